Background: an optimization exercise with open tools, aiming at small area and a short achievable clock period. Do not read the settings as production practice.
At most, simulation tests tie the RTL to the original design; equivalence was not proved.
Order is by start time. A run may have started before the one above it ended, and the first run may already hold edits.
Some runs may be left out. An edit can pass the tests and still lose a function that they never use.
The RTL of runs 3, 4 and 7 was laid out without a check of its function.
Power figures rest on the tool's default switching activity, not on a simulated workload.

==> flow/design.v <==
`timescale 1ns/1ns
module ALU_design(OPA_1,OPB_1,CIN,CLK,RST,CMD,CE,MODE,INP_VALID,COUT,OFLOW,RES,G,E,L,ERR);
    parameter WIDTH_O = 32;
    parameter WIDTH_C = 4;
    parameter WIDTH_RES = 2 * WIDTH_O;
    input [WIDTH_O-1:0] OPA_1, OPB_1;
    input CLK, RST, CE, MODE, CIN;
    input [WIDTH_C-1:0] CMD;
    input [1:0]INP_VALID;
    output reg signed [WIDTH_RES-1:0] RES;
    output reg COUT;
    output reg OFLOW;
    output reg G;
    output reg E;
    output reg L;
    output reg ERR;
    reg [WIDTH_O-1:0] OPA, OPB;
    integer shift; 
    reg signed [WIDTH_RES-1:0] RES_temp;
    reg COUT_temp, OFLOW_temp, G_temp, E_temp, L_temp, ERR_temp;
    reg [WIDTH_O-1:0]OPA_2,OPB_2;
    always@(posedge CLK or posedge RST)begin   
        if (RST) begin
            OPA <= 0;
            OPB <= 0;
        end else begin
            OPA <= OPA_1;
            OPB <= OPB_1;
        end
    end
    always @(posedge CLK) begin
        case (CMD)
            4'b1001: begin
                OPA_2 = OPA + 1;
                OPB_2 = OPB + 1;
            end
            4'b1010: begin
                OPA_2 = OPA << 1;
                OPB_2 = OPB;
            end
            default: begin
                OPA_2 = OPA;
                OPB_2 = OPB;
            end
        endcase
    end
    always @(posedge CLK or posedge RST) begin
        if (RST) begin
            RES   <= 0;
            COUT  <= 0;
            OFLOW <= 0;
            G     <= 0;
            E     <= 0;
            L     <= 0;
            ERR   <= 0;
        end else if (CE) begin
            RES   <= RES_temp;
            COUT  <= COUT_temp;
            OFLOW <= OFLOW_temp;
            G     <= G_temp;
            E     <= E_temp;
            L     <= L_temp;
            ERR   <= ERR_temp;
        end
    end
always @(*) begin
    if (RST) begin
        RES_temp   = {WIDTH_RES+1{1'b0}};
        COUT_temp  = 1'b0;
        OFLOW_temp = 1'b0;
        G_temp     = 1'b0;
        E_temp     = 1'b0;
        L_temp     = 1'b0;
        ERR_temp   = 1'b0;
    end 
    else if (CE) begin
        RES_temp   = {WIDTH_RES+1{1'b0}};
        COUT_temp  = 1'b0;
        OFLOW_temp = 1'b0;
        G_temp     = 1'b0;
        E_temp     = 1'b0;
        L_temp     = 1'b0;
        ERR_temp   = 1'b0;
        if (MODE == 1'b1) begin
		RES_temp = {WIDTH_RES+1{1'b0}};
                COUT_temp = 1'b0;
                OFLOW_temp = 1'b0;
                G_temp = 1'b0;
                E_temp = 1'b0;
                L_temp = 1'b0;
                ERR_temp = 1'b0;
            if (INP_VALID == 2'b11) begin
                    case (CMD)
                    4'b0000: 
                    begin
                        RES_temp[WIDTH_O-1:0] = OPA + OPB;
                        COUT_temp = RES_temp[WIDTH_O] ? 1 : 0;
                    end
                    4'b0001: 
                    begin
                        OFLOW_temp = (OPA < OPB) ? 1 : 0;
                        RES_temp = OPA - OPB;
                    end
                    4'b0010: 
                    begin
                        RES_temp = OPA + OPB + CIN;
                        COUT_temp = RES_temp[WIDTH_O] ? 1 : 0;
                    end
                    4'b0011: 
                    begin
                        OFLOW_temp = (OPA < OPB) ? 1 : 0;
                        RES_temp = OPA - OPB - CIN;
                    end
                       4'b0100:
                       begin
                           RES_temp = OPA + 1;               
                           OFLOW_temp = RES_temp[WIDTH_O] ? 1 : 0;
                       end
                   4'b0101:
                       begin
                        RES_temp = OPA - 1;               
                           OFLOW_temp = (OPA < 1'b1) ? 1 : 0;
                       end
                       4'b0110:
                       begin
                           RES_temp = OPB + 1;              
                           OFLOW_temp = RES_temp[WIDTH_O] ? 1 : 0;
                       end
                   4'b0111:
                   begin
                           RES_temp = OPB - 1;              
                           OFLOW_temp = (OPB < 1'b1) ? 1 : 0;
                   end
                   4'b1000: 
                   begin
                        RES_temp = {WIDTH_O+1{1'b0}};
                        if (OPA == OPB)
                        begin
                            E_temp = 1'b1;
                            G_temp = 1'b0;
                            L_temp = 1'b0;
                        end
                        else if (OPA > OPB)
                        begin
                            E_temp = 1'b0;
                            G_temp = 1'b1;
                            L_temp = 1'b0;
                        end
                        else
                        begin
                            E_temp = 1'b0;
                            G_temp = 1'b0;
                            L_temp = 1'b1;
                        end
                   end
                   4'b1001: 
                   begin
                        RES_temp = OPA_2 * OPB_2;
                        COUT_temp = RES_temp[WIDTH_O] ? 1 : 0;
                   end
                   4'b1010: 
                   begin
                        RES_temp = OPA_2 * OPB_2;
                        COUT_temp = RES_temp[WIDTH_O] ? 1 : 0;
                   end
                   4'b1011: 
                   begin
                        RES_temp = $signed(OPA) + $signed(OPB);
                        COUT_temp =  RES_temp[WIDTH_O] ? 1 : 0;
                        OFLOW_temp = (~(OPA[WIDTH_O-1] ^ OPB[WIDTH_O-1])) & (OPA[WIDTH_O-1] ^ RES_temp[WIDTH_O-1]);
                        E_temp = (RES_temp == 0) ? 1 : 0;
                        G_temp = (RES_temp > 0) ? 1 : 0;
                        L_temp = (RES_temp < 0) ? 1 : 0;
                   end
                   4'b1100: 
                   begin
                        RES_temp = $signed(OPA) - $signed(OPB);
                        COUT_temp =  (OPA < OPB) ? 1 : 0;
                        OFLOW_temp =(OPA[WIDTH_O-1] != OPB[WIDTH_O-1]) && (RES_temp[WIDTH_O-1] != OPA[WIDTH_O-1]);
                        E_temp = (RES_temp == 0) ? 1 : 0;
                        G_temp = (RES_temp > 0) ? 1 : 0;
                        L_temp = (RES_temp < 0) ? 1 : 0;
                   end
                   default:
                   begin
                        RES_temp = 'b0;
                        COUT_temp = 1'b0;
                        OFLOW_temp = 1'b0;
                        G_temp = 1'b0;
                        E_temp = 1'b0;
                        L_temp = 1'b0;
                        ERR_temp = 1'b1;
                   end
                   endcase
               end  
            else if (INP_VALID == 2'b01) begin
                       case(CMD)
                       4'b0100:
                       begin
                           RES_temp = OPA + 1;               
                           OFLOW_temp = RES_temp[WIDTH_O] ? 1 : 0;
                       end
                       4'b0101:
                       begin
                        RES_temp = OPA - 1;                
                            OFLOW_temp = (OPA < 1'b1) ? 1 : 0;
                       end
                       endcase
            end
            else if (INP_VALID == 2'b10) begin
                      case(CMD)
                       4'b0110:
                       begin
                           RES_temp = OPB + 1;              
                           OFLOW_temp = RES_temp[WIDTH_O] ? 1 : 0;
                       end
                       4'b0111:
                       begin
                           RES_temp = OPB - 1;             
                           OFLOW_temp = (OPB < 1'b1) ? 1 : 0;
                       end
                       endcase
            end
            else begin
                ERR_temp = 1'b1;
            end
        end 
        else if (MODE == 1'b0) begin
                    RES_temp = 'b0;
                    COUT_temp = 1'b0;
                    OFLOW_temp = 1'b0;
                    G_temp = 1'b0;
                    E_temp = 1'b0;
                    L_temp = 1'b0;
                    ERR_temp = 1'b0;
                    case (CMD)
                        4'b0000: RES_temp = {1'b0, OPA & OPB}; 
                        4'b0001: RES_temp = {1'b0, ~(OPA & OPB)}; 
                        4'b0010: RES_temp = {1'b0, OPA | OPB}; 
                        4'b0011: RES_temp = {1'b0, ~(OPA | OPB)}; 
                        4'b0100: RES_temp = {1'b0, OPA ^ OPB}; 
                        4'b0101: RES_temp = {1'b0, ~(OPA ^ OPB)}; 
                        4'b0110: RES_temp = {1'b0, ~OPA}; 
                        4'b0111: RES_temp = {1'b0, ~OPB}; 
                        4'b1000: RES_temp = {1'b0, OPA >> 1}; 
                        4'b1001: RES_temp = {1'b0, OPA << 1}; 
                        4'b1010: RES_temp = {1'b0, OPB >> 1}; 
                        4'b1011: RES_temp = {1'b0, OPB << 1}; 
                        4'b1100: 
                        begin
                            shift = OPB % WIDTH_O;
                            RES_temp = {1'b0, (OPA << shift) | (OPA >> (WIDTH_O - shift))};
                            if (|OPB[WIDTH_O-1:4])
                                ERR_temp = 1'b1;
                            else
                                ERR_temp = 1'b0;
                        end
                        4'b1101: 
                        begin
                            shift = OPB % WIDTH_O;
                            RES_temp = {1'b0, (OPA >> shift) | (OPA << (WIDTH_O - shift))};
                            if (|OPB[WIDTH_O-1:4])
                                ERR_temp = 1'b1;
                            else
                                ERR_temp = 1'b0;
                        end
                        default:
                        begin
                            RES_temp = 'b0;
                            COUT_temp = 1'b0;
                            OFLOW_temp = 1'b0;
                            G_temp = 1'b0;
                            E_temp = 1'b0;
                            L_temp = 1'b0;
                            ERR_temp = 1'b1;
                        end
                    endcase
        end
    end 
    else begin
        RES_temp   = 'b0;
        COUT_temp  = 1'b0;
        OFLOW_temp = 1'b0;
        G_temp     = 1'b0;
        E_temp     = 1'b0;
        L_temp     = 1'b0;
        ERR_temp   = 1'b0;
    end
end
endmodule
==> flow/run.sh <==
#!/bin/bash
# synth_recipe.tcl (not shown) runs the flow's synth.tcl, then flattens the netlist and writes it again
# the make line also repeats each setting of config.mk as NAME=value (left out here)
make -C /OpenROAD-flow-scripts/flow DESIGN_CONFIG=/design/flow/config.mk WORK_HOME=/design/flow/orfs CLKGATE_MAP_FILE= SYNTH_SCRIPT=/design/flow/synth_recipe.tcl finish
==> flow/config.mk <==
export PLATFORM = sky130hd
export DESIGN_NAME = ALU_design
export DESIGN_NICKNAME = ALU_design
export VERILOG_FILES = /design/flow/design.v
export SDC_FILE = /design/flow/constraint.sdc
export NUM_CORES = 4
export LEC_CHECK = 0
export CAP_MARGIN = 20
export CORE_MARGIN = 2
export CORE_UTILIZATION = 40
export SLEW_MARGIN = 20
==> flow/constraint.sdc <==
create_clock -name core_clock -period 10.5 [get_ports {CLK}]
set_input_delay 2.1000 -clock core_clock [delete_from_list [all_inputs] [get_ports {CLK}]]
set_output_delay 2.1000 -clock core_clock [all_outputs]
set_load 0.01 [all_outputs]
==> results of run 1 <==
## how the worst min path moves through the flow
stage	endpoint	start	depth (start not counted)	slack (ns)
floorplan	L	L	1	0.52
global placement	L	L	1	0.48
detailed placement	RES[9]	RES[9]	1	0.47
CTS	L	L	1	0.50
global route	ERR	ERR	1	0.51
finish	L	L	1	0.50
## layout by cell type, fill, tap and decap left out, drive strengths merged, types with 27 or more instances in the layout
master / instances
a21o: 53
and3: 33
a21oi: 404
mux2: 43
and2: 607
a221o: 48
nand3: 110
nand2: 859
o221ai: 45
nor3: 117
nor2: 420
mux2i: 133
o22ai: 100
xnor2: 171
a22oi: 66
a221oi: 83
fa: 900
nand4: 51
a211oi: 76
xor2: 52
nor4: 56
clkdlybuf4s50: 142
inv: 981
o31ai: 33
o21ai: 323
mux4: 30
a31oi: 54
or3: 31
buf: 212
o211ai: 60
nand2b: 27
ha: 370
dfxtp: 64
dfrtp: 134
## cell families after synthesis
logic type / Yosys count / synth area share (%)
simple gates: 2395 / 19.7
compound gates: 1595 / 17.8
buf+inv: 1538 / 9.73
fa+ha+maj: 1270 / 37.6
xor+xnor: 223 / 3.36
mux: 206 / 4.14
flops: 198 / 7.70
## stage by stage
step	cells	util [%]	cell area, µm²	hold slack (ns)
finish	9282	43.0	64300	0.497
global placement	9239	42.6	63700	0.479
floorplan	7425	-	60200	0.521
global route	9275	43.0	64300	0.513
detailed placement	9240	42.6	63700	0.472
CTS	9272	43.0	64300	0.500
## final cells by class
class / instances / area share [%]
antenna: 10 / 0.0389
clock buffer: 18 / 0.667
clock inverter: 14 / 0.231
inverter: 983 / 5.74
multi-input combinational: 5689 / 77.4
sequential: 198 / 7.24
tap: 2016 / 3.92
timing repair buffer: 354 / 4.77
## registers in the layout (all words and copies together), names as in the netlist
signal  count
COUT        1
E           1
ERR         1
G           1
L           1
OFLOW       1
OPA        32
OPA_2      32
OPB        32
OPB_2      32
RES        64
## worst reg2reg max path, stage by stage, from the launching register on
cell      delay (ns)
dfxtp_1         1.08
buf_4           0.39
and2_1          0.18
fa_1            0.41
inv_1           0.09
fa_1            0.39
inv_1           0.09
fa_1            0.44
fa_1            0.59
fa_1            0.47
fa_1            0.47
fa_1            0.60
fa_1            0.47
ha_1            0.45
nand2_1         0.14
or3_1           0.50
nor3_1          0.21
o311a_1         0.31
nor2_1          0.14
o31ai_1         0.70
a21oi_1         0.18
o311ai_0        0.51
a21oi_1         0.15
xnor2_1         0.15
a221o_1         0.34
## per-layer routing
layer / up-vias / wire length, µm / share of wire [%]
li1: 24360 / - / -
met1: 29300 / 115000 / 39
met2: 3793 / 122000 / 42
met3: 813 / 31900 / 11
met4: 16 / 21800 / 7.5
met5: - / 103 / 0.036
## synth_stat cells, drive strengths merged, types with 66 or more instances
cell      n  share of area (%)
nor2    420                2.6
o22ai   100                1.0
a211oi   76                1.0
dfrtp   134                5.6
buf      86               0.67
and2    607                6.3
inv     976                6.1
nand2   859                5.4
a22oi    66               0.82
a221oi   83                1.2
a21oi   404                3.4
fa      900                 30
mux2i   133                2.2
nand3   110               0.93
xnor2   171                2.6
ha      370                7.7
o21ai   323                2.7
clkbuf  469                2.9
nor3    117                1.0
==> run summary, run 1 <==
Fmax=0.104 GHz; Post-synth ARST share=67.7%; WP data required=10.93 ns; number of synthesized flops with an enable pin=0; slew of the pin with the lowest slew margin=1.24 ns; vias in the first global route=56,472; DR DRC count=0; CTS tree=yes; core area=150,000 µm²; sequential fraction of the synthesis area=7.70%; dpl hpwl=226,000 µm; Critical Path Stages=24; Worst-Skew Late Latency=0.56 ns; status=finished clean; routed len/inst=31.2 µm; Multi-input gate area=49,800 µm²; register bit total from synthesis=198; gr busiest metal=met2; Top Ports=145; min Tclk post-route=9.59 ns; R2R depth=24; GPL Wtd Cong=1.11; slack of the critical path=0.910 ns; final setup vio count=0; vias=58,282; maximum root-to-sink buffer count=2; Worst Setup SP=OPA_2[9]; hold buffers post-CTS=0; drt initial violations=7,794; Routed Antenna Nets=0; starting density of the core=40.2%; GRT Overall Usage=37.4%; crit path DAT=10.02 ns; Post-Syn Area=60,200 µm²; Register Area=4660 µm²; family with the most delay on the worst path=adder cells; pre-CTS setup slack=1.13 ns; most common flop cell mapped by yosys=dfrtp_1; worst rel slew slack=16.6%; r2r startpoint=OPA_2[9]; HP Class=flip-flop to flip-flop; crit-path max FO=20; Rows=142; CP dominant cell by count=fa_1; share of cells above drive strength 1=6.15%; area grow syn2layout=6.96%; initial antenna violation count=27; met3 usage=10.1%; CTS Buf Count=17; Reg-to-Reg End=RES[63]; PostCTS Resize Cnt=0; skew final=0.0321 ns; clock root buffer=clkbuf_16; largest net degree at the start of global routing=67; fill cell count=15,246; syn avg cell area=8.10 µm²; slowest CP cell=dfxtp_1; Crit. End Element=flip-flop; detailed-router iteration count before antenna repair=9; vias per cell=6.28; critical path type=flip-flop to flip-flop; CP peak stage delay=1.08 ns; met1 Use GR=49.3%; CTS sink count=198; Setup Buffers After CTS=0; sum of negative setup slack=0 ns; Die Wd=392 µm; Synth cell types=115; Fin. Hold Viols=0; Die ar.=154,000 µm²; wire length of the first global-routing pass=414,000 µm; Reg2Reg Setup Slack=0.91 ns; GRT met2 Usage=54.3%; Critical Path Sink=RES[63]; RSZ-0062 raised after global routing=false; Max-Cap Viols=0; GRT overflow=0; final wirelength=290,000 µm; Tcrit/Tclk final=91.3%; Slew Viols, Final=0; port buffer count=144; Final nets=8,588; total number of H-tree levels=4; die height=392 µm; clk slew on worst S/H paths=0.08 ns; CP Cell Sequence=buf_4 > and2_1 > fa_1 > inv_1 > fa_1 > inv_1 > fa_1 > fa_1 > fa_1 > fa_1 > fa_1 > fa_1 > ha_1 > nand2_1 > or3_1 > nor3_1 > o311a_1 > nor2_1 > o31ai_1 > a21oi_1 > o311ai_0 > a21oi_1 > xnor2_1 > a221o_1; Critical path buffers and inverters=3; Mapped Cells=7,425; Yosys warnings=1; type of origin of the critical path=flip-flop
Power of run 1 is not shown: default switching activity piles up to over one toggle a cycle in this logic, so the estimate is an artifact.
--- run 2: outline of the changes from run 1 ---
flow/design.v: 290 -> 1094 lines; modules unchanged: 0
  ALU_design: edited, 289 -> 1064 lines, shown in part
  alu_prefix: new, 21 lines
  alu_fa: new, 4 lines
  alu_ha: new, 4 lines
==> module ALU_design, changes in run 2, first 25 of 1295 lines <==
@@ -14,10 +14,6 @@
     output reg L;
     output reg ERR;
-    reg [WIDTH_O-1:0] OPA, OPB;
-    integer shift; 
-    reg signed [WIDTH_RES-1:0] RES_temp;
-    reg COUT_temp, OFLOW_temp, G_temp, E_temp, L_temp, ERR_temp;
-    reg [WIDTH_O-1:0]OPA_2,OPB_2;
-    always@(posedge CLK or posedge RST)begin   
+    reg [31:0] OPA, OPB;
+    always @(posedge CLK or posedge RST) begin
         if (RST) begin
             OPA <= 0;
@@ -28,20 +24,1023 @@
         end
     end
+    wire sel9  = (CMD == 4'd9);
+    wire sel10 = (CMD == 4'd10);
+    wire ma31  = OPA[31] & ~sel10;
+    reg  s10q, killq;
+    always @(posedge CLK) begin
+        s10q  <= sel10;
+        killq <= sel9 & ((&OPA) | (&OPB));
+    end
+    wire [63:0] px, py;
==> module alu_prefix as of run 2 <==
module alu_prefix(input [31:0] g, input [31:0] p, output [31:0] G, output [31:0] P);
    wire [31:0] gl [0:5];
    wire [31:0] pl [0:5];
    assign gl[0] = g;
    assign pl[0] = p;
    genvar l, i;
    generate for (l = 0; l < 5; l = l + 1) begin : lv
        for (i = 0; i < 32; i = i + 1) begin : b
            if ((i >> l) & 1) begin : n
                localparam integer J = ((i >> l) << l) - 1;
                assign gl[l+1][i] = gl[l][i] | pl[l][i] & gl[l][J];
                assign pl[l+1][i] = pl[l][i] & pl[l][J];
            end else begin : w
                assign gl[l+1][i] = gl[l][i];
                assign pl[l+1][i] = pl[l][i];
            end
        end
    end endgenerate
    assign G = gl[5];
    assign P = pl[5];
endmodule
==> module alu_fa as of run 2 <==
module alu_fa(input a, input b, input c, output s, output co);
    assign s = a ^ b ^ c;
    assign co = (a & b) | (a & c) | (b & c);
endmodule
==> module alu_ha as of run 2 <==
module alu_ha(input a, input b, output s, output co);
    assign s = a ^ b;
    assign co = a & b;
endmodule
--- a/flow/config.mk
+++ b/flow/config.mk
@@ -6,6 +6,8 @@
 export NUM_CORES = 4
 export LEC_CHECK = 0
-export CAP_MARGIN = 20
+export CAP_MARGIN = 25
 export CORE_MARGIN = 2
 export CORE_UTILIZATION = 40
+export SETUP_SLACK_MARGIN = 5
 export SLEW_MARGIN = 20
+export SYNTH_HIERARCHICAL = 1
==> run 2 against run 1 <==
Compared with the run above:
- worst hold slack got worse by 0.022 ns
- critical path type is now input pin to flip-flop
- sequential share of layout area increased by 3.8 points
- wire length fell by 16%
- count of clock-buffer cells in the layout rose by 26
- non-clock buffer count is 87 higher
- register-to-register slack gained 4.1 ns
- area after synthesis shrank 20%
- global-route usage rose by 0.46 points
- synthesized cell count fell by 28%
- highest routed layer unchanged
- setup slack better by 4.0 ns
==> run summary, run 2 <==
status=finished clean; RSZ-0062 raised after global routing=true; Post-synth ARST share=50.8% (-17 points); type of origin of the critical path=input pin; critical path type=input pin to flip-flop; total number of H-tree levels=2 (-2); GPL Wtd Cong=1.05 (-5.7%); register bit total from synthesis=264 (+33%); Top Ports=145 (unchanged); skew final=0.0385 ns (+0.00636 ns); Post-synth top cells=xnor2_1 (670), fa_1 (529), a22oi_1 (506); dpl hpwl=160,000 µm (-29%); vias in the first global route=46,131 (-18%); core area=118,000 µm² (-21%); Fin. Hold Viols=0 (unchanged); GRT Overall Usage=37.9% (+0.46 points); die height=350 µm (-11%); Final nets=6,165 (-28%); min Tclk post-route=5.56 ns (-4.03 ns); initial antenna violation count=14 (-48%); port buffer count=144 (unchanged); area grow syn2layout=14.2%; CTS Buf Count=35 (+18); leading cell type in the layout, fill and taps excluded=xnor2_1; slew of the pin with the lowest slew margin=1.23 ns (-0.0112 ns); Layout Cells excl Fill=6,933 (-25%); CP peak stage delay=0.65 ns (-0.43 ns); Synth cell types=105 (-8.7%); drt initial violations=7,874 (+1.0%); clock root buffer=clkbuf_16; clk slew on worst S/H paths=0.07 ns (about the same); Reg2Reg Setup Slack=5.00 ns (+4.09 ns); detailed-router iteration count before antenna repair=7 (-2); Max-Cap Viols=0 (unchanged); Largest Register=RES; top-area cell type share of the netlist area=22.1% (-7.8 points); Yosys warnings=8 (+7); Die Wd=350 µm (-11%); wire length of the first global-routing pass=336,000 µm (-19%); final setup vio count=0 (unchanged); most frequent cells in the layout=xnor2_1 (668), fa_1 (525), a22oi_1 (504); routed len/inst=35.2 µm (+13%); Tcrit/Tclk final=53.0% (-38 points); hold buffers post-CTS=0 (unchanged); Die ar.=122,000 µm² (-20%); Post-Syn Area=47,900 µm² (-20%); crit-path max FO=58 (+190%); Largest regs=RES x64, OPA x32, OPB x32; sum of negative setup slack=0 ns (unchanged); Worst-Skew Late Latency=0.61 ns (+0.05 ns); max reg flops=64 (unchanged); vias per cell=6.90 (+9.9%); HP Class=flip-flop to flip-flop; most area-hungry cell type in the Yosys netlist=fa_1; syn avg cell area=8.94 µm² (+10%); sequential fraction of the synthesis area=12.4% (+4.7 points); CP Cell Sequence=clkdlybuf4s50_1 > buf_4 > nand2b_1 > nor3b_2 > buf_4 > buf_12 > and2_1 > a21oi_1 > o221ai_1 > a211oi_1 > o2111ai_1 > a21oi_1 > a21oi_1; GRT overflow=0 (unchanged); largest cells by area after synthesis=fa_1 (22%), xnor2_1 (12%), a22oi_1 (7.9%); worst rel slew slack=17.6% (+1.0 points); crit path DAT=6.05 ns (-3.97 ns); Cell Pwr Density=275 nW/µm²; DR DRC count=0 (unchanged); starting density of the core=40.4% (+0.20 points); CTS tree=yes; slowest CP cell=a21oi_1; largest net degree at the start of global routing=62 (-7.5%); Lkg Pwr=20.6 nW; Mapped Cells=5,353 (-28%); IR drop worst, VDD=236 µV; vias=47,842 (-18%); most common flop cell mapped by yosys=dfrtp_1; final wirelength=244,000 µm (-16%); Fmax=0.180 GHz (+72%); share of cells above drive strength 1=11.7% (+5.5 points); CP dominant cell by count=a21oi_1; placed cells=6,740 (-27%); number of synthesized flops with an enable pin=0 (unchanged); most common cell in the netlist=xnor2_1; Rows=126 (-11%); Routed Antenna Nets=0 (unchanged); Slew Viols, Final=0 (unchanged); Crit. End Element=flip-flop; WP data required=10.99 ns (+0.06 ns); maximum root-to-sink buffer count=3 (+1); CTS sink count=264 (+33%)
## run 2: cell types whose count changed after synthesis, moves of 53 or more
cell      delta
a21oi_1     -98
a22oi_1    +440
and2_1     -498
clkbuf_1    -97
dfxtp_1     +66
fa_1       -371
ha_1       -112
inv_1      -790
nand2_1    -594
o21ai_0    -167
o22ai_1     -53
xnor2_1    +505
## run 2: Yosys stat by module (local to each module, per instance)
module / times used / cells
ALU_design: 1 / 4514
alu_fa: 528 / 1
alu_ha: 47 / 1
alu_prefix: 2 / 132
## run 2: final timing paths
kind	cells after the start	startpoint	endpoint
min in group asynchronous	2	RST	RES[15]
hold reg to reg	1	RES[47]	RES[47]
max in group asynchronous	3	RST	OPA[3]
hold / removal	1	RES[47]	RES[47]
setup reg to reg	13	OPA[0]	mq_31_1
setup / recovery	13	CMD[2]	RES[12]
## run 2: cell type report
cell class / count / area, µm²
fill: 11333 / 63800
multi-input combinational: 4369 / 39600
sequential: 264 / 6040
timing repair buffer: 441 / 4960
tap: 1600 / 2000
clock buffer: 44 / 962
inverter: 192 / 827
clock inverter: 18 / 251
antenna: 5 / 12.5
## run 2: power by group
part	leakage (nW)	total [mW]	internal, mW	switching (mW)
registers	2.63	1.74	1.58	0.160
clock network	0.579	1.31	0.760	0.551
logic	17.3	12.0	5.15	6.80
total	20.6	15.0	7.49	7.52
## run 2: cells by family (layout without fill, tap and decap cells)
kind of cell	after synthesis	in the layout	synth area share [%]
compound gates	1498	1498	21.9
xor+xnor	700	700	12.8
fa+ha+maj	787	787	28.9
buf+inv	721	695	5.94
flops	264	264	12.4
mux	200	200	5.88
other cells	2	7	0.0157
simple gates	1181	1182	12.1
## run 2: metal layers
layer  global-route usage (%)  up-vias  routed length (µm)
met3                     13.7     1017               38400
li1                         -    19094                   -
met4                     24.8       10               20200
met5                        0        -                  57
met1                     48.9    23431               88900
met2                     52.9     4290               96700
## run 2: repair_timing
action	4_1_cts	5_1_grt
gates resized for setup	129	161
pin swaps	4	26
buffers inserted	27	73
hold endpoints to repair	0	0
gates cloned	4	21
setup endpoints to repair	109	64
## run 2: stage by stage
step           power [mW]  worst slack, ns  cell area (µm²)  hold WS, ns  utilization [%]
2_1_floorplan        9.66             4.94            47900        0.516                -
3_3_place_gp         12.9             3.95            50700        0.465             42.8
3_5_place_dp         13.2             4.07            50700        0.466             42.8
4_1_cts              14.7             4.93            52800        0.479             44.6
5_1_grt              16.4             4.98            54600        0.499             46.1
6_report             15.0             4.94            54600        0.475             46.2
## run 2: critical path: cells and delay by family
| family | cells | cell delay [ns] |
|---|---|---|
| AO/OA/AOI/OAI | 6 | 2.17 |
| AND/OR/NAND/NOR | 3 | 0.52 |
| buffers and inverters | 4 | 1.22 |
--- run 3: outline of the changes from run 2 ---
flow/design.v: 1094 -> 2224 lines; modules unchanged: 3
  ALU_design: edited, 1064 -> 2191 lines, shown in part
  alu_bsel: new, 3 lines
==> module ALU_design as of run 3, first 34 of 2191 lines <==
module ALU_design(OPA_1,OPB_1,CIN,CLK,RST,CMD,CE,MODE,INP_VALID,COUT,OFLOW,RES,G,E,L,ERR);
    parameter WIDTH_O = 32;
    parameter WIDTH_C = 4;
    parameter WIDTH_RES = 2 * WIDTH_O;
    input [WIDTH_O-1:0] OPA_1, OPB_1;
    input CLK, RST, CE, MODE, CIN;
    input [WIDTH_C-1:0] CMD;
    input [1:0]INP_VALID;
    output reg signed [WIDTH_RES-1:0] RES;
    output reg COUT;
    output reg OFLOW;
    output reg G;
    output reg E;
    output reg L;
    output reg ERR;
    reg [31:0] OPA, OPB;
    always @(posedge CLK or posedge RST) begin
        if (RST) begin
            OPA <= 0;
            OPB <= 0;
        end else begin
            OPA <= OPA_1;
            OPB <= OPB_1;
        end
    end
    wire sel9  = (CMD == 4'd9);
    wire sel10 = (CMD == 4'd10);
    wire ma31  = OPA[31] & ~sel10;
    reg  s10q, killq;
    always @(posedge CLK) begin
        s10q  <= sel10;
        killq <= sel9 & ((&OPA) | (&OPB));
    end
    wire [63:0] px, py;
==> module alu_bsel as of run 3 <==
module alu_bsel(input one, input two, input y, input yl, output ns);
    assign ns = (one & y) | (two & yl);
endmodule
==> run 3 against run 2 <==
Compared with the run above:
- sequential power grew 15%
- maximum frequency decreased by 4.5%
- combinational power shrank 3%
- non-clock buffer count is 81 lower
- clock skew shrank 0.00062 ns
- register-to-register slack better by 0.04 ns
- clock power increased by 9.9%
- critical endpoint is now OFLOW
- final area shrank 11%
- global-route usage fell by 3.9 points
- wire length shrank 24%
==> run summary, run 3 <==
Synth cell types=83 (-21%); Post-synth ARST share=41.1% (-9.7 points); total number of H-tree levels=2 (unchanged); crit path DAT=6.26 ns (+0.21 ns); area grow syn2layout=15.1%; Register Area=7260 µm² (+20%); skew final=0.0379 ns (-0.000615 ns); Tcrit/Tclk final=55.4% (+2.5 points); GRT Overall Usage=33.9% (-3.9 points); most frequent cells in the layout=fa_1 (530), a22o_1 (501), xor2_1 (484); Lkg Pwr=20.0 nW (-2.7%); most common cell in the netlist=fa_1; vias per cell=6.59 (-4.5%); Reg2Reg Setup Slack=5.04 ns (+0.04 ns); wire length of the first global-routing pass=270,000 µm (-20%); largest net degree at the start of global routing=90 (+45%); Largest regs=RES x64, OPA x32, OPB x32; CP peak stage delay=0.46 ns (-0.19 ns); Rows=119 (-5.6%); starting density of the core=40.2% (-0.23 points); Largest Register=RES; Fin. Hold Viols=0 (unchanged); Final nets=5,184 (-16%); Fmax=0.172 GHz (-4.5%); Mapped Cells=4,296 (-20%); Top Ports=145 (unchanged); hold buffers post-CTS=0 (unchanged); Seq pwr share=13.3% (+1.7 points); Routed Antenna Nets=0 (unchanged); Clock power frac=9.6% (+0.9 points); Hold Slack=0.478 ns (+0.00261 ns); register bit total from synthesis=326 (+23%); CTS tree=yes; GRT overflow=0 (unchanged); dpl hpwl=127,000 µm (-21%); GPL Wtd Cong=1.04 (-1.1%); power share of the combinational group=77.2% (-2.5 points); Max-Cap Viols=0 (unchanged); Worst-Skew Late Latency=0.63 ns (+0.02 ns); core area=105,000 µm² (-11%); routed len/inst=31.9 µm (-9.5%); die height=329 µm (-6.0%); CTS sink count=326 (+23%); slew of the pin with the lowest slew margin=1.12 ns (-0.111 ns); R2R depth=13 (unchanged); final wirelength=187,000 µm (-24%); P_sw=8.05 mW (+7.1%); syn avg cell area=9.82 µm² (+9.8%); leading cell type in the layout, fill and taps excluded=fa_1; share of cells above drive strength 1=12.6% (+0.90 points); fill cell count=9,856 (-13%); Post-synth top cells=fa_1 (532), a22o_1 (501), xor2_1 (500); WP data required=10.94 ns (-0.05 ns); slowest CP cell=or4_1; maximum root-to-sink buffer count=3 (unchanged); critical path type=input pin to flip-flop; worst rel slew slack=25.5% (+7.9 points); Yosys warnings=7 (-1); IR drop worst, VDD=264 µV (+12%); final setup vio count=0 (unchanged); largest cells by area after synthesis=fa_1 (25%), a22o_1 (10%), xor2_1 (10%); most area-hungry cell type in the Yosys netlist=fa_1; CP Cell Sequence=buf_12 > buf_12 > nor2_4 > nand2_2 > o31ai_4 > buf_6 > buf_6 > o21ai_2 > nand2_1 > fa_2 > fa_2 > a211oi_4 > o21ai_2 > a21o_1 > a21oi_2 > xor2_1 > nor4_1 > nand4_1 > or4_1 > or4_1 > o21bai_1 > a31oi_1; switch share=53.3% (+3.3 points); sum of negative setup slack=0 ns (unchanged); Critical path buffers and inverters=4 (unchanged); most common flop cell mapped by yosys=dfxtp_1; Cell Pwr Density=311 nW/µm² (+13%); type of origin of the critical path=input pin; initial antenna violation count=8 (-6); max reg flops=64 (unchanged); Post-Syn Area=42,200 µm² (-12%); top-area cell type share of the netlist area=25.2% (+3.1 points); clk slew on worst S/H paths=0.06 ns (about the same); Tot Pwr=15.1 mW (+0.59%); number of synthesized flops with an enable pin=0 (unchanged); status=finished clean; vias in the first global route=38,495 (-17%); hold path cells=1 (unchanged); RSZ-0062 raised after global routing=true; Slew Viols, Final=0 (unchanged); drt initial violations=4,876 (-38%); CTS Buf Count=41 (+17%); Die ar.=108,000 µm² (-12%); Crit. End Element=flip-flop; Multi-input gate area=34,600 µm² (-13%); Die Wd=329 µm (-6.0%); crit-path max FO=5 (-91%); Internal=7.04 mW (-6.0%); port buffer count=144 (unchanged); min Tclk post-route=5.82 ns (+0.260 ns); vias=38,530 (-19%); clock root buffer=clkbuf_16; family with the most delay on the worst path=simple AND/OR/NAND/NOR gates; HP Class=flip-flop to flip-flop; DR DRC count=0 (unchanged); sequential fraction of the synthesis area=17.1% (+4.6 points); Critical Path Stages=22 (+9); detailed-router iteration count before antenna repair=8 (+1)
run 3: cell types whose count changed in the layout (fill, tap and decap cells not counted), sizes merged, moves of 96 or more:
cell	previous run	this run
a22o	33	501
a22oi	506	36
xor2	30	500
nor2	378	145
xnor2	670	87
ha	258	162
run 3: metal layers:
| metal | track usage [%] | up-vias | part of all wire [%] |
|---|---|---|---|
| li1 | - | 15833 | - |
| met1 | 43.7 | 19304 | 38 |
| met2 | 50.5 | 2704 | 43 |
| met3 | 10.7 | 683 | 12 |
| met4 | 18.9 | 6 | 6.5 |
| met5 | 0 | - | 0.019 |
run 3: cell type report:
cell class	instances	area share [%]
multi-input combinational	3605	71.2
sequential	326	15.0
timing repair buffer	360	6.78
tap	1391	3.58
clock buffer	50	2.29
inverter	81	0.685
clock inverter	26	0.448
antenna	7	0.0361
run 3: through the flow:
| step | std cells | setup slack, ns | util (%) | instance area (µm²) |
|---|---|---|---|---|
| floorplan | 4296 | 4.24 | - | 42600 |
| global route | 5840 | 4.50 | 46.2 | 48500 |
| CTS | 5812 | 4.71 | 45.6 | 47900 |
| detailed placement | 5702 | 2.60 | 43.7 | 45900 |
| global placement | 5702 | 2.63 | 43.7 | 45900 |
| finish | 5846 | 4.68 | 46.3 | 48600 |
run 3: cells by family after synthesis:
family | synth area share, %
other | 0.0178
multiplexers | 4.57
buffers and inverters | 3.32
XOR/XNOR | 12.2
adder cells (fa/ha/maj) | 30.6
flip-flops | 17.1
AND/OR/NAND/NOR | 8.64
AO/OA/AOI/OAI | 23.6
run 3: modules after synthesis, one instance, submodules excluded:
module,flip-flops and latches,times used
alu_ha,0,46
alu_fa,0,529
ALU_design,326,1
alu_bsel,0,496
run 3: path summary, 6_finish.rpt:
kind | start | endpoint
setup reg to reg | OPA[9] | mq_31_2
min in group asynchronous | RST | OPA[9]
max in group asynchronous | RST | OPB[24]
hold / removal | RES[51] | RES[51]
hold reg to reg | RES[51] | RES[51]
setup / recovery | CMD[0] | OFLOW
run 3: power by group through the flow:
stage | Clock, mW | Sequential (mW) | Combinational, mW
finish | 1.44 | 2.00 | 11.6
floorplan | 0 | 1.99 | 7.31
global placement | 0 | 2.02 | 11.1
CTS | 1.47 | 2.00 | 11.3
global route | 1.51 | 2.04 | 12.7
detailed placement | 0 | 2.02 | 11.1
run 3: timing repair:
item / in CTS / in global routing
cloned: 5 / 1
pin swaps: 16 / 39
resized for setup: 83 / 105
buffers inserted: 29 / 26
setup endpoints to repair: 136 / 53
## Run 4: large edit since run 3, in outline
flow/design.v: 2224 -> 2098 lines; modules unchanged: 4
  ALU_design: edited, 2191 -> 2065 lines, shown in part
==> module ALU_design as of run 4, first 34 of 2065 lines <==
module ALU_design(OPA_1,OPB_1,CIN,CLK,RST,CMD,CE,MODE,INP_VALID,COUT,OFLOW,RES,G,E,L,ERR);
    parameter WIDTH_O = 32;
    parameter WIDTH_C = 4;
    parameter WIDTH_RES = 2 * WIDTH_O;
    input [WIDTH_O-1:0] OPA_1, OPB_1;
    input CLK, RST, CE, MODE, CIN;
    input [WIDTH_C-1:0] CMD;
    input [1:0]INP_VALID;
    output reg signed [WIDTH_RES-1:0] RES;
    output reg COUT;
    output reg OFLOW;
    output reg G;
    output reg E;
    output reg L;
    output reg ERR;
    reg [31:0] OPA, OPB;
    always @(posedge CLK or posedge RST) begin
        if (RST) begin
            OPA <= 0;
            OPB <= 0;
        end else begin
            OPA <= OPA_1;
            OPB <= OPB_1;
        end
    end
    wire sel9  = (CMD == 4'd9);
    wire sel10 = (CMD == 4'd10);
    wire ma31  = OPA[31] & ~sel10;
    reg  s10q, killq;
    always @(posedge CLK) begin
        s10q  <= sel10;
        killq <= sel9 & ((&OPA) | (&OPB));
    end
    wire [63:0] px, py;
==> run 4 against run 3 <==
Compared with the run above:
- final area up 5.6%
- wire length up 11%
- core utilization up 2.6 points
- maximum frequency up 2.9%
- sequential cell count down 62
- sequential power down 14%
- total power up 2.3%
- synthesized cell count up 2.4%
- highest routed layer unchanged
==> run summary, run 4 <==
crit path DAT=6.14 ns (-0.12 ns); vias in the first global route=40,496 (+5.2%); DR DRC count=0 (unchanged); min Tclk post-route=5.66 ns (-0.164 ns); largest cells by area after synthesis=fa_1 (25%), a22o_1 (10%), xor2_1 (10%); clock root buffer=clkbuf_16; most area-hungry cell type in the Yosys netlist=fa_1; area grow syn2layout=21.4%; critical path type=input pin to flip-flop; sum of negative setup slack=0 ns (unchanged); Mapped Cells=4,400 (+2.4%); vias=41,092 (+6.6%); GRT Overall Usage=37.3% (+3.4 points); Hold Slack=0.495 ns (+0.0168 ns); Design Area, Final=51,300 µm² (+5.6%); final setup vio count=0 (unchanged); wire length of the first global-routing pass=294,000 µm (+9.0%); most common flop cell mapped by yosys=dfrtp_1; number of synthesized flops with an enable pin=0 (unchanged); family with the most delay on the worst path=compound AO/OA/AOI/OAI gates; Largest regs=RES x64, OPA x32, OPB x32; routed len/inst=34.2 µm (+7.0%); Top Ports=145 (unchanged); final wirelength=208,000 µm (+11%); Die ar.=108,000 µm² (+0.14%); skew final=0.0189 ns (-0.0190 ns); worst rel slew slack=22.1% (-3.4 points); Slew Viols, Final=0 (unchanged); Max-Cap Viols=0 (unchanged); Post-synth top cells=fa_1 (531), a22o_1 (500), xor2_1 (494); IR drop worst, VDD=272 µV (+2.8%); core area=105,000 µm² (unchanged); CP dominant cell by count=buf_12; sequential fraction of the synthesis area=14.1% (-3.0 points); Worst-Skew Late Latency=0.61 ns (-0.02 ns); CP Cell Sequence=buf_6 > buf_12 > buf_12 > clkinv_4 > buf_12 > nor2_4 > nand2_2 > buf_12 > buf_4 > buf_4 > buf_12 > nand2_1 > ha_2 > a21o_1 > a31o_2 > a21oi_1 > o21a_1 > a21boi_0 > a211o_1 > or4_1 > nor4_4 > a21oi_1; dpl hpwl=133,000 µm (+4.7%); CTS Buf Count=37 (-9.8%); Final nets=5,421 (+4.6%); Placed Instance Area=46,000 µm² (+0.30%); register bit total from synthesis=264 (-19%); initial antenna violation count=14 (+6); clk slew on worst S/H paths=0.05 ns (about the same); Die Wd=329 µm (about the same); CP peak stage delay=0.45 ns (about the same); RSZ-0062 raised after global routing=true; Lkg Pwr=20.8 nW (+3.9%); port buffer count=144 (unchanged); CTS tree=yes; GPL Wtd Cong=1.03 (-0.71%); syn avg cell area=9.60 µm² (-2.2%); Tcrit/Tclk final=53.9% (-1.6 points); Synth cell types=97 (+17%); max reg flops=64 (unchanged); type of origin of the critical path=input pin; slowest CP cell=or4_1; largest net degree at the start of global routing=73 (-19%); most common cell in the netlist=fa_1; Critical path buffers and inverters=9 (+5); slew of the pin with the lowest slew margin=1.16 ns (+0.0423 ns); HP Class=flip-flop to flip-flop; crit-path max FO=10 (+5); Largest Register=RES; total number of H-tree levels=2 (unchanged); drt initial violations=5,632 (+16%); Cell Pwr Density=301 nW/µm² (-3.1%); Yosys warnings=7 (unchanged); leading cell type in the layout, fill and taps excluded=fa_1; CTS sink count=264 (-19%); Fmax=0.177 GHz (+2.9%); WP data required=10.98 ns (+0.04 ns); top-area cell type share of the netlist area=25.2% (-0.083 points); Routed Antenna Nets=0 (unchanged); maximum root-to-sink buffer count=3 (unchanged); share of cells above drive strength 1=17.0% (+4.4 points); GRT overflow=0 (unchanged); vias per cell=6.76 (+2.6%); status=finished clean; Post-Syn Area=42,200 µm² (+0.14%); most frequent cells in the layout=fa_1 (510), a22o_1 (498), xor2_1 (464); starting density of the core=40.2% (+0.056 points); Post-synth ARST share=50.8% (+9.7 points); Rows=119 (unchanged); detailed-router iteration count before antenna repair=9 (+1); Fin. Hold Viols=0 (unchanged); die height=329 µm (about the same); fill cell count=9,795 (-0.62%); Crit. End Element=flip-flop
## run 4: timing repair
action	4_1_cts	5_1_grt
gates resized for setup	242	128
setup buffers	128	65
pin swaps	39	41
hold buffers	0	0
setup endpoints to repair	137	54
cloned	22	6
## run 4: final cells by class
type	instances	area (µm²)	area share [%]
diodes	6	15.0	0.0293
multi-input cells	3753	36200	70.7
inverters	81	358	0.698
clock buffers	52	1080	2.12
repair buffers	514	5660	11.0
flip-flops and latches	264	6030	11.8
clock inverters	16	150	0.293
well taps	1391	1740	3.39
## run 4: power by group
part           leakage (nW)  total, mW  internal [mW]  switching (mW)
Sequential             2.64       1.72           1.58           0.141
Combinational          17.5       12.4           5.29            7.11
Clock                 0.606       1.32          0.773           0.549
Total                  20.8       15.4           7.64            7.80
## run 4: logic make-up (layout without fill, tap and decap cells)
logic type | count (synthesis) | count (layout) | synth area share (%)
buffers and inverters | 385 | 663 | 3.50
adders and majority gates | 717 | 717 | 30.5
AOI/OAI and AO/OA | 1430 | 1432 | 25.1
muxes | 135 | 135 | 4.48
DFF | 264 | 264 | 14.1
xor gates and xnor gates | 561 | 561 | 11.6
other | 2 | 8 | 0.0178
and+or+nand+nor | 906 | 906 | 10.6
## run 4: metal layers
layer / share of wire (%) / wire (µm) / up-vias / track usage, %
li1: - / - / 16681 / -
met1: 37 / 76700 / 20510 / 47.2
met2: 43 / 90100 / 3128 / 56.1
met3: 12 / 25100 / 761 / 10.3
met4: 7.5 / 15600 / 12 / 24.1
met5: 0.036 / 75 / - / 0
## run 4: path summary, 6_finish.rpt
check / end / slack, ns / depth (start not counted) / startpoint
setup / recovery: OFLOW / 4.84 / 22 / CMD[0]
hold / removal: RES[50] / 0.49 / 1 / RES[50]
setup reg to reg: mq_28_1 / 4.97 / 15 / OPA[7]
hold reg to reg: RES[50] / 0.49 / 1 / RES[50]
max in group asynchronous: OPB[26] / 7.32 / 4 / RST
min in group asynchronous: RES[9] / 2.03 / 3 / RST
## run 4: modules after synthesis, one instance, submodules excluded
module / area (µm²) / cells inside / flip-flops and latches / copies in the design
alu_bsel: 8.76 / 1 / 0 / 496
ALU_design: 26700 / 3329 / 264 / 1
alu_fa: 20.0 / 1 / 0 / 528
alu_ha: 12.5 / 1 / 0 / 47
## run 4: per-stage QoR
stage | setup WS [ns] | utilization [%] | cells | power (mW)
6_report | 4.84 | 48.8 | 6077 | 15.4
5_1_grt | 4.76 | 48.8 | 6071 | 16.8
4_1_cts | 4.81 | 47.6 | 6000 | 15.0
3_5_place_dp | 2.69 | 43.8 | 5782 | 13.4
3_3_place_gp | 2.75 | 43.8 | 5780 | 13.2
2_1_floorplan | 4.43 | - | 4400 | 9.52
## run 4: worst reg2reg max path, stage by stage, from the launching register on
cell and delay, ns:
dfrtp_2 0.53, clkinvlp_4 0.23, or3_1 0.46, o21ai_4 0.10, buf_4 0.23, bufbuf_16 0.34, a22o_1 0.17, xor2_1 0.09
fa_1 0.47, fa_1 0.42, fa_1 0.43, fa_1 0.50, fa_1 0.48, fa_1 0.46, ha_1 0.23, ha_1 0.26
--- run 5: outline of the changes from run 4 ---
flow/design.v: 2098 -> 2472 lines; modules unchanged: 4
  ALU_design: edited, 2065 -> 2195 lines, shown in part
  alu_cpa: new, 244 lines
==> module ALU_design as of run 5, first 34 of 2195 lines <==
module ALU_design(OPA_1,OPB_1,CIN,CLK,RST,CMD,CE,MODE,INP_VALID,COUT,OFLOW,RES,G,E,L,ERR);
    parameter WIDTH_O = 32;
    parameter WIDTH_C = 4;
    parameter WIDTH_RES = 2 * WIDTH_O;
    input [WIDTH_O-1:0] OPA_1, OPB_1;
    input CLK, RST, CE, MODE, CIN;
    input [WIDTH_C-1:0] CMD;
    input [1:0]INP_VALID;
    output reg signed [WIDTH_RES-1:0] RES;
    output reg COUT;
    output reg OFLOW;
    output reg G;
    output reg E;
    output reg L;
    output reg ERR;
    reg [31:0] OPA, OPB;
    always @(posedge CLK or posedge RST) begin
        if (RST) begin
            OPA <= 0;
            OPB <= 0;
        end else begin
            OPA <= OPA_1;
            OPB <= OPB_1;
        end
    end
    wire sel9  = (CMD == 4'd9);
    wire sel10 = (CMD == 4'd10);
    wire ma31  = OPA[31] & ~sel10;
    reg  s10q, killq;
    always @(posedge CLK) begin
        s10q  <= sel10;
        killq <= sel9 & ((&OPA) | (&OPB));
    end
    wire [63:0] px, py;
==> module alu_cpa as of run 5 <==
module alu_cpa(input [63:0] a, input [63:0] b, output [63:0] s);
    wire [63:0] g = a & b, p = a ^ b;
    wire G1 = g[1] | p[1] & g[0];
    wire P1 = p[1] & p[0];
    wire G2 = g[3] | p[3] & g[2];
    wire P2 = p[3] & p[2];
    wire G3 = g[5] | p[5] & g[4];
    wire P3 = p[5] & p[4];
    wire G4 = g[7] | p[7] & g[6];
    wire P4 = p[7] & p[6];
    wire G5 = g[9] | p[9] & g[8];
    wire P5 = p[9] & p[8];
    wire G6 = g[11] | p[11] & g[10];
    wire P6 = p[11] & p[10];
    wire G7 = g[13] | p[13] & g[12];
    wire P7 = p[13] & p[12];
    wire G8 = g[15] | p[15] & g[14];
    wire P8 = p[15] & p[14];
    wire G9 = g[17] | p[17] & g[16];
    wire P9 = p[17] & p[16];
    wire G10 = g[19] | p[19] & g[18];
    wire P10 = p[19] & p[18];
    wire G11 = g[21] | p[21] & g[20];
    wire P11 = p[21] & p[20];
    wire G12 = g[23] | p[23] & g[22];
    wire P12 = p[23] & p[22];
    wire G13 = g[25] | p[25] & g[24];
    wire P13 = p[25] & p[24];
    wire G14 = g[27] | p[27] & g[26];
    wire P14 = p[27] & p[26];
    wire G15 = g[29] | p[29] & g[28];
    wire P15 = p[29] & p[28];
    wire G16 = g[31] | p[31] & g[30];
    wire P16 = p[31] & p[30];
    wire G17 = g[33] | p[33] & g[32];
    wire P17 = p[33] & p[32];
    wire G18 = g[35] | p[35] & g[34];
    wire P18 = p[35] & p[34];
    wire G19 = g[37] | p[37] & g[36];
    wire P19 = p[37] & p[36];
    wire G20 = g[39] | p[39] & g[38];
    wire P20 = p[39] & p[38];
    wire G21 = g[41] | p[41] & g[40];
    wire P21 = p[41] & p[40];
    wire G22 = g[43] | p[43] & g[42];
    wire P22 = p[43] & p[42];
    wire G23 = g[45] | p[45] & g[44];
    wire P23 = p[45] & p[44];
    wire G24 = g[47] | p[47] & g[46];
    wire P24 = p[47] & p[46];
    wire G25 = g[49] | p[49] & g[48];
    wire P25 = p[49] & p[48];
    wire G26 = g[51] | p[51] & g[50];
    wire P26 = p[51] & p[50];
    wire G27 = g[53] | p[53] & g[52];
    wire P27 = p[53] & p[52];
    wire G28 = g[55] | p[55] & g[54];
    wire P28 = p[55] & p[54];
    wire G29 = g[57] | p[57] & g[56];
    wire P29 = p[57] & p[56];
    wire G30 = g[59] | p[59] & g[58];
    wire P30 = p[59] & p[58];
    wire G31 = g[61] | p[61] & g[60];
    wire P31 = p[61] & p[60];
    wire G32 = g[63] | p[63] & g[62];
    wire P32 = p[63] & p[62];
    wire G33 = G2 | P2 & G1;
    wire P33 = P2 & P1;
    wire G34 = G4 | P4 & G3;
    wire P34 = P4 & P3;
    wire G35 = G6 | P6 & G5;
    wire P35 = P6 & P5;
    wire G36 = G8 | P8 & G7;
    wire P36 = P8 & P7;
    wire G37 = G10 | P10 & G9;
    wire P37 = P10 & P9;
    wire G38 = G12 | P12 & G11;
    wire P38 = P12 & P11;
    wire G39 = G14 | P14 & G13;
    wire P39 = P14 & P13;
    wire G40 = G16 | P16 & G15;
    wire P40 = P16 & P15;
    wire G41 = G18 | P18 & G17;
    wire P41 = P18 & P17;
    wire G42 = G20 | P20 & G19;
    wire P42 = P20 & P19;
    wire G43 = G22 | P22 & G21;
    wire P43 = P22 & P21;
    wire G44 = G24 | P24 & G23;
    wire P44 = P24 & P23;
    wire G45 = G26 | P26 & G25;
    wire P45 = P26 & P25;
    wire G46 = G28 | P28 & G27;
    wire P46 = P28 & P27;
    wire G47 = G30 | P30 & G29;
    wire P47 = P30 & P29;
    wire G48 = G32 | P32 & G31;
    wire P48 = P32 & P31;
    wire G49 = G34 | P34 & G33;
    wire P49 = P34 & P33;
    wire G50 = G36 | P36 & G35;
    wire P50 = P36 & P35;
    wire G51 = G38 | P38 & G37;
    wire P51 = P38 & P37;
    wire G52 = G40 | P40 & G39;
    wire P52 = P40 & P39;
    wire G53 = G42 | P42 & G41;
    wire P53 = P42 & P41;
    wire G54 = G44 | P44 & G43;
    wire P54 = P44 & P43;
    wire G55 = G46 | P46 & G45;
    wire P55 = P46 & P45;
    wire G56 = G48 | P48 & G47;
    wire P56 = P48 & P47;
    wire G57 = G50 | P50 & G49;
    wire P57 = P50 & P49;
    wire G58 = G52 | P52 & G51;
    wire P58 = P52 & P51;
    wire G59 = G54 | P54 & G53;
    wire P59 = P54 & P53;
    wire G60 = G56 | P56 & G55;
    wire P60 = P56 & P55;
    wire G61 = G58 | P58 & G57;
    wire P61 = P58 & P57;
    wire G62 = G60 | P60 & G59;
    wire P62 = P60 & P59;
    wire G63 = G62 | P62 & G61;
    wire P63 = P62 & P61;
    wire G64 = G59 | P59 & G61;
    wire P64 = P59 & P61;
    wire G65 = G51 | P51 & G57;
    wire P65 = P51 & P57;
    wire G66 = G53 | P53 & G61;
    wire P66 = P53 & P61;
    wire G67 = G55 | P55 & G64;
    wire P67 = P55 & P64;
    wire G68 = G35 | P35 & G49;
    wire P68 = P35 & P49;
    wire G69 = G37 | P37 & G57;
    wire P69 = P37 & P57;
    wire G70 = G39 | P39 & G65;
    wire P70 = P39 & P65;
    wire G71 = G41 | P41 & G61;
    wire P71 = P41 & P61;
    wire G72 = G43 | P43 & G66;
    wire P72 = P43 & P66;
    wire G73 = G45 | P45 & G64;
    wire P73 = P45 & P64;
    wire G74 = G47 | P47 & G67;
    wire P74 = P47 & P67;
    wire G75 = G3 | P3 & G33;
    wire P75 = P3 & P33;
    wire G76 = G5 | P5 & G49;
    wire P76 = P5 & P49;
    wire G77 = G7 | P7 & G68;
    wire P77 = P7 & P68;
    wire G78 = G9 | P9 & G57;
    wire P78 = P9 & P57;
    wire G79 = G11 | P11 & G69;
    wire P79 = P11 & P69;
    wire G80 = G13 | P13 & G65;
    wire P80 = P13 & P65;
    wire G81 = G15 | P15 & G70;
    wire P81 = P15 & P70;
    wire G82 = G17 | P17 & G61;
    wire P82 = P17 & P61;
    wire G83 = G19 | P19 & G71;
    wire P83 = P19 & P71;
    wire G84 = G21 | P21 & G66;
    wire P84 = P21 & P66;
    wire G85 = G23 | P23 & G72;
    wire P85 = P23 & P72;
    wire G86 = G25 | P25 & G64;
    wire P86 = P25 & P64;
    wire G87 = G27 | P27 & G73;
    wire P87 = P27 & P73;
    wire G88 = G29 | P29 & G67;
    wire P88 = P29 & P67;
    wire G89 = G31 | P31 & G74;
    wire P89 = P31 & P74;
    wire G90 = g[2] | p[2] & G1;
    wire P90 = p[2] & P1;
    wire G91 = g[4] | p[4] & G33;
    wire P91 = p[4] & P33;
    wire G92 = g[6] | p[6] & G75;
    wire P92 = p[6] & P75;
    wire G93 = g[8] | p[8] & G49;
    wire P93 = p[8] & P49;
    wire G94 = g[10] | p[10] & G76;
    wire P94 = p[10] & P76;
    wire G95 = g[12] | p[12] & G68;
    wire P95 = p[12] & P68;
    wire G96 = g[14] | p[14] & G77;
    wire P96 = p[14] & P77;
    wire G97 = g[16] | p[16] & G57;
    wire P97 = p[16] & P57;
    wire G98 = g[18] | p[18] & G78;
    wire P98 = p[18] & P78;
    wire G99 = g[20] | p[20] & G69;
    wire P99 = p[20] & P69;
    wire G100 = g[22] | p[22] & G79;
    wire P100 = p[22] & P79;
    wire G101 = g[24] | p[24] & G65;
    wire P101 = p[24] & P65;
    wire G102 = g[26] | p[26] & G80;
    wire P102 = p[26] & P80;
    wire G103 = g[28] | p[28] & G70;
    wire P103 = p[28] & P70;
    wire G104 = g[30] | p[30] & G81;
    wire P104 = p[30] & P81;
    wire G105 = g[32] | p[32] & G61;
    wire P105 = p[32] & P61;
    wire G106 = g[34] | p[34] & G82;
    wire P106 = p[34] & P82;
    wire G107 = g[36] | p[36] & G71;
    wire P107 = p[36] & P71;
    wire G108 = g[38] | p[38] & G83;
    wire P108 = p[38] & P83;
    wire G109 = g[40] | p[40] & G66;
    wire P109 = p[40] & P66;
    wire G110 = g[42] | p[42] & G84;
    wire P110 = p[42] & P84;
    wire G111 = g[44] | p[44] & G72;
    wire P111 = p[44] & P72;
    wire G112 = g[46] | p[46] & G85;
    wire P112 = p[46] & P85;
    wire G113 = g[48] | p[48] & G64;
    wire P113 = p[48] & P64;
    wire G114 = g[50] | p[50] & G86;
    wire P114 = p[50] & P86;
    wire G115 = g[52] | p[52] & G73;
    wire P115 = p[52] & P73;
    wire G116 = g[54] | p[54] & G87;
    wire P116 = p[54] & P87;
    wire G117 = g[56] | p[56] & G67;
    wire P117 = p[56] & P67;
    wire G118 = g[58] | p[58] & G88;
    wire P118 = p[58] & P88;
    wire G119 = g[60] | p[60] & G74;
    wire P119 = p[60] & P74;
    wire G120 = g[62] | p[62] & G89;
    wire P120 = p[62] & P89;
    assign s = p ^ {G120, G89, G119, G74, G118, G88, G117, G67, G116, G87, G115, G73, G114, G86, G113, G64, G112, G85, G111, G72, G110, G84, G109, G66, G108, G83, G107, G71, G106, G82, G105, G61, G104, G81, G103, G70, G102, G80, G101, G65, G100, G79, G99, G69, G98, G78, G97, G57, G96, G77, G95, G68, G94, G76, G93, G49, G92, G75, G91, G33, G90, G1, g[0], 1'b0};
endmodule
removed: flow/run.sh
==> flow/flow/run.sh (new file) <==
#!/bin/bash
set -euo pipefail
export SETUP_SLACK_MARGIN=6.0
bash standard.sh > standard_sh.log 2>&1
==> flow/standard.sh (new file) <==
#!/bin/bash
# synth_recipe.tcl (not shown) runs the flow's synth.tcl, then flattens the netlist and writes it again
# the make line also repeats each setting of config.mk as NAME=value (left out here)
make -C /OpenROAD-flow-scripts/flow DESIGN_CONFIG=/design/flow/config.mk WORK_HOME=/design/flow/orfs CLKGATE_MAP_FILE= SYNTH_SCRIPT=/design/flow/synth_recipe.tcl "${@:-finish}"
--- a/flow/config.mk
+++ b/flow/config.mk
@@ -9,5 +9,4 @@
 export CORE_MARGIN = 2
 export CORE_UTILIZATION = 40
-export SETUP_SLACK_MARGIN = 5
 export SLEW_MARGIN = 20
 export SYNTH_HIERARCHICAL = 1
==> run 5 against run 4 <==
Compared with the run above:
- via count down 3.1%
- clock power up 16%
- critical path depth down 2
- register-to-register slack better by 0.64 ns
==> run summary, run 5 <==
Internal=7.43 mW (-2.8%); worst rel slew slack=20.4% (-1.7 points); total number of H-tree levels=2 (unchanged); most common cell in the netlist=fa_1; status=finished clean; starting density of the core=40.2% (-0.052 points); Crit. End Element=flip-flop; RSZ-0062 raised after global routing=true; Synth cell types=85 (-12%); CP Cell Sequence=buf_8 > buf_12 > nor2b_4 > nand2_8 > nor2_4 > a21o_1 > fa_2 > inv_2 > fa_2 > nor2b_2 > o31a_1 > o21a_2 > nand4_4 > a2111oi_4 > o21ai_1 > a31o_2 > buf_6 > a22oi_2 > buf_4 > a31oi_1; min Tclk post-route=5.17 ns (-0.490 ns); Yosys warnings=7 (unchanged); skew final=0.0521 ns (+0.0332 ns); max reg flops=64 (unchanged); GPL Wtd Cong=0.993 (-3.5%); sequential fraction of the synthesis area=16.8% (+2.7 points); Lkg Pwr=22.5 nW (+8.4%); hold buffers post-CTS=0 (unchanged); Post-synth ARST share=41.1% (-9.7 points); GRT overflow=0 (unchanged); maximum root-to-sink buffer count=3 (unchanged); register bit total from synthesis=326 (+23%); Die ar.=110,000 µm² (+1.5%); IR drop worst, VDD=206 µV (-24%); power share of the combinational group=75.4% (-4.9 points); most common flop cell mapped by yosys=dfxtp_1; vias=39,813 (-3.1%); most frequent cells in the layout=a22o_1 (511), xor2_1 (430), fa_1 (373); CTS sink count=326 (+23%); Top Ports=145 (unchanged); die height=332 µm (+0.77%); Tcrit/Tclk final=49.2% (-4.7 points); Largest regs=RES x64, OPA x32, OPB x32; Rows=120 (+0.84%); Cell Pwr Density=259 nW/µm² (-14%); Max-Cap Viols=0 (unchanged); clock root buffer=clkbuf_16; Seq pwr share=13.9% (+2.8 points); routed len/inst=33.2 µm (-2.6%); Critical path buffers and inverters=5 (-4); Largest Register=RES; area grow syn2layout=28.4%; number of synthesized flops with an enable pin=0 (unchanged); syn avg cell area=10.2 µm² (+6.4%); Hold Startpoint=RES[5]; largest net degree at the start of global routing=83 (+14%); GRT Overall Usage=35.1% (-2.2 points); slowest CP cell=a2111oi_4; port buffer count=144 (unchanged); Final nets=5,400 (-0.39%); Post-Syn Area=42,900 µm² (+1.6%); P_sw=6.85 mW (-12%); detailed-router iteration count before antenna repair=6 (-3); CTS Buf Count=44 (+19%); Register Area=7270 µm² (+21%); Reg2Reg Setup Slack=5.61 ns (+0.64 ns); clk slew on worst S/H paths=0.05 ns (about the same); dpl hpwl=116,000 µm (-13%); vias per cell=6.62 (-2.1%); sum of negative setup slack=0 ns (unchanged); top-area cell type share of the netlist area=26.3% (+1.1 points); vias in the first global route=39,342 (-2.8%); r2r startpoint=OPA[2]; Tot Pwr=14.3 mW (-7.5%); share of cells above drive strength 1=25.4% (+8.4 points); switch share=48.0% (-2.6 points); drt initial violations=5,586 (-0.82%); Multi-input gate area=36,500 µm² (+0.72%); crit path DAT=5.61 ns (-0.53 ns); initial antenna violation count=12 (-2); CP peak stage delay=0.40 ns (-0.05 ns); largest cells by area after synthesis=fa_1 (26%), a22o_1 (11%), xor2_1 (10%); Routed Antenna Nets=0 (unchanged); slew of the pin with the lowest slew margin=1.18 ns (+0.0242 ns); WP data required=10.95 ns (-0.03 ns); Post-synth top cells=fa_1 (563), a22o_1 (518), xor2_1 (507); final wirelength=200,000 µm (-3.6%); Fmax=0.194 GHz (+9.5%); core area=107,000 µm² (+1.7%); CTS tree=yes; critical path type=input pin to flip-flop; Mapped Cells=4,201 (-4.5%); type of origin of the critical path=input pin; final setup vio count=0 (unchanged); HP Class=flip-flop to flip-flop; most area-hungry cell type in the Yosys netlist=fa_1; CP dominant cell by count=fa_2; fill cell count=9,324 (-4.8%); Slew Viols, Final=0 (unchanged); Worst-Skew Late Latency=0.66 ns (+0.05 ns); leading cell type in the layout, fill and taps excluded=a22o_1; wire length of the first global-routing pass=282,000 µm (-4.0%); Fin. Hold Viols=0 (unchanged); Worst Setup SP=CMD[3]; Die Wd=332 µm (+0.77%); family with the most delay on the worst path=compound AO/OA/AOI/OAI gates; DR DRC count=0 (unchanged); Clock power frac=10.7% (+2.1 points); crit-path max FO=8 (-2)
run 5: cell types whose count changed in the layout (fill, tap and decap cells not counted), moves of 44 or more:
cell and delta:
nor2_1 -61, a22oi_1 +44, a21oi_1 -87, xor2_2 +45
dfxtp_1 +62, fa_2 +169, fa_1 -137, o21ai_0 -66
nand2_1 -64, inv_1 +95
run 5: cell type report:
type / instances / area share, %
timing repair buffer: 607 / 13.3
sequential: 326 / 13.2
inverter: 179 / 1.35
multi-input combinational: 3412 / 66.3
clock buffer: 64 / 2.38
antenna: 8 / 0.0364
tap: 1403 / 3.19
clock inverter: 17 / 0.259
run 5: logic make-up after synthesis:
kind of cell	after synthesis	share of synthesized area [%]
mux	163	5.30
buf+inv	469	4.34
other cells	2	0.0175
fa+ha+maj	778	32.4
simple gates	668	7.73
flops	326	16.8
compound gates	1203	21.3
xor+xnor	592	12.1
run 5: power by group through the flow:
stage | clock network, mW | logic (mW) | registers [mW]
CTS | 1.57 | 10.1 | 1.99
finish | 1.53 | 10.8 | 1.99
floorplan | 0 | 6.41 | 1.99
detailed placement | 0 | 9.35 | 2.01
global route | 1.61 | 11.7 | 2.02
global placement | 0 | 9.15 | 2.00
run 5: final timing paths:
kind,to,cells past startpoint
min in group asynchronous,RES[19],3
setup reg to reg,mq_31_2,12
setup / recovery,RES[58],20
max in group asynchronous,OPB[30],4
hold reg to reg,RES[5],1
hold / removal,RES[5],1
run 5: layer usage:
layer / wire [µm] / GRT usage, %
met1: 73800 / 44.9
met2: 81500 / 49.6
met3: 29000 / 13.4
met4: 15700 / 22.2
met5: 19 / 0.174
run 5: per-stage QoR:
step	cells	area [µm²]	hold WS, ns	setup WS, ns	utilization, %
2_1_floorplan	4201	43600	0.516	4.73	-
3_3_place_gp	5610	46700	0.466	3.38	43.7
3_5_place_dp	5610	46700	0.468	3.31	43.7
4_1_cts	5925	53100	0.481	5.37	49.7
5_1_grt	6009	55100	0.489	5.21	51.6
6_report	6016	55100	0.477	5.33	51.6
run 5: what timing repair did:
action	in CTS	in global routing
endpoints found under the setup margin	210	128
setup buffers	189	73
gates resized for setup	465	256
pin swaps	139	174
gates cloned	45	7
run 5: Yosys stat by module, one instance, submodules excluded:
module / flops+latches / cells / times used / cell area, µm²
alu_bsel: 0 / 1 / 496 / 8.76
ALU_design: 326 / 2810 / 1 / 24600
alu_cpa: 0 / 320 / 1 / 2770
alu_fa: 0 / 1 / 529 / 20.0
alu_ha: 0 / 1 / 46 / 12.5
==> run 6, diff against run 5 <==
==> flow/run.sh (new file) <==
#!/bin/bash
# synth_recipe.tcl (not shown) runs the flow's synth.tcl, then flattens the netlist and writes it again
# the make line also repeats each setting of config.mk as NAME=value (left out here)
make -C /OpenROAD-flow-scripts/flow DESIGN_CONFIG=/design/flow/config.mk WORK_HOME=/design/flow/orfs CLKGATE_MAP_FILE= SYNTH_SCRIPT=/design/flow/synth_recipe.tcl finish
--- a/flow/config.mk
+++ b/flow/config.mk
@@ -9,4 +9,5 @@
 export CORE_MARGIN = 2
 export CORE_UTILIZATION = 40
+export SETUP_SLACK_MARGIN = 5
 export SLEW_MARGIN = 20
 export SYNTH_HIERARCHICAL = 1
removed: flow/flow/run.sh
removed: flow/standard.sh
==> run 6 against run 5 <==
Compared with the run above:
- sequential cell count unchanged
- total power shrank 7.9%
- final area is 12% lower
- largest cell class unchanged
- still clean on timing, DRC and antenna
- via count fell by 6.8%
- critical path depth shrank 6
- clock skew shrank 0.033 ns
- register-to-register slack got worse by 0.58 ns
- worst hold slack improved by 0.0052 ns
- synthesized cell count unchanged
==> run summary, run 6 <==
Synth cell types=85 (unchanged); final setup vio count=0 (unchanged); Tot Pwr=13.1 mW (-7.9%); Largest Register=RES; Post-synth top cells=fa_1 (563), a22o_1 (518), xor2_1 (507); clk slew on worst S/H paths=0.06 ns (about the same); vias in the first global route=36,961 (-6.1%); sequential fraction of the synthesis area=16.8% (unchanged); IR drop worst, VDD=234 µV (+13%); drt initial violations=4,666 (-16%); leading cell type in the layout, fill and taps excluded=fa_1; Seq pwr share=15.0% (+1.1 points); clock root buffer=clkbuf_16; DR DRC count=0 (unchanged); fill cell count=10,028 (+7.6%); GRT overflow=0 (unchanged); Critical path buffers and inverters=3 (-2); Mapped Cells=4,201 (unchanged); P_sw=6.38 mW (-6.8%); largest net degree at the start of global routing=86 (+3.6%); Reg2Reg Setup Slack=5.03 ns (-0.58 ns); CP dominant cell by count=fa_1; detailed-router iteration count before antenna repair=6 (unchanged); gr busiest metal=met2; vias per cell=6.48 (-2.1%); critical path type=flip-flop to flip-flop; Die ar.=110,000 µm² (unchanged); status=finished clean; Die Wd=332 µm (unchanged); die height=332 µm (unchanged); HP Class=flip-flop to flip-flop; Routed Antenna Nets=0 (unchanged); Clock power frac=12.4% (+1.7 points); Fin. Hold Viols=0 (unchanged); share of cells above drive strength 1=11.6% (-14 points); power share of the combinational group=72.6% (-2.8 points); Tcrit/Tclk final=52.1% (+2.9 points); initial antenna violation count=7 (-5); Final nets=5,109 (-5.4%); Yosys warnings=7 (unchanged); met3 usage=9.44% (-4.0 points); Top Ports=145 (unchanged); syn avg cell area=10.2 µm² (unchanged); Final Util=45.5% (-6.1 points); crit-path max FO=31 (+23); CTS tree=yes; routed len/inst=30.9 µm (-7.2%); crit path DAT=6.00 ns (+0.39 ns); top-area cell type share of the netlist area=26.3% (unchanged); CP peak stage delay=0.55 ns (+0.15 ns); GRT met2 Usage=45.2% (-4.4 points); min Tclk post-route=5.47 ns (+0.306 ns); maximum root-to-sink buffer count=3 (unchanged); Worst-Skew Late Latency=0.64 ns (-0.02 ns); Slew Viols, Final=0 (unchanged); GPL Wtd Cong=0.960 (-3.3%); CP Cell Sequence=buf_4 > clkinv_4 > or3_1 > o21ai_4 > buf_6 > a22o_1 > xor2_1 > fa_1 > fa_1 > fa_1 > fa_1 > fa_1 > fa_1 > ha_1; dpl hpwl=114,000 µm (-1.9%); worst rel slew slack=29.6% (+9.2 points); Post-Syn Area=42,900 µm² (unchanged); Post-synth ARST share=41.1% (unchanged); Register Area=7270 µm² (-0.12%); type of origin of the critical path=flip-flop; met1 Use GR=42.5% (-2.4 points); slew of the pin with the lowest slew margin=1.05 ns (-0.137 ns); most frequent cells in the layout=fa_1 (561), a22o_1 (518), xor2_1 (493); most common cell in the netlist=fa_1; GRT Overall Usage=31.4% (-3.7 points); register bit total from synthesis=326 (unchanged); Fmax=0.183 GHz (-5.6%); Layout Cells excl Fill=5,724 (-4.9%); skew final=0.0188 ns (-0.0333 ns); Placed Instance Area=46,400 µm² (-0.70%); hold buffers post-CTS=0 (unchanged); port buffer count=144 (unchanged); Crit. End Element=flip-flop; RSZ-0062 raised after global routing=false; most area-hungry cell type in the Yosys netlist=fa_1; largest cells by area after synthesis=fa_1 (26%), a22o_1 (11%), xor2_1 (10%); Lkg Pwr=20.2 nW (-11%); wire length of the first global-routing pass=256,000 µm (-9.1%); final wirelength=177,000 µm (-12%); total number of H-tree levels=2 (unchanged); family with the most delay on the worst path=adder cells; Internal=6.76 mW (-9.0%); Design Area, Final=48,500 µm² (-12%); max reg flops=64 (unchanged); CTS Buf Count=44 (unchanged); vias=37,099 (-6.8%); area grow syn2layout=13.1%; WP data required=11.02 ns (+0.07 ns); CTS sink count=326 (unchanged); core area=107,000 µm² (unchanged); slowest CP cell=fa_1; Cell Pwr Density=271 nW/µm² (+4.4%); most common flop cell mapped by yosys=dfxtp_1; switch share=48.6% (+0.59 points); Rows=120 (unchanged); sum of negative setup slack=0 ns (unchanged); Multi-input gate area=34,300 µm² (-5.9%); placed cells=5,606 (-0.071%); starting density of the core=40.2% (unchanged); Max-Cap Viols=0 (unchanged); number of synthesized flops with an enable pin=0 (unchanged); Largest regs=RES x64, OPA x32, OPB x32
-- run 6: changes by cell type in the layout (fill, tap and decap cells not counted), moves of 14 or more --
cell and change:
a21oi_1 +15, buf_12 -78, buf_16 -23, buf_4 -117, buf_6 -45, bufbuf_16 -20, fa_1 +188, fa_2 -188
ha_1 +31, ha_4 -21, o21ai_0 +17, o21ai_4 -14, xor2_1 +63, xor2_2 -51
-- run 6: per-module statistics from Yosys, one instance, submodules excluded --
| module | times used | cell area [µm²] | flip-flops and latches | cells |
|---|---|---|---|---|
| alu_bsel | 496 | 8.76 | 0 | 1 |
| alu_fa | 529 | 20.0 | 0 | 1 |
| alu_cpa | 1 | 2770 | 0 | 320 |
| alu_ha | 46 | 12.5 | 0 | 1 |
| ALU_design | 1 | 24600 | 326 | 2810 |
-- run 6: per-layer routing --
layer	part of all wire, %	vias up
li1	-	15260
met1	40	18507
met2	42	2710
met3	12	618
met4	5.8	4
met5	0.015	-
-- run 6: worst paths after layout --
path	start	endpoint	depth (start not counted)
min in group asynchronous	RST	RES[7]	3
worst min-delay path	RES[5]	RES[5]	1
max in group asynchronous	RST	OPB[0]	4
worst min register to register	RES[5]	RES[5]	1
worst max-delay path	OPA[5]	mq_30_2	14
worst max register to register	OPA[5]	mq_30_2	14
-- run 6: what timing repair did --
action                     4_1_cts  5_1_grt
resized for setup               31       45
pin swaps                        5        8
setup endpoints to repair       85       58
hold endpoints to repair         0        0
buffers inserted                15        5
gates cloned                     4        3
-- run 6: cell families (layout without fill, tap and decap cells) --
family | count (synthesis) | count (layout) | synth area share (%)
other | 2 | 8 | 0.0175
buffers and inverters | 469 | 579 | 4.34
AND/OR/NAND/NOR | 668 | 671 | 7.73
AO/OA/AOI/OAI | 1203 | 1204 | 21.3
XOR/XNOR | 592 | 592 | 12.1
multiplexers | 163 | 163 | 5.30
flip-flops | 326 | 326 | 16.8
adder cells (fa/ha/maj) | 778 | 778 | 32.4
-- run 6: through the flow --
step / hold WS (ns) / setup WS, ns
floorplan: 0.516 / 4.73
global placement: 0.469 / 3.45
detailed placement: 0.472 / 3.34
CTS: 0.485 / 4.98
global route: 0.524 / 4.99
finish: 0.483 / 5.03
-- run 6: final cells by class --
cell class / count / area share [%]
tap: 1403 / 3.62
multi-input combinational: 3410 / 70.7
inverter: 179 / 1.42
antenna: 6 / 0.0309
timing repair buffer: 318 / 6.09
sequential: 326 / 15.0
clock inverter: 26 / 0.704
clock buffer: 56 / 2.44
-- run 6: power groups by stage --
stage / Sequential (mW) / Combinational [mW] / Clock (mW)
after floorplan: 1.99 / 6.39 / 0
after detailed placement: 2.00 / 9.34 / 0
after CTS: 1.97 / 9.42 / 1.66
after global placement: 1.99 / 9.18 / 0
final: 1.97 / 9.55 / 1.63
after global routing: 2.01 / 10.6 / 1.71
## Run 7: large edit since run 6, in outline
flow/design.v: 2472 -> 2416 lines; modules unchanged: 5
  ALU_design: edited, 2195 -> 2139 lines, shown in part
==> module ALU_design as of run 7, first 34 of 2139 lines <==
module ALU_design(OPA_1,OPB_1,CIN,CLK,RST,CMD,CE,MODE,INP_VALID,COUT,OFLOW,RES,G,E,L,ERR);
    parameter WIDTH_O = 32;
    parameter WIDTH_C = 4;
    parameter WIDTH_RES = 2 * WIDTH_O;
    input [WIDTH_O-1:0] OPA_1, OPB_1;
    input CLK, RST, CE, MODE, CIN;
    input [WIDTH_C-1:0] CMD;
    input [1:0]INP_VALID;
    output reg signed [WIDTH_RES-1:0] RES;
    output reg COUT;
    output reg OFLOW;
    output reg G;
    output reg E;
    output reg L;
    output reg ERR;
    reg [31:0] OPA, OPB;
    always @(posedge CLK or posedge RST) begin
        if (RST) begin
            OPA <= 0;
            OPB <= 0;
        end else begin
            OPA <= OPA_1;
            OPB <= OPB_1;
        end
    end
    wire sel9  = (CMD == 4'd9);
    wire sel10 = (CMD == 4'd10);
    wire ma31  = OPA[31] & ~sel10;
    reg  s10q, killq;
    always @(posedge CLK) begin
        s10q  <= sel10;
        killq <= sel9 & ((&OPA) | (&OPB));
    end
    wire [63:0] px, py;
==> run 7 against run 6 <==
Compared with the run above:
- total power decreased by 1.7%
- first-iteration DRC count increased by 9.5%
- count of clock-buffer cells in the layout decreased by 9
- setup slack improved by 0.019 ns
- via count increased by 0.84%
- combinational power increased by 3.2%
==> run summary, run 7 <==
sequential fraction of the synthesis area=14.5% (-2.3 points); skew final=0.0479 ns (+0.0291 ns); Lkg Pwr=20.2 nW (about the same); type of origin of the critical path=flip-flop; Mapped Cells=4,288 (+2.1%); Yosys warnings=7 (unchanged); final wirelength=180,000 µm (+2.0%); Synth Area in Simple Gates=8.35% (+0.61 points); Hold Startpoint=RES[19]; crit path DAT=5.97 ns (-0.03 ns); R2R depth=14 (unchanged); status=finished clean; Reg-to-Reg End=mq_28_1; Post-synth ARST share=48.7% (+7.6 points); wire length of the first global-routing pass=258,000 µm (+0.74%); Antenna Cells=0 (-6); r2r startpoint=OPA[1]; Synth cell types=88 (+3.5%); Synth Area in Adders=34.3% (+1.9 points); starting density of the core=40.3% (+0.16 points); largest family of logic cells by synthesized area=adder cells; GRT Overall Usage=32.3% (+0.91 points); maximum root-to-sink buffer count=3 (unchanged); initial antenna violation count=8 (+1); port buffer count=144 (unchanged); dpl hpwl=114,000 µm (-0.14%); clock root buffer=clkbuf_16; max reg flops=64 (unchanged); leading cell type in the layout, fill and taps excluded=fa_1; Placed Instance Area=46,100 µm² (-0.51%); most common cell in the netlist=fa_1; drt initial violations=5,109 (+9.5%); register bit total from synthesis=275 (-16%); Cell Pwr Density=268 nW/µm² (-0.92%); vias per cell=6.47 (-0.15%); most common flop cell mapped by yosys=dfxtp_1; hold path cells=1 (unchanged); vias=37,411 (+0.84%); largest cells by area after synthesis=fa_1 (27%), a22o_1 (11%), xor2_1 (10%); syn avg cell area=9.92 µm² (-2.9%); IR drop worst, VDD=163 µV (-30%); Worst Hold End=RES[19]; area grow syn2layout=13.3%; Reg2Reg Setup Slack=5.05 ns (+0.02 ns); critical path type=flip-flop to flip-flop; Top Ports=145 (unchanged); Compound-Gate Fraction of Synth Area=21.9% (+0.59 points); Rows=119 (-0.83%); detailed-router iteration count before antenna repair=27 (+21); vias in the first global route=36,996 (+0.095%); Final nets=5,241 (+2.6%); Crit. End Element=flip-flop; Final Util=45.7% (+0.23 points); Post-Syn Area=42,500 µm² (-0.86%); core area=105,000 µm² (-1.3%); GPL Wtd Cong=0.956 (-0.49%); GRT overflow=0 (unchanged); WP data required=11.02 ns (about the same); RSZ-0062 raised after global routing=false; fill cell count=9,948 (-0.80%); mux contribution to synthesized area=4.35% (-0.95 points); DR DRC count=0 (unchanged); Die Wd=330 µm (-0.43%); sum of negative setup slack=0 ns (unchanged); Fin. Hold Viols=0 (unchanged); most area-hungry cell type in the Yosys netlist=fa_1; hold buffers post-CTS=0 (unchanged); Routed Antenna Nets=0 (unchanged); top-area cell type share of the netlist area=26.5% (+0.28 points); Design Area, Final=48,200 µm² (-0.76%); final setup vio count=0 (unchanged); die height=330 µm (-0.43%); Worst-Skew Late Latency=0.62 ns (-0.02 ns); largest net degree at the start of global routing=74 (-14%); Max-Cap Viols=0 (unchanged); total number of H-tree levels=2 (unchanged); HP Class=flip-flop to flip-flop; CTS Buf Count=37 (-16%); crit-path max FO=33 (+6.5%); most frequent cells in the layout=fa_1 (562), a22o_1 (510), xor2_1 (487); Die ar.=109,000 µm² (-0.85%); Fmax=0.183 GHz (+0.35%); Slew Viols, Final=0 (unchanged); XOR/XNOR share of the synthesized area=12.1% (+0.017 points); min Tclk post-route=5.45 ns (-0.0192 ns); routed len/inst=31.2 µm (+1.0%); share of cells above drive strength 1=11.1% (-0.54 points); slew of the pin with the lowest slew margin=1.11 ns (+0.0625 ns); Tcrit/Tclk final=51.9% (-0.18 points); Largest Register=RES; number of synthesized flops with an enable pin=0 (unchanged); clk slew on worst S/H paths=0.07 ns (about the same); Largest regs=RES x64, OPA x32, OPB x32; worst rel slew slack=26.1% (-3.5 points); Post-synth top cells=fa_1 (564), a22o_1 (510), xor2_1 (502); CTS tree=yes; CTS sink count=275 (-16%)
[run 7: layout make-up]
| type | count | area, µm² | share of cell area, % |
|---|---|---|---|
| repair inverters | 1 | 5.00 | 0.0104 |
| inverters | 194 | 758 | 1.57 |
| flip-flops and latches | 275 | 6240 | 13.0 |
| well taps | 1391 | 1740 | 3.61 |
| repair buffers | 315 | 3040 | 6.31 |
| clock buffers | 47 | 1020 | 2.13 |
| multi-input cells | 3538 | 35100 | 72.9 |
| clock inverters | 20 | 225 | 0.467 |
[run 7: kinds of logic (layout without fill, tap and decap cells)]
group	count (synthesis)	in the layout
simple gates	719	722
other cells	2	6
fa+ha+maj	834	834
xor+xnor	589	589
mux	140	140
flops	275	275
compound gates	1245	1247
buf+inv	484	577
[run 7: power by group]
part	internal (mW)	leakage, nW	switching [mW]	total, mW
Clock	0.777	0.611	0.578	1.36
Combinational	4.31	16.8	5.55	9.86
Sequential	1.57	2.74	0.138	1.71
Total	6.66	20.2	6.27	12.9
[run 7: what timing repair did]
action	CTS	global route
gates cloned	4	5
resized for setup	46	46
pin swaps	3	4
endpoints found under the setup margin	128	83
buffers inserted	10	17
[run 7: per-stage QoR]
step / hold slack (ns) / cells / total power, mW / worst slack (ns)
6_report: 0.477 / 5781 / 12.9 / 5.05
5_1_grt: 0.499 / 5781 / 14.3 / 4.99
4_1_cts: 0.483 / 5759 / 12.9 / 5.00
3_5_place_dp: 0.471 / 5678 / 11.4 / 3.12
3_3_place_gp: 0.470 / 5677 / 11.2 / 3.23
2_1_floorplan: 0.516 / 4292 / 8.52 / 4.90
[run 7: per-module statistics from Yosys, one instance, submodules excluded]
module      cell area (µm²)  cells inside
alu_ha                 12.5             1
alu_fa                 20.0             1
ALU_design            23700          2849
alu_bsel               8.76             1
alu_cpa                2770           320
[run 7: worst max-delay path by stage]
stage | startpoint | end | slack (ns)
global route | CMD[2] | RES[57] | 4.99
finish | OPA[1] | mq_28_1 | 5.05
detailed placement | CMD[2] | RES[39] | 3.12
global placement | CMD[2] | RES[39] | 3.23
CTS | OPA[1] | mq_28_1 | 5.00
floorplan | CMD[2] | RES[33] | 4.90
[run 7: routing by layer]
layer	GRT usage [%]	share of wire (%)
met1	42.8	39
met2	47.7	42
met3	9.83	13
met5	0	0.027
met4	16.1	5.7
[run 7: worst max-delay path: stages (launching register included)]
cell and delay, ns:
dfrtp_2 0.34, buf_4 0.33, buf_8 0.40, nand3_1 0.15
o21ai_2 0.18, buf_6 0.34, a22o_1 0.20, xor2_1 0.25
fa_1 0.50, fa_1 0.49, fa_1 0.43, fa_1 0.52
fa_1 0.45, fa_1 0.45, ha_1 0.28
==> run 8, diff against run 7 <==
--- a/flow/design.v
+++ b/flow/design.v
@@ -2068,9 +2068,6 @@
     wire [4:0] nsh = ~B[4:0] + 5'd1;
     wire [4:0] sh = c13 ? nsh : B[4:0];
-    wire [31:0] rl0 = sh[0] ? {A[30:0], A[31]} : A;
-    wire [31:0] rl1 = sh[1] ? {rl0[29:0], rl0[31:30]} : rl0;
-    wire [31:0] rl2 = sh[2] ? {rl1[27:0], rl1[31:28]} : rl1;
-    wire [31:0] rl3 = sh[3] ? {rl2[23:0], rl2[31:24]} : rl2;
-    wire [31:0] rot = sh[4] ? {rl3[15:0], rl3[31:16]} : rl3;
+    wire [31:0] rot;
+    alu_rotl u_rot (.a(A), .s(sh), .y(rot));
     wire hiB = |B[31:4];
     wire ar   = MODE & (INP_VALID == 2'b11);
@@ -2404,4 +2401,11 @@
     assign s = p ^ {G120, G89, G119, G74, G118, G88, G117, G67, G116, G87, G115, G73, G114, G86, G113, G64, G112, G85, G111, G72, G110, G84, G109, G66, G108, G83, G107, G71, G106, G82, G105, G61, G104, G81, G103, G70, G102, G80, G101, G65, G100, G79, G99, G69, G98, G78, G97, G57, G96, G77, G95, G68, G94, G76, G93, G49, G92, G75, G91, G33, G90, G1, g[0], 1'b0};
 endmodule
+module alu_rotl(input [31:0] a, input [4:0] s, output [31:0] y);
+    wire [31:0] r0 = s[0] ? {a[30:0], a[31]} : a;
+    wire [31:0] r1 = s[1] ? {r0[29:0], r0[31:30]} : r0;
+    wire [31:0] r2 = s[2] ? {r1[27:0], r1[31:28]} : r1;
+    wire [31:0] r3 = s[3] ? {r2[23:0], r2[31:24]} : r2;
+    assign y = s[4] ? {r3[15:0], r3[31:16]} : r3;
+endmodule
 module alu_fa(input a, input b, input c, output s, output co);
     assign s = a ^ b ^ c;
--- a/flow/config.mk
+++ b/flow/config.mk
@@ -9,4 +9,5 @@
 export CORE_MARGIN = 2
 export CORE_UTILIZATION = 40
+export CTS_BUF_LIST = sky130_fd_sc_hd__clkbuf_4 sky130_fd_sc_hd__clkbuf_8
 export SETUP_SLACK_MARGIN = 5
 export SLEW_MARGIN = 20
==> run 8 against run 7 <==
Compared with the run above:
- total power rose by 2.9%
- global-route usage fell by 0.29 points
- register-to-register slack got worse by 0.02 ns
- via count rose by 0.81%
- sequential cell count did not move
- worst hold slack improved by 0.0080 ns
- count of clock-buffer cells in the layout rose by 28
- critical path depth did not move
==> run summary, run 8 <==
status=finished clean; hold buffers post-CTS=0 (unchanged); WP data required=11.08 ns (+0.06 ns); slew of the pin with the lowest slew margin=1.01 ns (-0.0959 ns); type of origin of the critical path=flip-flop; Fin. Hold Viols=0 (unchanged); Routed Antenna Nets=0 (unchanged); routed len/inst=31.1 µm (-0.23%); vias per cell=6.59 (+1.8%); final setup vio count=0 (unchanged); leading cell type in the layout, fill and taps excluded=fa_1; sequential fraction of the synthesis area=14.5% (-0.019 points); register bit total from synthesis=275 (unchanged); initial antenna violation count=6 (-2); largest net degree at the start of global routing=107 (+45%); Clock power frac=9.3% (-1.2 points); Crit. End Element=flip-flop; wire length of the first global-routing pass=257,000 µm (-0.60%); Worst-Skew Late Latency=0.74 ns (+0.12 ns); share of cells above drive strength 1=13.6% (+2.5 points); maximum root-to-sink buffer count=3 (unchanged); die height=330 µm (about the same); Slew Viols, Final=0 (unchanged); Cell Pwr Density=275 nW/µm² (+2.6%); Post-synth top cells=fa_1 (564), a22o_1 (529), xor2_1 (509); P_sw=6.62 mW (+5.6%); Seq pwr share=12.9% (-0.3 points); vias in the first global route=36,984 (-0.032%); RSZ-0062 raised after global routing=true; Tcrit/Tclk final=52.2% (+0.24 points); GRT overflow=0 (unchanged); Post-Syn Area=42,600 µm² (+0.13%); Yosys warnings=7 (unchanged); starting density of the core=40.4% (+0.053 points); Die ar.=109,000 µm² (+0.13%); Rows=119 (unchanged); critical path type=flip-flop to flip-flop; GRT Overall Usage=32.0% (-0.29 points); port buffer count=144 (unchanged); sum of negative setup slack=0 ns (unchanged); core area=105,000 µm² (unchanged); vias=37,713 (+0.81%); CTS Buf Count=53 (+43%); IR drop worst, VDD=160 µV (-1.3%); Critical path buffers and inverters=3 (unchanged); most area-hungry cell type in the Yosys netlist=fa_1; slowest CP cell=fa_1; syn avg cell area=10.2 µm² (+2.8%); most frequent cells in the layout=fa_1 (562), a22o_1 (529), xor2_1 (492); power share of the combinational group=77.7% (+1.4 points); Design Area, Final=48,300 µm² (+0.31%); switch share=49.7% (+1.3 points); dpl hpwl=116,000 µm (+1.7%); Internal=6.69 mW (+0.35%); HP Class=flip-flop to flip-flop; CP dominant cell by count=fa_1; most common cell in the netlist=fa_1; Placed Instance Area=46,200 µm² (+0.10%); top-area cell type share of the netlist area=26.5% (-0.035 points); Lkg Pwr=20.4 nW (+1.1%); Mapped Cells=4,175 (-2.6%); clock root buffer=clkbuf_8; largest cells by area after synthesis=fa_1 (27%), a22o_1 (11%), xor2_1 (10%); skew final=0.0528 ns (+0.00493 ns); Max-Cap Viols=0 (unchanged); Tot Pwr=13.3 mW (+2.9%); area grow syn2layout=13.5%; GPL Wtd Cong=0.984 (+3.0%); Die Wd=330 µm (about the same); CP Cell Sequence=buf_8 > clkinvlp_4 > or3_1 > o21ai_4 > buf_12 > a22o_1 > xor2_1 > fa_1 > fa_1 > fa_1 > fa_1 > fa_1 > fa_1 > ha_1; Post-synth ARST share=48.7% (unchanged); DR DRC count=0 (unchanged); CTS tree=yes; CP peak stage delay=0.51 ns (about the same); drt initial violations=5,009 (-2.0%); number of synthesized flops with an enable pin=0 (unchanged); max reg flops=64 (unchanged); Largest regs=RES x64, OPA x32, OPB x32; clk slew on worst S/H paths=0.06 ns (about the same); Hold Slack=0.485 ns (+0.00800 ns); final wirelength=178,000 µm (-1.2%); crit path DAT=6.06 ns (+0.09 ns); crit-path max FO=21 (-36%); Largest Register=RES; Synth cell types=85 (-3.4%); CTS sink count=275 (unchanged); total number of H-tree levels=2 (unchanged); Fmax=0.183 GHz (-0.45%); most common flop cell mapped by yosys=dfxtp_1; min Tclk post-route=5.48 ns (+0.0249 ns); family with the most delay on the worst path=adder cells; worst rel slew slack=31.9% (+5.8 points); detailed-router iteration count before antenna repair=17 (-37%); Final nets=5,167 (-1.4%); Top Ports=145 (unchanged)
[run 8: cells by family (layout without fill, tap and decap cells)]
family / count (synthesis) / in the layout / share of synthesized area (%)
compound gates: 1242 / 1242 / 22.2
xor+xnor: 589 / 590 / 12.1
fa+ha+maj: 805 / 805 / 33.6
buf+inv: 480 / 629 / 4.52
flops: 275 / 275 / 14.5
mux: 153 / 153 / 5.70
other cells: 2 / 10 / 0.0176
simple gates: 629 / 631 / 7.32
[run 8: cell type report]
cell class | count | area, µm²
clock inverter | 23 | 243
tap | 1391 | 1740
timing repair buffer | 342 | 3250
antenna | 4 | 10.0
fill | 9850 | 57100
sequential | 275 | 6250
multi-input combinational | 3427 | 35100
clock buffer | 75 | 970
inverter | 189 | 767
[run 8: through the flow]
step	cells	setup WS (ns)	util (%)
2_1_floorplan	4179	4.71	-
3_3_place_gp	5569	3.10	43.8
3_5_place_dp	5572	3.09	43.8
4_1_cts	5682	5.02	45.3
5_1_grt	5723	4.99	45.8
6_report	5726	5.02	45.8
[run 8: timing repair]
action / CTS / global route
gates resized for setup: 61 / 42
setup buffers: 11 / 30
endpoints found under the setup margin: 151 / 77
pin swaps: 5 / 6
cloned: 1 / 7
[run 8: per-module statistics from Yosys, one instance, submodules excluded]
module / flops+latches / cells
alu_fa: 0 / 1
ALU_design: 275 / 2619
alu_bsel: 0 / 1
alu_rotl: 0 / 116
alu_cpa: 0 / 321
alu_ha: 0 / 1
[run 8: worst paths after layout]
| kind | from | endpoint | cells after the start | slack [ns] |
|---|---|---|---|---|
| max in group asynchronous | RST | OPA[17] | 4 | 7.42 |
| hold / removal | RES[12] | RES[12] | 1 | 0.49 |
| hold reg to reg | RES[12] | RES[12] | 1 | 0.49 |
| setup / recovery | OPA[19] | mq_28_1 | 14 | 5.02 |
| setup reg to reg | OPA[19] | mq_28_1 | 14 | 5.02 |
| min in group asynchronous | RST | RES[53] | 3 | 1.89 |
[run 8: per-layer routing]
| metal | up-vias | wire length (µm) | global-route usage [%] | share of wire, % |
|---|---|---|---|---|
| li1 | 15407 | - | - | - |
| met1 | 18728 | 68600 | 42.4 | 39 |
| met4 | 8 | 11000 | 16.7 | 6.2 |
| met3 | 664 | 23600 | 10.4 | 13 |
| met2 | 2906 | 74900 | 46.5 | 42 |
| met5 | - | 49 | 0 | 0.028 |
[run 8: power by group through the flow]
| stage | combinational [mW] | clock (mW) | sequential (mW) |
|---|---|---|---|
| 6_report | 10.3 | 1.24 | 1.72 |
| 5_1_grt | 11.6 | 1.32 | 1.74 |
| 4_1_cts | 10.2 | 1.28 | 1.72 |
| 3_5_place_dp | 10.1 | 0 | 1.74 |
| 3_3_place_gp | 9.92 | 0 | 1.74 |
| 2_1_floorplan | 6.85 | 0 | 1.75 |
[run 8: worst reg2reg max path, cell delays in order (launching register included)]
cell and delay [ns]:
dfrtp_2 0.36, buf_8 0.28, clkinvlp_4 0.33, or3_1 0.46, o21ai_4 0.23, buf_12 0.26, a22o_1 0.18, xor2_1 0.20
fa_1 0.46, fa_1 0.49, fa_1 0.43, fa_1 0.51, fa_1 0.44, fa_1 0.45, ha_1 0.27
==> run 9, diff against run 8 <==
==> flow/flow/run.sh (new file) <==
#!/bin/bash
set -euo pipefail
export BUFFER_PORTS_ARGS="-buffer_cell sky130_fd_sc_hd__buf_1"
bash standard.sh > standard_sh.log 2>&1
==> flow/standard.sh (new file) <==
#!/bin/bash
# synth_recipe.tcl (not shown) runs the flow's synth.tcl, then flattens the netlist and writes it again
# the make line also repeats each setting of config.mk as NAME=value (left out here)
make -C /OpenROAD-flow-scripts/flow DESIGN_CONFIG=/design/flow/config.mk WORK_HOME=/design/flow/orfs CLKGATE_MAP_FILE= SYNTH_SCRIPT=/design/flow/synth_recipe.tcl "${@:-finish}"
removed: flow/run.sh
==> run 9 against run 8 <==
Compared with the run above:
- wire length hardly changed
- sequential power hardly changed
- non-clock buffer count is 19 higher
- setup slack better by 0.013 ns
- count of clock-buffer cells in the layout is 1 higher
- largest power group unchanged
- via count is 0.45% lower
- area after synthesis stayed put
- critical path depth is 1 lower
- clock skew is 0.013 ns higher
- total power is 0.19% higher
==> run summary, run 9 <==
status=finished clean; number of synthesized flops with an enable pin=0 (unchanged); most frequent cells in the layout=fa_1 (562), a22o_1 (529), xor2_1 (492); most area-hungry cell type in the Yosys netlist=fa_1; final setup vio count=0 (unchanged); slack of the critical path=5.03 ns (+0.0130 ns); Mapped Cells=4,175 (unchanged); area grow syn2layout=12.5%; top-area cell type share of the netlist area=26.5% (unchanged); Cell Pwr Density=278 nW/µm² (+1.1%); CTS Buf Count=53 (unchanged); min Tclk post-route=5.47 ns (-0.0130 ns); Top Ports=145 (unchanged); Post-Syn Area=42,600 µm² (unchanged); Synth cell types=85 (unchanged); crit path DAT=6.06 ns (about the same); most common flop cell mapped by yosys=dfxtp_1; most common cell in the netlist=fa_1; Final nets=5,185 (+0.35%); leading cell type in the layout, fill and taps excluded=fa_1; RSZ-0062 raised after global routing=false; Post-synth ARST share=48.7% (unchanged); largest cells by area after synthesis=fa_1 (27%), a22o_1 (11%), xor2_1 (10%); GPL Wtd Cong=0.952 (-3.3%); type of origin of the critical path=flip-flop; skew final=0.0657 ns (+0.0129 ns); syn avg cell area=10.2 µm² (unchanged); sum of negative setup slack=0 ns (unchanged); Tcrit/Tclk final=52.1% (-0.12 points); Reg2Reg Setup Slack=5.03 ns (about the same); IR drop worst, VDD=193 µV (+20%); register bit total from synthesis=275 (unchanged); clock root buffer=clkbuf_8; Routed Antenna Nets=0 (unchanged); CTS sink count=275 (unchanged); Fmax=0.183 GHz (+0.24%); crit-path max FO=33 (+57%); starting density of the core=40.4% (unchanged); Layout Cells excl Fill=5,746 (+0.35%); detailed-router iteration count before antenna repair=17 (unchanged); DR DRC count=0 (unchanged); placed cells=5,565 (-0.13%); Fin. Hold Viols=0 (unchanged); Lkg Pwr=20.2 nW (-0.93%); Crit. End Element=flip-flop; core area=105,000 µm² (unchanged); slew of the pin with the lowest slew margin=1.21 ns (+0.202 ns); die height=330 µm (unchanged); R2R depth=13 (-1); Worst-Skew Late Latency=0.75 ns (about the same); max reg flops=64 (unchanged); Worst Hold End=RES[2]; Largest Register=RES; vias in the first global route=36,668 (-0.85%); Die ar.=109,000 µm² (unchanged); hold path cells=1 (unchanged); CTS tree=yes; initial antenna violation count=7 (+1); port buffer count=144 (unchanged); maximum root-to-sink buffer count=3 (unchanged); worst rel slew slack=18.3% (-14 points); Max-Cap Viols=0 (unchanged); dpl hpwl=116,000 µm (+0.62%); critical path type=flip-flop to flip-flop; share of cells above drive strength 1=14.7% (+1.1 points); routed len/inst=31.0 µm (-0.30%); vias per cell=6.53 (-0.79%); HP Class=flip-flop to flip-flop; vias=37,544 (-0.45%); wire length of the first global-routing pass=255,000 µm (-0.84%); total number of H-tree levels=2 (unchanged); Post-synth top cells=fa_1 (564), a22o_1 (529), xor2_1 (509); Largest regs=RES x64, OPA x32, OPB x32; final wirelength=178,000 µm (about the same); clk slew on worst S/H paths=0.06 ns (about the same); hold buffers post-CTS=0 (unchanged); Yosys warnings=7 (unchanged); Rows=119 (unchanged); largest net degree at the start of global routing=111 (+3.7%); Die Wd=330 µm (unchanged); pre-CTS setup slack=3.30 ns (+0.212 ns); Slew Viols, Final=0 (unchanged); Reg-to-Reg End=mq_29_2; GRT overflow=0 (unchanged); GRT Overall Usage=31.6% (-0.37 points); sequential fraction of the synthesis area=14.5% (unchanged); r2r startpoint=OPA[3]; WP data required=11.10 ns (+0.02 ns); drt initial violations=4,458 (-11%); Hold Startpoint=RES[2]
## run 9: kinds of logic (layout without fill, tap and decap cells)
kind of cell / count (synthesis) / in the layout / synth area share, %
multiplexers: 153 / 154 / 5.70
flip-flops: 275 / 275 / 14.5
AO/OA/AOI/OAI: 1242 / 1242 / 22.2
buffers and inverters: 480 / 650 / 4.52
other: 2 / 10 / 0.0176
XOR/XNOR: 589 / 589 / 12.1
adder cells (fa/ha/maj): 805 / 805 / 33.6
AND/OR/NAND/NOR: 629 / 630 / 7.32
## run 9: area by class of cell
type,instances,area (µm²)
flip-flops and latches,275,6240
fillers,9928,57500
repair buffers,361,2660
inverters,189,772
clock inverters,24,264
multi-input cells,3426,35300
clock buffers,76,952
diodes,4,10.0
well taps,1391,1740
## run 9: what timing repair did
item,CTS,global route
pin swaps,2,23
endpoints found under the hold margin,0,0
buffers inserted,11,48
gates resized for setup,52,98
setup endpoints to repair,134,77
gates cloned,2,13
## run 9: critical path, cell delays in order, from the launching register on
cell and delay, ns:
dfrtp_4 0.72, buf_8 0.40, nand2b_1 0.12, o21ai_2 0.12, buf_4 0.42, a22o_1 0.22
xor2_1 0.10, fa_1 0.45, fa_1 0.58, fa_1 0.55, fa_1 0.48, fa_1 0.42
fa_1 0.46, ha_1 0.28
## run 9: how the worst max path moves through the flow
| stage | startpoint | end | slack (ns) | depth (start not counted) |
|---|---|---|---|---|
| final | OPA[3] | mq_29_2 | 5.03 | 13 |
| after global routing | OPA[17] | mq_39_1 | 4.99 | 14 |
| after CTS | OPA[29] | mq_42_1 | 5.00 | 14 |
| after detailed placement | CMD[2] | RES[19] | 3.30 | 15 |
| after global placement | CMD[2] | RES[16] | 3.32 | 15 |
| after floorplan | CMD[1] | RES[33] | 4.71 | 22 |
## run 9: metal layers
metal,track usage (%),vias up,share of wire (%)
met1,43.0,18828,40
met4,14.5,8,5.2
met5,0,-,0.051
met3,8.49,555,12
met2,46.9,2718,43
li1,-,15435,-
## run 9: through the flow
| step | power [mW] | util, % | hold slack (ns) | instance area (µm²) |
|---|---|---|---|---|
| floorplan | 8.60 | - | 0.516 | 43000 |
| global placement | 11.6 | 42.9 | 0.474 | 45200 |
| detailed placement | 11.8 | 42.9 | 0.474 | 45200 |
| CTS | 13.2 | 44.4 | 0.487 | 46800 |
| global route | 14.7 | 45.4 | 0.511 | 47900 |
| finish | 13.3 | 45.4 | 0.485 | 47900 |
## run 9: per-module statistics from Yosys (local to each module, per instance)
module      copies in the design  cell area, µm²
ALU_design                     1           21800
alu_bsel                     496            8.76
alu_cpa                        1            2770
alu_fa                       530            20.0
alu_ha                        93            12.5
alu_rotl                       1            1950
## run 9: power by group
part | internal [mW] | total (mW) | switching [mW]
logic | 4.39 | 10.4 | 5.97
clock network | 0.693 | 1.24 | 0.548
registers | 1.57 | 1.72 | 0.147
==> run 10, diff against run 9 <==
--- a/flow/config.mk
+++ b/flow/config.mk
@@ -6,8 +6,9 @@
 export NUM_CORES = 4
 export LEC_CHECK = 0
-export CAP_MARGIN = 25
+export CAP_MARGIN = 20
 export CORE_MARGIN = 2
-export CORE_UTILIZATION = 40
+export CORE_UTILIZATION = 55
 export CTS_BUF_LIST = sky130_fd_sc_hd__clkbuf_4 sky130_fd_sc_hd__clkbuf_8
+export PLACE_DENSITY = 0.68
 export SETUP_SLACK_MARGIN = 5
 export SLEW_MARGIN = 20
==> run 10 against run 9 <==
Compared with the run above:
- still clean on timing, DRC and antenna
- sequential cell count unchanged
- combinational power about the same
- first-iteration DRC count increased by 17%
- wire length decreased by 2.6%
- maximum frequency increased by 0.25%
- sequential power about the same
- critical path type is now input pin to flip-flop
- largest cell class unchanged
- highest routed layer unchanged
==> run summary, run 10 <==
hold path cells=1 (unchanged); Critical Path Stages=20 (+7); GRT Overall Usage=43.1% (+11 points); Largest Register=RES; core area=77,100 µm² (-27%); max reg flops=64 (unchanged); Hold Startpoint=RES[19]; largest net degree at the start of global routing=98 (-12%); CTS Buf Count=52 (-1.9%); Die ar.=79,700 µm² (-27%); vias per cell=7.05 (+8.0%); number of synthesized flops with an enable pin=0 (unchanged); slew of the pin with the lowest slew margin=1.18 ns (-0.0313 ns); CP peak stage delay=0.45 ns (-0.27 ns); port buffer count=144 (unchanged); Rows=102 (-14%); Tcrit/Tclk final=51.9% (-0.13 points); Die Wd=282 µm (-15%); Top Ports=145 (unchanged); Largest regs=RES x64, OPA x32, OPB x32; crit path DAT=6.01 ns (-0.05 ns); Max-Cap Viols=0 (unchanged); Critical path buffers and inverters=6 (+4); vias=37,974 (+1.1%); IR drop worst, VDD=203 µV (+5.1%); largest cells by area after synthesis=fa_1 (27%), a22o_1 (11%), xor2_1 (10%); Tot Pwr=13.4 mW (+0.35%); leading cell type in the layout, fill and taps excluded=fa_1; Post-synth top cells=fa_1 (564), a22o_1 (529), xor2_1 (509); type of origin of the critical path=input pin; Internal=6.73 mW (+0.96%); sum of negative setup slack=0 ns (unchanged); hold buffers post-CTS=0 (unchanged); initial antenna violation count=4 (-3); Fmax=0.183 GHz (+0.25%); power share of the combinational group=78.0% (+0.2 points); slowest CP cell=a221o_2; Design Area, Final=47,300 µm² (-1.2%); switch share=49.7% (-0.31 points); Routed Antenna Nets=0 (unchanged); GPL Wtd Cong=1.02 (+6.7%); routed len/inst=32.2 µm (+3.9%); Final nets=5,176 (-0.17%); RSZ-0062 raised after global routing=false; Post-synth ARST share=48.7% (unchanged); Slew Viols, Final=0 (unchanged); Worst-Skew Late Latency=0.68 ns (-0.07 ns); Worst Setup SP=CMD[0]; detailed-router iteration count before antenna repair=6 (-11); Reg2Reg Setup Slack=5.07 ns (+0.04 ns); final wirelength=174,000 µm (-2.6%); drt initial violations=5,231 (+17%); wire length of the first global-routing pass=251,000 µm (-1.4%); starting density of the core=55.3% (+15 points); pre-CTS setup slack=3.38 ns (+0.0786 ns); DR DRC count=0 (unchanged); critical path type=input pin to flip-flop; register bit total from synthesis=275 (unchanged); Post-Syn Area=42,600 µm² (unchanged); worst rel slew slack=20.4% (+2.1 points); CP Cell Sequence=buf_8 > inv_2 > buf_12 > o211ai_1 > buf_4 > buf_6 > nand2_1 > o21ai_1 > nand2_1 > ha_4 > nand2_4 > nor2_4 > a211oi_1 > a211o_1 > and4b_2 > o21ba_1 > or2_4 > a221o_2 > buf_12 > o22a_1; syn avg cell area=10.2 µm² (unchanged); CTS tree=yes; slack of the critical path=5.05 ns (+0.0136 ns); Synth cell types=85 (unchanged); WP data required=11.06 ns (-0.04 ns); CTS sink count=275 (unchanged); Clock power frac=9.2% (about the same); r2r startpoint=OPA[9]; Worst Hold End=RES[19]; most area-hungry cell type in the Yosys netlist=fa_1; crit-path max FO=26 (-21%); Cell Pwr Density=283 nW/µm² (+1.6%); die height=282 µm (-15%); maximum root-to-sink buffer count=3 (unchanged); vias in the first global route=37,167 (+1.4%); dpl hpwl=111,000 µm (-4.9%); Reg-to-Reg End=mq_39_1; Crit. End Element=flip-flop; status=finished clean; most frequent cells in the layout=fa_1 (562), a22o_1 (529), xor2_1 (492); most common cell in the netlist=fa_1; Placed Instance Area=44,700 µm² (-1.2%); family with the most delay on the worst path=compound AO/OA/AOI/OAI gates; sequential fraction of the synthesis area=14.5% (unchanged); top-area cell type share of the netlist area=26.5% (unchanged); R2R depth=14 (+1); P_sw=6.65 mW (-0.27%); GRT overflow=0 (unchanged); HP Class=flip-flop to flip-flop; Yosys warnings=7 (unchanged); most common flop cell mapped by yosys=dfxtp_1; clk slew on worst S/H paths=0.06 ns (about the same); Mapped Cells=4,175 (unchanged); total number of H-tree levels=2 (unchanged); Fin. Hold Viols=0 (unchanged); final setup vio count=0 (unchanged); share of cells above drive strength 1=14.5% (-0.13 points); Lkg Pwr=20.1 nW (-0.47%); skew final=0.0419 ns (-0.0238 ns); clock root buffer=clkbuf_8; Seq pwr share=12.8% (about the same); min Tclk post-route=5.45 ns (-0.0136 ns); area grow syn2layout=11.1%
## run 10: per-module statistics from Yosys, one instance, submodules excluded
module      cells inside  cell area (µm²)  flops+latches
ALU_design          2619            21800            275
alu_cpa              321             2770              0
alu_rotl             116             1950              0
alu_fa                 1             20.0              0
alu_ha                 1             12.5              0
alu_bsel               1             8.76              0
## run 10: stage by stage
| stage | hold WS, ns | instances | utilization, % |
|---|---|---|---|
| final | 0.476 | 5383 | 61.4 |
| after global routing | 0.501 | 5383 | 61.4 |
| after CTS | 0.481 | 5329 | 60.3 |
| after detailed placement | 0.466 | 5206 | 58.0 |
| after global placement | 0.460 | 5206 | 58.0 |
| after floorplan | 0.516 | 4179 | - |
## run 10: how the worst max path moves through the flow
stage                     slack [ns]       to
final                           5.05  RES[47]
after global routing            4.96  RES[25]
after CTS                       5.00  RES[47]
after detailed placement        3.38  RES[47]
after global placement          3.50  RES[41]
after floorplan                 4.71  RES[33]
## run 10: layer usage
layer | track usage, % | share of wire (%)
met1 | 56.2 | 36
met2 | 61.9 | 42
met3 | 15.7 | 15
met4 | 23.9 | 6.8
met5 | 0.488 | 0.041
## run 10: layout make-up
class	count	area (µm²)
inverters	189	763
repair buffers	351	2450
clock buffers	79	1010
clock inverters	19	219
multi-input cells	3428	35300
fillers	6444	29800
flip-flops and latches	275	6250
diodes	2	5.00
well taps	1040	1300
## run 10: cells by family after synthesis
| logic type | Yosys count | share of synthesized area (%) |
|---|---|---|
| fa+ha+maj | 805 | 33.6 |
| xor+xnor | 589 | 12.1 |
| mux | 153 | 5.70 |
| compound gates | 1242 | 22.2 |
| buf+inv | 480 | 4.52 |
| simple gates | 629 | 7.32 |
| other cells | 2 | 0.0176 |
| flops | 275 | 14.5 |
## run 10: power by group through the flow
stage	clock (mW)	combinational (mW)	sequential [mW]
after floorplan	0	6.85	1.75
after global placement	0	9.75	1.73
after detailed placement	0	9.99	1.74
after CTS	1.25	10.1	1.72
after global routing	1.30	11.6	1.74
final	1.22	10.4	1.71
## run 10: what timing repair did
action,CTS,global route
gates resized for setup,60,94
endpoints found under the setup margin,155,98
cloned,6,4
pin swaps,5,18
buffers inserted,19,47
==> run 11, diff against run 10 <==
==> flow/flow/run.sh (replaced) <==
#!/bin/bash
set -euo pipefail
export BUFFER_PORTS_ARGS="-buffer_cell sky130_fd_sc_hd__buf_1"
export SETUP_SLACK_MARGIN=5.5
bash standard.sh > standard_sh.log 2>&1
--- a/flow/config.mk
+++ b/flow/config.mk
@@ -11,5 +11,4 @@
 export CTS_BUF_LIST = sky130_fd_sc_hd__clkbuf_4 sky130_fd_sc_hd__clkbuf_8
 export PLACE_DENSITY = 0.68
-export SETUP_SLACK_MARGIN = 5
 export SLEW_MARGIN = 20
 export SYNTH_HIERARCHICAL = 1
==> run 11 against run 10 <==
Compared with the run above:
- total power is 2.8% higher
- critical path type unchanged
- clock skew rose by 0.018 ns
- critical path depth rose by 2
- maximum frequency increased by 1.3%
- largest cell class unchanged
- area after synthesis unchanged
- wire length up 7.0%
- register-to-register slack better by 0.34 ns
- core utilization rose by 3.9 points
- combinational power is 4% higher
- final cell count rose by 2.3%
==> run summary, run 11 <==
detailed-router iteration count before antenna repair=9 (+3); number of synthesized flops with an enable pin=0 (unchanged); most common cell in the netlist=fa_1; switch share=50.0% (+0.31 points); CP peak stage delay=0.46 ns (about the same); Largest regs=RES x64, OPA x32, OPB x32; Synth cell types=85 (unchanged); CP dominant cell by count=fa_2; worst rel slew slack=14.7% (-5.7 points); power share of the combinational group=78.7% (+0.7 points); Lkg Pwr=21.4 nW (+6.5%); placed cells=5,206 (unchanged); GPL Wtd Cong=1.04 (+2.9%); most common flop cell mapped by yosys=dfxtp_1; Rows=102 (unchanged); maximum root-to-sink buffer count=3 (unchanged); Hold Slack=0.474 ns (-0.00218 ns); Tcrit/Tclk final=51.2% (-0.68 points); Largest Register=RES; Fmax=0.186 GHz (+1.3%); vias per cell=7.23 (+2.5%); Routed Antenna Nets=0 (unchanged); P_sw=6.88 mW (+3.4%); starting density of the core=55.3% (unchanged); CTS sink count=275 (unchanged); sum of negative setup slack=0 ns (unchanged); Top Ports=145 (unchanged); vias in the first global route=38,390 (+3.3%); hold path cells=1 (unchanged); top-area cell type share of the netlist area=26.5% (unchanged); area grow syn2layout=18.1%; IR drop worst, VDD=219 µV (+7.6%); Cell Pwr Density=273 nW/µm² (-3.4%); Die Wd=282 µm (unchanged); status=finished clean; DR DRC count=0 (unchanged); Post-Syn Area=42,600 µm² (unchanged); register bit total from synthesis=275 (unchanged); R2R depth=14 (unchanged); crit-path max FO=8 (-69%); CTS tree=yes; port buffer count=144 (unchanged); largest net degree at the start of global routing=110 (+12%); slew of the pin with the lowest slew margin=1.27 ns (+0.0844 ns); initial antenna violation count=6 (+2); wire length of the first global-routing pass=259,000 µm (+3.4%); skew final=0.0595 ns (+0.0177 ns); Fin. Hold Viols=0 (unchanged); drt initial violations=6,559 (+25%); r2r startpoint=OPA[13]; Reg2Reg Setup Slack=5.41 ns (+0.34 ns); HP Class=flip-flop to flip-flop; Die ar.=79,700 µm² (unchanged); Final nets=5,305 (+2.5%); critical path type=input pin to flip-flop; max reg flops=64 (unchanged); Seq pwr share=12.4% (-0.4 points); final wirelength=186,000 µm (+7.0%); Design Area, Final=50,300 µm² (+6.3%); WP data required=11.07 ns (about the same); most area-hungry cell type in the Yosys netlist=fa_1; Tot Pwr=13.7 mW (+2.8%); Post-synth ARST share=48.7% (unchanged); die height=282 µm (unchanged); RSZ-0062 raised after global routing=true; Slew Viols, Final=0 (unchanged); Clock power frac=8.9% (-0.3 points); type of origin of the critical path=input pin; vias=39,834 (+4.9%); clk slew on worst S/H paths=0.06 ns (about the same); Final Util=65.3% (+3.9 points); Max-Cap Viols=0 (unchanged); Crit. End Element=flip-flop; Worst Hold End=RES[7]; Yosys warnings=7 (unchanged); Layout Cells excl Fill=5,509 (+2.3%); final setup vio count=0 (unchanged); Mapped Cells=4,175 (unchanged); GRT Overall Usage=44.8% (+1.7 points); Hold Startpoint=RES[7]; share of cells above drive strength 1=18.9% (+4.4 points); CTS Buf Count=51 (-1.9%); Internal=6.87 mW (+2.1%); Post-synth top cells=fa_1 (564), a22o_1 (529), xor2_1 (509); CP Cell Sequence=clkbuf_16 > nand2_8 > nand2_4 > o211ai_1 > buf_4 > buf_8 > nand2_2 > o21ai_1 > nand2_1 > fa_2 > inv_2 > fa_2 > and2b_2 > o2111ai_2 > nand3b_1 > o21bai_2 > and4b_2 > o21ba_4 > or2_4 > a221o_4 > buf_12 > o22a_1; min Tclk post-route=5.38 ns (-0.0713 ns); core area=77,100 µm² (unchanged); GRT overflow=0 (unchanged); Placed Instance Area=44,900 µm² (+0.33%); crit path DAT=5.95 ns (-0.06 ns); slowest CP cell=a221o_4; sequential fraction of the synthesis area=14.5% (unchanged); pre-CTS setup slack=3.54 ns (+0.164 ns); Reg-to-Reg End=mq_31_2; slack of the critical path=5.12 ns (+0.0713 ns); routed len/inst=33.7 µm (+4.6%); clock root buffer=clkbuf_8; largest cells by area after synthesis=fa_1 (27%), a22o_1 (11%), xor2_1 (10%); leading cell type in the layout, fill and taps excluded=fa_1; dpl hpwl=110,000 µm (-0.68%); total number of H-tree levels=2 (unchanged); syn avg cell area=10.2 µm² (unchanged); most frequent cells in the layout=fa_1 (535), a22o_1 (529), xor2_1 (474); Worst-Skew Late Latency=0.72 ns (+0.04 ns)
==> run 11: power by group through the flow <==
stage	Combinational (mW)	Clock [mW]	Sequential, mW
2_1_floorplan	6.87	0	1.75
5_1_grt	11.9	1.28	1.73
6_report	10.8	1.22	1.71
3_5_place_dp	10.0	0	1.73
4_1_cts	10.3	1.23	1.71
3_3_place_gp	9.82	0	1.72
==> run 11: modules after synthesis (local to each module, per instance) <==
module      cells inside  flip-flops and latches  area [µm²]
ALU_design          2619                     275       21800
alu_bsel               1                       0        8.76
alu_cpa              321                       0        2770
alu_fa                 1                       0        20.0
alu_ha                 1                       0        12.5
alu_rotl             116                       0        1950
==> run 11: layout make-up <==
class                   count  area [µm²]
multi-input cells        3428       36000
clock buffers              84        1030
repair buffers            480        4760
repair inverters            1        16.3
fillers                  6177       26800
well taps                1040        1300
inverters                 189         808
clock inverters            11         164
diodes                      1        2.50
flip-flops and latches    275        6250
==> run 11: routing by layer <==
metal | vias up | wire length (µm) | global-route usage, %
met4 | 10 | 15700 | 27.0
met3 | 1064 | 30600 | 18.2
met5 | - | 264 | 0.305
met2 | 3797 | 74600 | 63.1
li1 | 15661 | - | -
met1 | 19302 | 64500 | 57.4
==> run 11: worst max-delay path by stage <==
stage	start	endpoint	slack [ns]	cells after the start
5_1_grt	CMD[0]	RES[35]	5.07	22
2_1_floorplan	CMD[1]	RES[33]	4.71	22
3_5_place_dp	CMD[0]	RES[44]	3.54	20
4_1_cts	CMD[0]	RES[45]	5.28	22
3_3_place_gp	CMD[0]	RES[58]	3.55	20
6_report	CMD[0]	RES[45]	5.12	22
==> run 11: cell families after synthesis <==
family | share of synthesized area [%]
adders and majority gates | 33.6
other | 0.0176
muxes | 5.70
xor gates and xnor gates | 12.1
DFF | 14.5
AOI/OAI and AO/OA | 22.2
buffers and inverters | 4.52
and+or+nand+nor | 7.32
==> run 11: repair_timing <==
action | CTS | global route
setup endpoints to repair | 187 | 128
hold buffers | 0 | 0
resized for setup | 236 | 141
cloned | 25 | 18
pin swaps | 30 | 47
buffers inserted | 102 | 61
==> run 11: worst max-delay path: cells and delay by family <==
kind | cells | cell delay, ns
and+or+nand+nor | 8 | 1.26
AOI/OAI and AO/OA | 7 | 1.25
buffers and inverters | 5 | 0.71
adders and majority gates | 2 | 0.57
==> run 12, diff against run 11 <==
==> flow/flow/run.sh (replaced) <==
#!/bin/bash
set -euo pipefail
export BUFFER_PORTS_ARGS="-buffer_cell sky130_fd_sc_hd__buf_1"
bash standard.sh > standard_sh.log 2>&1
--- a/flow/config.mk
+++ b/flow/config.mk
@@ -10,5 +10,7 @@
 export CORE_UTILIZATION = 55
 export CTS_BUF_LIST = sky130_fd_sc_hd__clkbuf_4 sky130_fd_sc_hd__clkbuf_8
+export GPL_TIMING_DRIVEN = 0
 export PLACE_DENSITY = 0.68
+export SETUP_SLACK_MARGIN = 5
 export SLEW_MARGIN = 20
 export SYNTH_HIERARCHICAL = 1
==> run 12 against run 11 <==
Compared with the run above:
- still clean on timing, DRC and antenna
- sequential share of layout area is essentially flat
- combinational power is essentially flat
- wire length grew 9.4%
- maximum frequency shrank 5.3%
- non-clock buffer count grew 153
- clock power grew 8%
- die area is the same
- global-route usage grew 5.4 points
- setup slack lost 0.30 ns
- register-to-register slack lost 0.46 ns
- largest power group unchanged
==> run summary, run 12 <==
drt initial violations=6,245 (-4.8%); Rows=102 (unchanged); Fin. Hold Viols=0 (unchanged); hold buffers post-CTS=0 (unchanged); CP Cell Sequence=buf_16 > clkbuf_16 > clkbuf_16 > buf_12 > clkbuf_16 > nor2_4 > nand2_4 > mux2_4 > buf_12 > buf_12 > mux4_2 > mux4_2 > mux2_4 > a221o_1 > a221oi_4 > o21ai_0 > o22ai_1 > nor2_1; Post-Syn Area=42,600 µm² (unchanged); DR DRC count=0 (unchanged); crit path DAT=6.25 ns (+0.30 ns); top-area cell type share of the netlist area=26.5% (unchanged); Final Util=65.3% (+0.079 points); Largest regs=RES x64, OPA x32, OPB x32; leading cell type in the layout, fill and taps excluded=fa_1; CTS sink count=275 (unchanged); wire length of the first global-routing pass=284,000 µm (+9.3%); largest net degree at the start of global routing=39 (-65%); Placed Instance Area=46,800 µm² (+4.3%); starting density of the core=55.3% (unchanged); vias=40,822 (+2.5%); family with the most delay on the worst path=multiplexers; HP Class=flip-flop to flip-flop; register bit total from synthesis=275 (unchanged); CTS tree=yes; most area-hungry cell type in the Yosys netlist=fa_1; slack of the critical path=4.82 ns (-0.299 ns); core area=77,100 µm² (unchanged); clock root buffer=clkbuf_8; dpl hpwl=151,000 µm (+37%); Worst-Skew Late Latency=0.72 ns (about the same); detailed-router iteration count before antenna repair=10 (+1); Synth cell types=85 (unchanged); syn avg cell area=10.2 µm² (unchanged); type of origin of the critical path=input pin; Max-Cap Viols=0 (unchanged); worst rel slew slack=7.29% (-7.4 points); sequential fraction of the synthesis area=14.5% (unchanged); Die ar.=79,700 µm² (unchanged); number of synthesized flops with an enable pin=0 (unchanged); crit-path max FO=7 (-1); Critical path buffers and inverters=7 (+2); max reg flops=64 (unchanged); Cell Pwr Density=281 nW/µm² (+2.9%); most frequent cells in the layout=fa_1 (562), a22o_1 (529), xor2_1 (495); die height=282 µm (unchanged); final setup vio count=0 (unchanged); min Tclk post-route=5.68 ns (+0.299 ns); vias in the first global route=39,786 (+3.6%); routed len/inst=35.8 µm (+6.3%); final wirelength=203,000 µm (+9.4%); slew of the pin with the lowest slew margin=1.39 ns (+0.123 ns); Die Wd=282 µm (unchanged); most common flop cell mapped by yosys=dfxtp_1; port buffer count=140 (-2.8%); area grow syn2layout=18.3%; clk slew on worst S/H paths=0.06 ns (about the same); Crit. End Element=flip-flop; total number of H-tree levels=2 (unchanged); share of cells above drive strength 1=16.4% (-2.5 points); critical path type=input pin to flip-flop; GRT Overall Usage=50.2% (+5.4 points); skew final=0.0507 ns (-0.00884 ns); sum of negative setup slack=0 ns (unchanged); Slew Viols, Final=0 (unchanged); Mapped Cells=4,175 (unchanged); Top Ports=145 (unchanged); RSZ-0062 raised after global routing=true; WP data required=11.07 ns (about the same); largest cells by area after synthesis=fa_1 (27%), a22o_1 (11%), xor2_1 (10%); vias per cell=7.20 (-0.45%); Largest Register=RES; maximum root-to-sink buffer count=3 (unchanged); most common cell in the netlist=fa_1; Post-synth top cells=fa_1 (564), a22o_1 (529), xor2_1 (509); Routed Antenna Nets=0 (unchanged); initial antenna violation count=18 (+12); GPL Wtd Cong=1.07 (+2.5%); CP peak stage delay=0.51 ns (+0.05 ns); Fmax=0.176 GHz (-5.3%); IR drop worst, VDD=277 µV (+27%); CTS Buf Count=54 (+5.9%); GRT overflow=0 (unchanged); Tcrit/Tclk final=54.1% (+2.9 points); Lkg Pwr=21.5 nW (+0.46%); Yosys warnings=7 (unchanged); Design Area, Final=50,400 µm² (+0.12%); slowest CP cell=mux4_2; status=finished clean; Final nets=5,457 (+2.9%); Post-synth ARST share=48.7% (unchanged); pre-CTS setup slack=2.60 ns (-0.942 ns)
## run 12: cell count changes in the layout (fill, tap and decap cells not counted), moves of 15 or more
cell,before,now
buf_16,16,34
clkbuf_4,20,36
fa_1,535,562
buf_1,139,176
xor2_1,474,495
clkbuf_1,0,113
fa_2,29,2
clkbuf_2,0,22
mux2_2,42,57
buf_4,214,141
buf_2,1,24
xor2_2,30,0
mux2_4,27,11
## run 12: area by class of cell
cell class	count	area, µm²
tap	1040	1300
clock buffer	82	1040
clock inverter	20	272
buffer	291	1960
sequential	275	6250
fill	6226	26700
timing repair buffer	342	3310
multi-input combinational	3425	35400
inverter	189	759
antenna	7	17.5
## run 12: per-module statistics from Yosys (local to each module, per instance)
module      cells inside  flip-flops and latches  cell area, µm²  times used
ALU_design          2619                     275           21800           1
alu_bsel               1                       0            8.76         496
alu_cpa              321                       0            2770           1
alu_fa                 1                       0            20.0         530
alu_ha                 1                       0            12.5          93
alu_rotl             116                       0            1950           1
## run 12: report_power, final
group          internal (mW)  switching, mW  leakage (nW)
sequential              1.57          0.198          2.73
clock                  0.764          0.554         0.670
combinational           4.60           6.47          18.1
total                   6.94           7.22          21.5
## run 12: kinds of logic after synthesis
group | count (synthesis) | share of synthesized area, %
flops | 275 | 14.5
mux | 153 | 5.70
buf+inv | 480 | 4.52
fa+ha+maj | 805 | 33.6
compound gates | 1242 | 22.2
other cells | 2 | 0.0176
xor+xnor | 589 | 12.1
simple gates | 629 | 7.32
## run 12: repair_timing
action / in CTS / in global routing
gates resized for setup: 251 / 124
endpoints found under the setup margin: 204 / 102
setup buffers: 64 / 65
gates cloned: 4 / 4
pin swaps: 34 / 35
## run 12: path summary, 6_finish.rpt
path,slack [ns],endpoint,start,cells after the start
max reg2reg,4.95,mq_29_2,OPB[0],12
min reg2reg,0.47,RES[25],RES[25],1
min,0.47,RES[25],RES[25],1
max in group asynchronous,8.08,OPA[29],RST,5
min in group asynchronous,1.38,RES[56],RST,2
max,4.82,RES[26],CMD[1],18
## run 12: stage by stage
step                hold slack (ns)  std cells  power (mW)
CTS                           0.478       5594        13.7
finish                        0.474       5671        14.2
detailed placement            0.465       5424        12.2
floorplan                     0.516       4179        8.60
global placement              0.458       5359        11.8
global route                  0.493       5666        15.2
## run 12: layer usage
metal | up-vias | routed length [µm] | global-route usage (%)
li1 | 15979 | - | -
met5 | - | 255 | 1.10
met3 | 1008 | 31400 | 20.6
met2 | 3851 | 82700 | 70.9
met1 | 19972 | 73000 | 63.5
met4 | 12 | 15700 | 31.4

port drivers added, routing unchanged:
How much do the figures lean on ideal ports? The routed layouts below were timed once more, with nothing changed but the port constraints. Step 1: set_driving_cell puts a clkbuf_16 on CLK and a buf_2 on each other input, an assumption about the parent block. Step 2 times the ports against the registers' clock, not the clock port: input delays grow and output delays shrink by t, the midpoint of the rising clock arrivals with the driver on. Three values: ideal, step 1, step 2; two values: the first two.
run | shift t [ns] | setup slack, ns | worst register clock-pin slew, ns
run 1 | 0.619 | 0.910 / 0.910 / 0.910 | 0.10 / 0.10
run 2 | 0.661 | 4.939 / 4.979 / 4.318 | 0.07 / 0.07
run 3 | 0.688 | 4.679 / 4.685 / 3.998 | 0.07 / 0.07
run 4 | 0.663 | 4.843 / 4.779 / 4.115 | 0.07 / 0.07
run 5 | 0.701 | 5.333 / 5.234 / 4.533 | 0.06 / 0.06
run 6 | 0.703 | 5.027 / 4.981 / 4.278 | 0.07 / 0.07
run 7 | 0.672 | 5.046 / 5.046 / 4.390 | 0.08 / 0.08
run 8 | 0.776 | 5.021 / 4.979 / 4.204 | 0.08 / 0.08
run 9 | 0.783 | 5.034 / 4.924 / 4.141 | 0.08 / 0.08
run 10 | 0.738 | 5.048 / 4.953 / 4.215 | 0.07 / 0.07
run 11 | 0.752 | 5.119 / 5.093 / 4.341 | 0.07 / 0.07
run 12 | 0.760 | 4.820 / 4.816 / 4.056 | 0.07 / 0.07
After both steps setup and hold are still met in every run listed. For run 9, which loses most, drivers alone change the setup slack by -0.110 ns; drivers and shift together by -0.893 ns.
